Context: an optimization exercise on an open-source flow, tuned for small area. The choices shown serve that exercise and are no tape-out recipe.
The RTL was checked by simulation tests, not by an equivalence proof against the original design.
Order is by start time. A run may have started before the one above it ended, and the first run may already hold edits.
Some runs may be left out. An edit can pass the tests and still lose a function that they never use.
Power and IR drop assume default switching activity.

===== design/flow/run.sh =====
#!/bin/bash
# synth_recipe.tcl (not shown) runs the flow's synth.tcl, then flattens the netlist and writes it again
# the make line also repeats each setting of config.mk as NAME=value (left out here)
make -C /OpenROAD-flow-scripts/flow DESIGN_CONFIG=/design/flow/config.mk WORK_HOME=/design/flow/orfs CLKGATE_MAP_FILE= SYNTH_SCRIPT=/design/flow/synth_recipe.tcl finish

===== design/flow/config.mk =====
export PLATFORM = sky130hd
export DESIGN_NAME = AHB_Master_ALU_REG_pipelined
export DESIGN_NICKNAME = AHB_Master_ALU_REG_pipelined
export VERILOG_FILES = /design/flow/design.v
export SDC_FILE = /design/flow/constraint.sdc
export NUM_CORES = 4
export LEC_CHECK = 0
export CAP_MARGIN = 20
export CORE_MARGIN = 2
export CORE_UTILIZATION = 40
export PLACE_DENSITY = 0.6
export SLEW_MARGIN = 20

===== design/flow/constraint.sdc =====
create_clock -name core_clock -period 6.0 [get_ports {HCLK}]
set_input_delay 1.2000 -clock core_clock [delete_from_list [all_inputs] [get_ports {HCLK}]]
set_output_delay 1.2000 -clock core_clock [all_outputs]
set_load 0.01 [all_outputs]

===== design/flow/design.v =====
module AHB_Master_ALU_REG_pipelined (
    input wire        HCLK,        
    input wire        HRESETn,     
    output reg [31:0] HADDR,       
    output reg [2:0] HBURST,         
    output reg [2:0]  HSIZE,       
    output reg [1:0]  HTRANS,      
    output reg [31:0] HWDATA,      
    output reg        HWRITE,      
    input wire [31:0] HRDATA,      
    input wire        HREADY,      
    input wire        HRESP,
    input wire [63:0] cpu_inst
);
    wire [31:0] ReadData1, ReadData2;
    wire [31:0] ALUResult;
    reg RegWrite;
    reg [31:0] WriteData;
    reg type_data ;
    reg ALU_REG;
    reg write_read;
    reg [7:0] burst_length;
    reg [2:0] ReadReg1_ADDR;  
    reg [2:0] ReadReg2_ADDR;   
    reg [2:0] WriteReg_ADDR;   
    reg [2:0] AlU_OP;
    reg [2:0] WriteReg_ADDR2;
    reg [31:0] HWDATA_t;
    reg [31:0] HADDR_delay;
ALU alu(
    .A(ReadData1),
    .B(ReadData2),
    .AlU_OP(AlU_OP),
    .Result(ALUResult)
);
RegisterFile rf(
    .clk(HCLK),
    .rst_n(HRESETn),
    .ReadReg1_ADDR(ReadReg1_ADDR),
    .ReadReg2_ADDR(ReadReg2_ADDR),
    .WriteReg_ADDR(WriteReg_ADDR2),
    .WriteData(WriteData),
    .RegWrite(RegWrite),
    .ReadData1(ReadData1),
    .ReadData2(ReadData2)
);
localparam      IDLE         = 2'b00,
                BUSY     = 2'b01,
                NONSEQ   = 2'b10,
                SEQ      = 2'b11;
reg [9:0] burst_counter;
reg work;
always @(posedge HCLK or negedge HRESETn) begin
    if (!HRESETn)
        HADDR_delay <= 32'b0;
    else
        HADDR_delay <= cpu_inst [63:32];
end
always @(posedge HCLK or negedge HRESETn) begin
    if (!HRESETn)
    begin   
        HTRANS <= IDLE;   
        HADDR <= 32'b0;
        HBURST <= 3'b0;
        HSIZE <= 3'b0;
        HWDATA <= 32'b0;
        HWRITE <= 1'b0;
        RegWrite <= 1'b0;
        WriteData <= 32'b0;
        type_data <= 1'b0;
        ALU_REG <= 1'b0;
        write_read <= 1'b0;
        burst_length <= 8'b0;
        ReadReg1_ADDR <= 3'b0;
        ReadReg2_ADDR <= 3'b0;
        WriteReg_ADDR <= 3'b0;
        AlU_OP <= 3'b0;
        WriteReg_ADDR2 <= 3'b0;
        HWDATA_t <= 32'b0;
        burst_counter <= 10'b0;
        work <= 1'b0;
    end
    else
begin
        RegWrite <= 0;
        case (HTRANS)
            IDLE:begin
                if (type_data == 1)
                begin
                    if(ALU_REG)
                        begin
                            if(write_read)
                            begin
                                WriteData   <= ALUResult;
                                RegWrite    <= 1;
                            end                           
                             else
                            begin
                                HWDATA_t      <= ALUResult;
                                RegWrite    <= 0;
                            end                        end
                        else
                        begin
                            if (HWRITE)
                            begin
                                WriteData   <= HRDATA;
                                RegWrite    <= 1;
                            end
                            else
                            begin
                                HWDATA_t      <= ReadData1;
                                RegWrite    <= 0;
                            end
                        end
                        type_data <= 1;
                end
                type_data <= 1;
                HADDR <= HADDR_delay;
                HSIZE <= cpu_inst[6:4];  
                HWRITE <= cpu_inst[0];   
                HBURST <= cpu_inst[3:1];
                work <= cpu_inst[7];
                write_read <= cpu_inst [31];
                ALU_REG <= cpu_inst [18];
                burst_length <= cpu_inst[15:8];
                ReadReg1_ADDR <= cpu_inst[21:19]; 
                ReadReg2_ADDR <=  cpu_inst[24:22]; 
                WriteReg_ADDR <=  cpu_inst[27:25]; 
                WriteReg_ADDR2 <= WriteReg_ADDR;
                HWDATA <= HWDATA_t;
                AlU_OP <= cpu_inst [30:28];
                if (HREADY && work) begin
                    HTRANS <= NONSEQ;
                    burst_counter <= 0;        
                end
            end 
            BUSY:begin
                work <= cpu_inst[7];
                if (work) begin
                    HTRANS <= IDLE; 
                end
            end
            NONSEQ:begin
                type_data <= 1;
                HADDR <= HADDR_delay;
                HSIZE <= cpu_inst[6:4];  
                HWRITE <= cpu_inst[0];   
                HBURST <= cpu_inst[3:1];
                work <= cpu_inst[7];
                write_read <= cpu_inst [31];
                ALU_REG <= cpu_inst [18];
                burst_length <= cpu_inst[15:8];
                ReadReg1_ADDR <= cpu_inst[21:19]; 
                ReadReg2_ADDR <=  cpu_inst[24:22]; 
                WriteReg_ADDR <=  cpu_inst[27:25]; 
                WriteReg_ADDR2 <= WriteReg_ADDR;
                HWDATA <= HWDATA_t;
                AlU_OP <= cpu_inst [30:28];
                if(ALU_REG)
                        begin
                            if(write_read)
                            begin
                                WriteData   <= ALUResult;
                                RegWrite    <= 1;
                            end
                            else
                            begin
                                HWDATA_t      <= ALUResult;
                                RegWrite    <= 0;
                            end
                        end
                        else
                        begin
                            if (HWRITE)
                            begin
                                WriteData   <= HRDATA;
                                RegWrite    <= 1;
                            end
                            else
                            begin
                                HWDATA_t      <= ReadData1;
                                RegWrite    <= 0;
                            end
                        end
                if (HREADY) begin
                    if (!work)
                    HTRANS <= BUSY;
                    else if (HBURST) begin
                        type_data <= 1;
                        burst_counter <= burst_counter + 1;
                        HTRANS <= SEQ;
                    end else begin
                        type_data <= 1;
                        HTRANS <= IDLE;
                    end
                end
            end  
            SEQ:begin
                HWDATA <= HWDATA_t;
                ReadReg1_ADDR <= ReadReg1_ADDR +1;
                WriteReg_ADDR <=  WriteReg_ADDR;
                WriteReg_ADDR2 <= WriteReg_ADDR;
                RegWrite    <= 0;
                if (HREADY) begin
                    if(ALU_REG)
                        begin
                            if(write_read)
                            begin
                                WriteData   <= ALUResult;
                                RegWrite    <= 1;
                            end
                            else
                            begin
                                HWDATA_t      <= ALUResult;
                                RegWrite    <= 0;
                            end                        end
                        else
                        begin
                            if (HWRITE)
                            begin
                                WriteData   <= HRDATA;
                                RegWrite    <= 1;
                            end
                            else
                            begin
                                HWDATA_t      <= ReadData1;
                                RegWrite    <= 0;
                            end
                        end
                    HADDR <= HADDR + (4 << HSIZE); 
                        burst_counter <= burst_counter + 1;
                    if (!work)
                    HTRANS <= BUSY;
                    else if(HBURST == 3'b001 && burst_counter * HSIZE < 8'b11111111 && burst_counter < burst_length-1)
                    HTRANS <= SEQ;
                        else begin
                        HTRANS <= IDLE;
                    end
                end  
            end
            default:HTRANS <= IDLE;
        endcase
    end
end
endmodule
module ALU(
    input [31:0] A,    
    input [31:0] B,       
    input [2:0] AlU_OP,   
    output reg [31:0] Result 
);
    always @(*) begin
        case (AlU_OP)
            3'b000: Result = A + B;     
            3'b001: Result = A - B;     
            3'b010: Result = A & B;     
            3'b011: Result = A | B;     
            3'b100: Result = A ^ B;     
            3'b101: Result = ~A;        
            3'b110: Result = A << 1;    
            3'b111: Result = A >> 1;    
            default: Result = 8'b0;
        endcase
    end
endmodule
module RegisterFile(
    input clk,
    input rst_n,
    input [2:0] ReadReg1_ADDR,
    input [2:0] ReadReg2_ADDR,
    input [2:0] WriteReg_ADDR,
    input [31:0] WriteData,
    input RegWrite,
    output [31:0] ReadData1,
    output [31:0] ReadData2
);
    reg [31:0] registers [7:0]; 
    assign ReadData1 = registers[ReadReg1_ADDR];
    assign ReadData2 = registers[ReadReg2_ADDR];
    integer i;
    always @(posedge clk or negedge rst_n) begin
        if (!rst_n) begin
            for (i = 0; i < 8; i = i + 1)
                registers[i] <= 32'b0;
        end
        else if (RegWrite) begin
            registers[WriteReg_ADDR] <= WriteData;
        end
    end
endmodule

==> flow_metrics.env, run 1 <==
export IMPL_ctsLongestPathBuffers=3
export IMPL_max_slew_worst_pin_slew_ns=0.949
export IMPL_viasPerCell=5.86
export IMPL_maxCapViolCount=0
export IMPL_nets=3369
export IMPL_final_cells=4111
export IMPL_clk_pin_slew_ns=0.06
export IMPL_asyncSetResetFlopFracSynth=1.00
export IMPL_layout_commonest_cell="dfrtp_1"
export IMPL_worstPathMaxFanout=12
export IMPL_drive_above_1_share=0.228
export IMPL_syn_nets=3116
export IMPL_finalCritPeriodShare=0.942
export IMPL_critPathCaptureType="register"
export IMPL_ys_flop_type="dfrtp_1"
export IMPL_clkLatencyLatePin_ns=0.62
export IMPL_dp_cells=4012
export IMPL_grt_pass1_wl_mm=145
export IMPL_ctsHoldBuffers=0
export IMPL_dp_hpwl_mm=64.7
export IMPL_routabilityCongestion=0.889
export IMPL_yosys_register_bits=463
export IMPL_cts_root_buffer="clkbuf_16"
export IMPL_grt_ovfl_total=0
export IMPL_period_minus_slack_ns=5.65
export IMPL_grt_max_degree=133
export IMPL_startpoint_type="register"
export IMPL_drc=0
export IMPL_final_cell_mix="456 x dfrtp_1, 345 x mux2_2, 274 x nand2_1"
export IMPL_routed_wl_mm=94.3
export IMPL_clock_skew_ns=0.0128
export IMPL_detail_route_antenna_nets=0
export IMPL_synth_yosys_seq_area_share=0.405
export IMPL_io_pins=173
export IMPL_synth_avg_cell_area_sq_um=9.99
export IMPL_critPathKind="register to register"
export IMPL_cp_required_ns=6.50
export IMPL_cts_max_level=2
export IMPL_synthCells=2864
export IMPL_coreArea_sq_mm=0.0711
export IMPL_synth_edf_count=0
export IMPL_setup_viol=0
export IMPL_rsz0062_at_grt="false"
export IMPL_wl_per_cell_um=22.9
export IMPL_critPathArrivalTime_ns=6.15
export IMPL_fin_tns_setup_ns=0
export IMPL_grt_pass1_vias=24395
export IMPL_fmax_ghz=0.177
export IMPL_netlist_area_sq_mm=0.0286
export IMPL_firstDrtPassIters=8
export IMPL_io_buffers=169
export IMPL_worst_hold_slack_ns=0.445
export IMPL_ys_warn_count=4
export IMPL_die_w_um=271
export IMPL_die_h_um=271
export IMPL_cts_tree="yes"
export IMPL_rows=98
export IMPL_initial_utilization=0.402
export IMPL_fin_ws_ns=0.345
export IMPL_status="finished clean"
export IMPL_yosysUniqueCellTypes=98
export IMPL_holdCritPathClass="register to register"
export IMPL_dp_slack_ns=0.208
export IMPL_cts_made_buffers=52
export IMPL_final_max_slew_viol_count=0
export IMPL_antenna_found_initial=3
export IMPL_vias=24083
export IMPL_clock_sinks=463
export IMPL_relSlewSlack=0.359
export IMPL_drt_initial_drc_count=2025
export IMPL_hold_viol=0
export IMPL_grtUsageTotal=0.253
export IMPL_nFillCells=6573
export IMPL_dieArea_sq_mm=0.0737
export IMPL_area_delta_synth_final_pct=19.5
## cell families after synthesis
group	count (synthesis)	synth area share
xor gates and xnor gates	73	0.0224
buffers and inverters	323	0.0473
DFF	463	0.405
AOI/OAI and AO/OA	716	0.171
adders and majority gates	152	0.0691
and+or+nand+nor	700	0.112
muxes	437	0.173
## per-stage QoR
stage	util	area (sq um)
2_1_floorplan	-	28600
3_3_place_gp	0.456	32400
3_5_place_dp	0.456	32400
4_1_cts	0.480	34100
5_1_grt	0.480	34200
6_report	0.480	34200
## final timing paths
path | start | end | slack [ns] | depth (start not counted)
worst max-delay path | ReadReg2_ADDR[1]$_DFFE_PN0N_ | WriteData[23]$_DFFE_PN0P_ | 0.35 | 24
worst min-delay path | HADDR_delay[0]$_DFF_PN0_ | HADDR[0]$_DFFE_PN0P_ | 0.44 | 2
worst max register to register | ReadReg2_ADDR[1]$_DFFE_PN0N_ | WriteData[23]$_DFFE_PN0P_ | 0.35 | 24
worst min register to register | HADDR_delay[0]$_DFF_PN0_ | HADDR[0]$_DFFE_PN0P_ | 0.44 | 2
max in group asynchronous | HRESETn | HADDR[6]$_DFFE_PN0P_ | 4.15 | 2
min in group asynchronous | HRESETn | HWDATA_t[12]$_DFFE_PN0P_ | 0.58 | 1
## layout make-up
type | instances | area (sq um) | area share
diodes | 1 | 2.50 | 0.0000732
clock buffers | 72 | 1470 | 0.0429
clock inverters | 25 | 270 | 0.00791
inverters | 131 | 492 | 0.0144
multi-input cells | 2078 | 15700 | 0.460
flip-flops and latches | 463 | 11600 | 0.340
well taps | 950 | 1190 | 0.0348
repair buffers | 391 | 3440 | 0.101
## critical path, stage by stage (launching register included)
cell and delay [ns]:
dfrtp_4 0.59, buf_4 0.22, nor2b_1 0.15, buf_4 0.18, buf_4 0.18, a222oi_1 0.33
o2bb2ai_2 0.26, inv_2 0.12, nor4_4 0.26, nand2_2 0.12, o21ai_0 0.23, xnor2_1 0.19
ha_1 0.29, a21o_1 0.19, a21o_1 0.17, a21oi_1 0.20, buf_4 0.16, o21ai_0 0.06
o21ba_2 0.32, o31ai_1 0.13, a21oi_1 0.23, mux2_2 0.36, o311ai_0 0.33, buf_4 0.20
a21oi_1 0.06
## flip-flops by register name, summed over array words and instances, names as in the netlist, 2 cells and up
| name | count |
|---|---|
| rf.registers | 256 |
| HADDR | 32 |
| HADDR_delay | 32 |
| HWDATA | 32 |
| HWDATA_t | 32 |
| WriteData | 32 |
| burst_counter | 10 |
| burst_length | 8 |
| AlU_OP | 3 |
| HBURST | 3 |
| HSIZE | 3 |
| ReadReg1_ADDR | 3 |
| ReadReg2_ADDR | 3 |
| WriteReg_ADDR2 | 3 |
| WriteReg_ADDR | 3 |
| HTRANS | 2 |
## cells in the mapped netlist, types with 20 or more instances
cell,n,share of area
a31oi_1,27,0.0059
o211ai_1,24,0.0063
o31ai_1,27,0.0071
o21a_1,26,0.0068
a221oi_1,38,0.012
nor2_1,216,0.028
a21o_1,20,0.0052
xnor2_1,58,0.018
nand2_1,274,0.036
nand2b_1,24,0.0052
clkbuf_1,132,0.017
mux2i_1,76,0.027
buf_2,28,0.0049
dfrtp_1,463,0.41
o21ai_0,156,0.027
ha_1,142,0.062
mux2_2,345,0.14
nor2b_1,21,0.0046
nand3_1,29,0.0051
inv_1,125,0.016
a21oi_1,163,0.029
a222oi_1,36,0.013
nand4_1,23,0.0050
o22ai_1,29,0.0063
and3_1,20,0.0044
a211oi_1,22,0.0058
## routing by layer
metal | GRT usage | routed length [um] | vias to the layer above
met5 | 0 | 0 | -
met1 | 0.325 | 39700 | 12092
met2 | 0.428 | 45100 | 892
met3 | 0.0409 | 6110 | 177
met4 | 0.0934 | 3500 | 0
li1 | - | - | 10922
## what timing repair did
action | CTS | global route
gates resized for setup | 0 | 4
endpoints found under the hold margin | 0 | 0
setup buffers | 0 | 1
endpoints found under the setup margin | 0 | 8
Power of run 1 is left out: the tool's default activity adds up to more than one toggle a clock period on the data nets, which glitch-free logic cannot reach.
==> run 2, diff against run 1 <==
==> design/flow/design.v (replaced) <==
module AHB_Master_ALU_REG_pipelined (
    input wire        HCLK,
    input wire        HRESETn,
    output reg [31:0] HADDR,
    output reg [2:0]  HBURST,
    output reg [2:0]  HSIZE,
    output reg [1:0]  HTRANS,
    output reg [31:0] HWDATA,
    output reg        HWRITE,
    input wire [31:0] HRDATA,
    input wire        HREADY,
    input wire        HRESP,
    input wire [63:0] cpu_inst
);
localparam IDLE = 2'b00, BUSY = 2'b01, NONSEQ = 2'b10, SEQ = 2'b11;
reg        type_data;    
reg        work;
reg        RegWrite;
reg        t_written;    
reg [7:0]  rf_valid;     
reg [31:0] HADDR_delay;
reg [31:0] HWDATA_t;
reg [31:0] WriteData;
reg        ALU_REG;
reg        write_read;
reg [2:0]  AlU_OP;
reg [2:0]  ReadReg1_ADDR;
reg [2:0]  ReadReg2_ADDR;
reg [2:0]  WriteReg_ADDR;
reg [2:0]  WriteReg_ADDR2;
reg [7:0]  beats;        
reg [31:0] registers [0:7];
wire st_idle   = (HTRANS == IDLE);
wire st_busy   = (HTRANS == BUSY);
wire st_nonseq = (HTRANS == NONSEQ);
wire st_seq    = (HTRANS == SEQ);
wire ld        = ~HTRANS[0];             
reg [31:0] A, B;
integer i;
always @(*) begin
    A = 32'b0;
    B = 32'b0;
    for (i = 0; i < 8; i = i + 1) begin
        if (ReadReg1_ADDR == i && rf_valid[i]) A = A | registers[i];
        if (ReadReg2_ADDR == i && rf_valid[i]) B = B | registers[i];
    end
end
wire op_add = ALU_REG & (AlU_OP == 3'd0);
wire op_sub = ALU_REG & (AlU_OP == 3'd1);
wire op_and = ALU_REG & (AlU_OP == 3'd2);
wire op_or  = ALU_REG & (AlU_OP == 3'd3);
wire op_xor = ALU_REG & (AlU_OP == 3'd4);
wire op_not = ALU_REG & (AlU_OP == 3'd5);
wire op_shl = ALU_REG & (AlU_OP == 3'd6);
wire op_shr = ALU_REG & (AlU_OP == 3'd7);
wire mv_a   = ~ALU_REG & ~HWRITE;
wire mv_h   = ~ALU_REG & HWRITE;
wire bm     = op_add | op_sub | op_and | op_or | op_xor;    
wire bi     = op_sub | op_not;                              
wire selP   = op_add | op_sub | op_or | op_xor | op_not | mv_a;
wire selG   = op_and | op_or;
wire arith  = op_add | op_sub;
wire [31:0] bx = (B & {32{bm}}) ^ {32{bi}};
wire [31:0] p  = A ^ bx;
wire [31:0] g  = A & bx;
reg  [31:0] pg_g, pg_p;
integer l, k;
always @(*) begin
    pg_g = g & {32{arith}};
    pg_p = p;
    pg_g[0] = pg_g[0] | (pg_p[0] & op_sub);
    for (l = 0; l < 5; l = l + 1)
        for (k = 0; k < 32; k = k + 1)
            if ((k + 1) % (2 << l) == 0) begin
                pg_g[k] = pg_g[k] | (pg_p[k] & pg_g[k - (1 << l)]);
                pg_p[k] = pg_p[k] & pg_p[k - (1 << l)];
            end
    for (l = 3; l >= 0; l = l - 1)
        for (k = 0; k < 32; k = k + 1)
            if (k >= (3 << l) - 1 && (k + 1 - (1 << l)) % (2 << l) == 0) begin
                pg_g[k] = pg_g[k] | (pg_p[k] & pg_g[k - (1 << l)]);
                pg_p[k] = pg_p[k] & pg_p[k - (1 << l)];
            end
end
wire [31:0] carry = {pg_g[30:0], op_sub};
wire [31:0] result = ((p & {32{selP}}) ^ carry) | (g & {32{selG}})
                   | ({A[30:0], 1'b0} & {32{op_shl}}) | ({1'b0, A[31:1]} & {32{op_shr}})
                   | (HRDATA & {32{mv_h}});
wire        to_rf  = ALU_REG ? write_read : HWRITE;       
wire        fire   = (st_idle & type_data) | st_nonseq | (st_seq & HREADY);
wire [7:0] len_in  = cpu_inst[15:8];
wire [2:0] size_in = cpu_inst[6:4];
reg  [6:0] len_m2;
reg        bor;
integer m;
always @(*) begin
    bor = 1'b1;
    for (m = 1; m < 8; m = m + 1) begin
        len_m2[m-1] = len_in[m] ^ bor;
        bor = bor & ~len_in[m];
    end
end
wire [7:0] lim_len = (len_in == 8'd0) ? 8'd255 :
                     (len_in[7:1] == 7'd0 || len_in == 8'd2) ? 8'd0 : {len_m2, len_in[0]};
reg  [7:0] lim_size;
always @(*) begin
    case (size_in)
        3'd0: lim_size = 8'd255;
        3'd1: lim_size = 8'd254;
        3'd2: lim_size = 8'd127;
        3'd3: lim_size = 8'd84;
        3'd4: lim_size = 8'd63;
        3'd5: lim_size = 8'd50;
        3'd6: lim_size = 8'd42;
        default: lim_size = 8'd36;
    endcase
end
reg        len_lt;
reg  [7:0] beats_m1;
reg        bb;
always @(*) begin
    len_lt = 1'b0;
    for (m = 0; m < 8; m = m + 1)
        len_lt = (~lim_len[m] & lim_size[m]) | (~(lim_len[m] ^ lim_size[m]) & len_lt);
    bb = 1'b1;
    for (m = 0; m < 8; m = m + 1) begin
        beats_m1[m] = beats[m] ^ bb;
        bb = bb & ~beats[m];
    end
end
wire [7:0] beats_ld = len_lt ? lim_len : lim_size;
wire       seq_more = (HBURST == 3'b001) && (beats != 8'd0);
wire       inc = st_seq & HREADY;
reg [29:0] acarry;
integer j;
always @(*) begin
    acarry[0] = inc & (HSIZE == 3'd0);
    for (j = 1; j < 30; j = j + 1)
        acarry[j] = (acarry[j-1] & HADDR[j+1]) | (j < 8 ? (inc & (HSIZE == j)) : 1'b0);
end
always @(posedge HCLK or negedge HRESETn) begin
    if (!HRESETn) begin
        HTRANS    <= IDLE;
        HADDR     <= 32'b0;
        HBURST    <= 3'b0;
        HSIZE     <= 3'b0;
        HWDATA    <= 32'b0;
        HWRITE    <= 1'b0;
        RegWrite  <= 1'b0;
        type_data <= 1'b0;
        work      <= 1'b0;
        t_written <= 1'b0;
        rf_valid  <= 8'b0;
    end else begin
        type_data <= 1'b1;
        RegWrite  <= fire & to_rf;
        if (fire & ~to_rf)
            t_written <= 1'b1;
        if (RegWrite)
            rf_valid[WriteReg_ADDR2] <= 1'b1;
        if (~st_seq)
            work <= cpu_inst[7];
        if (ld) begin
            HSIZE  <= cpu_inst[6:4];
            HWRITE <= cpu_inst[0];
            HBURST <= cpu_inst[3:1];
        end
        if (~st_busy & t_written)
            HWDATA <= HWDATA_t;
        if ((st_idle & type_data) | st_nonseq)
            HADDR <= HADDR_delay;
        else
            HADDR <= HADDR ^ {acarry, 2'b00};
        case (HTRANS)
            IDLE:   if (HREADY && work) HTRANS <= NONSEQ;
            BUSY:   if (work) HTRANS <= IDLE;
            NONSEQ: if (HREADY) HTRANS <= !work ? BUSY : (HBURST != 3'b0) ? SEQ : IDLE;
            SEQ:    if (HREADY) HTRANS <= !work ? BUSY : seq_more ? SEQ : IDLE;
        endcase
    end
end
always @(posedge HCLK) begin
    HADDR_delay <= cpu_inst[63:32];
    WriteData   <= result;
    WriteReg_ADDR2 <= WriteReg_ADDR;
    if (fire & ~to_rf)
        HWDATA_t <= result;
    if (RegWrite)
        registers[WriteReg_ADDR2] <= WriteData;
    if (ld) begin
        write_read    <= cpu_inst[31];
        ALU_REG       <= cpu_inst[18];
        AlU_OP        <= cpu_inst[30:28];
        ReadReg2_ADDR <= cpu_inst[24:22];
        WriteReg_ADDR <= cpu_inst[27:25];
        ReadReg1_ADDR <= cpu_inst[21:19];
    end else if (st_seq)
        ReadReg1_ADDR <= {ReadReg1_ADDR[2] ^ (ReadReg1_ADDR[1] & ReadReg1_ADDR[0]), ReadReg1_ADDR[1] ^ ReadReg1_ADDR[0], ~ReadReg1_ADDR[0]};
    if (st_nonseq)
        beats <= beats_ld;
    else if (HREADY && ~&beats)
        beats <= beats_m1;
end
endmodule
==> flow_metrics.env, run 2 <==
export IMPL_largest_reg_flops=256
export IMPL_setup_viol=8
export IMPL_grt_ovfl_total=0
export IMPL_synth_edf_count=310
export IMPL_grt_use_met2=0.385
export IMPL_worst_path_max_delay_cell="mux2_4"
export IMPL_routed_wl_mm=67.0
export IMPL_path_delay_family="adder cells"
export IMPL_synth_common_cells="310 x edfxtp_1, 112 x a22oi_1, 91 x ha_1"
export IMPL_status="finished with violations"
export IMPL_coreArea_sq_mm=0.0514
export IMPL_io_pins=173
export IMPL_vias=15471
export IMPL_critPathCaptureType="register"
export IMPL_synth_avg_cell_area_sq_um=13.4
export IMPL_netlist_top_cells_area="edfxtp_1 45%, dfrtp_1 10%, dfxtp_1 6.4%"
export IMPL_final_design_area_no_fill_sq_mm=0.0258
export IMPL_power_density_mw_per_mm2=536
export IMPL_routabilityCongestion=0.891
export IMPL_yosysMostFrequentCell="edfxtp_1"
export IMPL_grtUsageTotal=0.245
export IMPL_hold_viol=0
export IMPL_synthMuxAreaShare=0.0516
export IMPL_wl_per_cell_um=27.1
export IMPL_die_h_um=232
export IMPL_drc=0
export IMPL_detail_route_antenna_nets=0
export IMPL_critPathKind="input port to register"
export IMPL_max_stage_delay_ns=0.25
export IMPL_fin_ws_ns=-0.962
export IMPL_yosys_register_bits=462
export IMPL_io_buffers=169
export IMPL_antenna_found_initial=2
export IMPL_drive_above_1_share=0.173
export IMPL_cts_root_buffer="clkbuf_16"
export IMPL_ctsLongestPathBuffers=3
export IMPL_rr_endpoint="HADDR[30]$_DFF_PN0_"
export IMPL_min_to="WriteReg_ADDR2[0]$_DFF_P_"
export IMPL_grt_use_met3=0.0560
export IMPL_fmax_ghz=0.144
export IMPL_synthXorXnorAreaFrac=0.0168
export IMPL_drt_initial_drc_count=2551
export IMPL_final_core_util=0.502
export IMPL_cp_common_cell="ha_4"
export IMPL_synth_yosys_seq_area_share=0.614
export IMPL_so_faults="setup timing"
export IMPL_netlist_area_sq_mm=0.0208
export IMPL_grt_max_degree=52
export IMPL_nets=1943
export IMPL_clk_pin_slew_ns=0.06
export IMPL_final_max_slew_viol_count=0
export IMPL_reg2reg_slack_ns=-0.65
export IMPL_ff2ff_path_depth=41
export IMPL_synth_adder_area_share=0.0547
export IMPL_rows=83
export IMPL_diodes=0
export IMPL_clock_skew_ns=0.0335
export IMPL_yosysTopAreaCellShare=0.447
export IMPL_multiInputGateArea_sq_mm=0.00798
export IMPL_finalCritPeriodShare=1.16
export IMPL_initial_utilization=0.405
export IMPL_ctsHoldBuffers=0
export IMPL_viasPerCell=6.26
export IMPL_synthSimpleGateAreaFrac=0.0582
export IMPL_critPathBufInv=2
export IMPL_place_area_sq_mm=0.0240
export IMPL_final_cells=2472
export IMPL_startpoint="HREADY"
export IMPL_min_from="WriteReg_ADDR[0]$_DFFE_PN_"
export IMPL_ff_latch_area_sq_mm=0.0128
export IMPL_dp_hpwl_mm=43.1
export IMPL_synth_compound_area_frac=0.176
export IMPL_reg2reg_from="HTRANS[0]$_DFFE_PN0P_"
export IMPL_firstDrtPassIters=9
export IMPL_yosysTopAreaCell="edfxtp_1"
export IMPL_grtUsageMet1=0.335
export IMPL_area_delta_synth_final_pct=24.0
export IMPL_nFillCells=4464
export IMPL_synth_top_family_by_area="compound AO/OA/AOI/OAI gates"
export IMPL_cts_made_buffers=49
export IMPL_grt_pass1_vias=15718
export IMPL_clkLatencyLatePin_ns=0.59
export IMPL_finalPower_mw=13.8
export IMPL_synthCells=1555
export IMPL_cts_max_level=2
export IMPL_vdd_ir_drop_max_mv=0.290
export IMPL_ys_warn_count=1
export IMPL_holdCritPathClass="register to register"
export IMPL_syn_nets=1746
export IMPL_final_cell_mix="310 x edfxtp_1, 167 x clkdlybuf4s50_1, 112 x a22oi_1"
export IMPL_rsz0062_at_grt="true"
export IMPL_die_w_um=232
export IMPL_top_register="registers"
export IMPL_yosysUniqueCellTypes=76
export IMPL_grt_busiest_layer="met2"
export IMPL_holdPathStages=0
export IMPL_clock_sinks=462
export IMPL_cts_tree="yes"
export IMPL_startpoint_type="input port"
export IMPL_worstPathMaxFanout=2
export IMPL_dieArea_sq_mm=0.0539
export IMPL_period_minus_slack_ns=6.96
export IMPL_dp_cells=2379
export IMPL_p_leak_nw=9.21
export IMPL_asyncSetResetFlopFracSynth=0.184
export IMPL_cp_required_ns=6.46
export IMPL_maxCapViolCount=0
export IMPL_critPathArrivalTime_ns=7.42
export IMPL_relSlewSlack=0.218
export IMPL_layout_commonest_cell="edfxtp_1"
export IMPL_max_slew_worst_pin_slew_ns=1.17
export IMPL_ys_flop_type="edfxtp_1"
export IMPL_grt_pass1_wl_mm=98.5
## run 2: logic make-up after synthesis
family                     after synthesis
DFF                                    462
other                                    1
AOI/OAI and AO/OA                      474
and+or+nand+nor                        235
muxes                                   97
buffers and inverters                  155
adders and majority gates               91
xor gates and xnor gates                40
## run 2: power breakdown
group	switching, mW	total [mW]	internal, mW
Clock	1.26	3.11	1.84
Combinational	3.29	5.57	2.28
Sequential	0.615	5.16	4.54
## run 2: final cells by class
cell class	instances	area share
flip-flops and latches	462	0.495
clock buffers	65	0.0538
inverters	52	0.00756
well taps	680	0.0330
clock inverters	26	0.0106
multi-input cells	938	0.309
repair buffers	249	0.0906
## run 2: routing by layer
layer,vias up,part of all wire
met5,-,0.00019
met4,2,0.028
met3,148,0.11
met2,951,0.46
met1,7699,0.41
li1,6671,-
## run 2: what timing repair did
item,4_1_cts,5_1_grt
pin swaps,8,7
setup endpoints to repair,10,9
gates resized for setup,15,5
setup buffers,2,0
## run 2: worst reg2reg max path: cells and delay by family (launching register included)
family | cells | cell delay [ns]
muxes | 1 | 0.25
and+or+nand+nor | 3 | 0.23
buffers and inverters | 1 | 0.05
AOI/OAI and AO/OA | 7 | 1.00
adders and majority gates | 29 | 4.55
DFF | 1 | 0.41
## run 2: per-stage QoR
stage / hold WS, ns / worst slack (ns) / setup TNS [ns]
6_report: 0.342 / -0.962 / -4.39
5_1_grt: 0.361 / -1.10 / -5.53
4_1_cts: 0.344 / -0.965 / -4.39
3_5_place_dp: 0.330 / -1.98 / -15.69
3_3_place_gp: 0.334 / -1.92 / -14.88
2_1_floorplan: 0.323 / -1.28 / -7.34
## run 2: how the worst max path moves through the flow
stage | to | slack [ns] | cells past startpoint
after detailed placement | HADDR[30]$_DFF_PN0_ | -1.98 | 42
after global placement | HADDR[30]$_DFF_PN0_ | -1.92 | 42
after floorplan | HADDR[30]$_DFF_PN0_ | -1.28 | 41
after global routing | HADDR[30]$_DFF_PN0_ | -1.10 | 42
final | HADDR[30]$_DFF_PN0_ | -0.96 | 42
after CTS | HADDR[30]$_DFF_PN0_ | -0.97 | 42
==> run 3, diff against run 2 <==
--- a/design/flow/design.v
+++ b/design/flow/design.v
@@ -131,12 +131,20 @@
 wire [7:0] beats_ld = len_lt ? lim_len : lim_size;
 wire       seq_more = (HBURST == 3'b001) && (beats != 8'd0);
 wire       inc = st_seq & HREADY;
+reg [29:0] y, pre;
 reg [29:0] acarry;
-integer j;
-always @(*) begin
+integer j, q;
+always @(*) begin
+    for (j = 0; j < 30; j = j + 1)
+        y[j] = HADDR[j+2] | (j < 8 ? (HSIZE > j) : 1'b0);
+    pre = y;
+    for (q = 0; q < 5; q = q + 1)
+        for (j = 29; j >= 0; j = j - 1)
+            if (j & (1 << q))
+                pre[j] = pre[j] & pre[((j >> q) << q) - 1];
     acarry[0] = inc & (HSIZE == 3'd0);
     for (j = 1; j < 30; j = j + 1)
-        acarry[j] = (acarry[j-1] & HADDR[j+1]) | (j < 8 ? (inc & (HSIZE == j)) : 1'b0);
+        acarry[j] = inc & pre[j-1] & (j < 8 ? (HSIZE <= j) : 1'b1);
 end
 always @(posedge HCLK or negedge HRESETn) begin
     if (!HRESETn) begin
==> flow_metrics.env, run 3 <==
export IMPL_p_leak_nw=8.93
export IMPL_wl_per_cell_um=25.9
export IMPL_grt_pass1_vias=15607
export IMPL_cts_made_buffers=48
export IMPL_rsz0062_at_grt="false"
export IMPL_yosysTopAreaCellShare=0.448
export IMPL_die_w_um=232
export IMPL_vdd_ir_drop_max_mv=0.233
export IMPL_setup_viol=0
export IMPL_holdCritPathClass="register to register"
export IMPL_synth_avg_cell_area_sq_um=12.7
export IMPL_yosysMostFrequentCell="edfxtp_1"
export IMPL_clkLatencyLatePin_ns=0.60
export IMPL_dp_cells=2433
export IMPL_top_register="registers"
export IMPL_dp_hpwl_mm=40.3
export IMPL_internal_power_mw=8.52
export IMPL_synthCells=1644
export IMPL_layout_commonest_cell="edfxtp_1"
export IMPL_drive_above_1_share=0.111
export IMPL_hold_viol=0
export IMPL_post_cts_setup_buffers=0
export IMPL_cts_max_level=2
export IMPL_yosysUniqueCellTypes=67
export IMPL_dieArea_sq_mm=0.0538
export IMPL_cts_root_buffer="clkbuf_16"
export IMPL_top_layer="met4"
export IMPL_maxCapViolCount=0
export IMPL_pwr_share_comb=0.386
export IMPL_grt_ovfl_total=0
export IMPL_synth_common_cells="310 x edfxtp_1, 115 x nand2_1, 113 x a22oi_1"
export IMPL_max_slew_worst_pin_slew_ns=1.15
export IMPL_routabilityCongestion=0.870
export IMPL_initial_utilization=0.405
export IMPL_relSlewSlack=0.235
export IMPL_finalCritPeriodShare=0.814
export IMPL_switching_share=0.372
export IMPL_nFillCells=4495
export IMPL_met1_length_mm=26.6
export IMPL_cp_required_ns=6.30
export IMPL_ctsHoldBuffers=0
export IMPL_drt_initial_drc_count=2606
export IMPL_io_buffers=169
export IMPL_viasPerCell=6.25
export IMPL_antenna_found_initial=1
export IMPL_routed_wl_met3_mm=6.69
export IMPL_yosysTopAreaCell="edfxtp_1"
export IMPL_fin_tns_setup_ns=0
export IMPL_syn_nets=1805
export IMPL_final_cells=2525
export IMPL_cts_resized=0
export IMPL_io_pins=173
export IMPL_ys_flop_type="edfxtp_1"
export IMPL_critPathCaptureType="register"
export IMPL_critPathArrivalTime_ns=5.19
export IMPL_p_clk_frac=0.233
export IMPL_largest_reg_flops=256
export IMPL_ctsLongestPathBuffers=3
export IMPL_startpoint_type="register"
export IMPL_netlist_top_cells_area="edfxtp_1 45%, dfrtp_1 10%, dfxtp_1 6.4%"
export IMPL_power_density_mw_per_mm2=540
export IMPL_detail_route_antenna_nets=0
export IMPL_vias=15791
export IMPL_total_switching_power_mw=5.06
export IMPL_synth_edf_count=310
export IMPL_final_cell_mix="310 x edfxtp_1, 168 x clkdlybuf4s50_1, 114 x nand2_1"
export IMPL_clock_skew_ns=0.0253
export IMPL_clock_sinks=462
export IMPL_nets=1965
export IMPL_pwr_share_seq=0.381
export IMPL_ff_latch_area_sq_mm=0.0128
export IMPL_multiInputGateArea_sq_mm=0.00752
export IMPL_final_max_slew_viol_count=0
export IMPL_synth_yosys_seq_area_share=0.614
export IMPL_rows=83
export IMPL_asyncSetResetFlopFracSynth=0.184
export IMPL_final_core_util=0.489
export IMPL_firstDrtPassIters=7
export IMPL_yosys_register_bits=462
export IMPL_grtUsageTotal=0.239
export IMPL_ys_warn_count=1
export IMPL_grt_pass1_wl_mm=96.2
export IMPL_netlist_area_sq_mm=0.0208
export IMPL_drc=0
export IMPL_routed_wl_mm=65.3
export IMPL_coreArea_sq_mm=0.0514
export IMPL_wl_met2_mm=29.8
export IMPL_worstPathMaxFanout=15
export IMPL_critPathKind="register to register"
export IMPL_cts_tree="yes"
export IMPL_fmax_ghz=0.205
export IMPL_die_h_um=232
export IMPL_status="finished clean"
export IMPL_area_delta_synth_final_pct=20.9
export IMPL_grt_max_degree=57
export IMPL_clk_pin_slew_ns=0.06
export IMPL_period_minus_slack_ns=4.89
run 3: metrics by stage:
stage / area, sq um / total power, mW / setup slack, ns / hold slack [ns]
floorplan: 20800 / 8.16 / 1.69 / 0.323
global placement: 23400 / 10.2 / 0.940 / 0.325
detailed placement: 23400 / 10.3 / 0.838 / 0.328
CTS: 25100 / 13.5 / 1.21 / 0.341
global route: 25200 / 14.2 / 0.952 / 0.345
finish: 25200 / 13.6 / 1.11 / 0.340
run 3: layout make-up:
type / count / share of cell area
well taps: 680 / 0.0338
inverters: 62 / 0.00925
clock inverters: 18 / 0.00915
diodes: 1 / 0.0000995
repair buffers: 217 / 0.0820
clock buffers: 72 / 0.0587
multi-input cells: 1013 / 0.299
flip-flops and latches: 462 / 0.508
run 3: cell families (layout without fill, tap and decap cells):
| family | after synthesis | in the layout | share of synthesized area |
|---|---|---|---|
| other cells | 1 | 2 | 0.000180 |
| flops | 462 | 462 | 0.614 |
| fa+ha+maj | 61 | 61 | 0.0367 |
| buf+inv | 169 | 369 | 0.0307 |
| compound gates | 502 | 502 | 0.182 |
| simple gates | 322 | 322 | 0.0767 |
| xor+xnor | 67 | 67 | 0.0282 |
| mux | 60 | 60 | 0.0316 |
run 3: worst paths after layout:
kind | slack [ns] | start | cells after the start | end
max in group asynchronous | 4.32 | HRESETn | 2 | HWDATA[30]$_DFFE_PN0P_
hold / removal | 0.34 | WriteReg_ADDR[1]$_DFFE_PN_ | 0 | WriteReg_ADDR2[1]$_DFF_P_
min in group asynchronous | 0.57 | HRESETn | 1 | HADDR[7]$_DFF_PN0_
setup reg to reg | 1.11 | ReadReg2_ADDR[1]$_DFFE_PN_ | 13 | HWDATA_t[31]$_DFFE_PP_
hold reg to reg | 0.34 | WriteReg_ADDR[1]$_DFFE_PN_ | 0 | WriteReg_ADDR2[1]$_DFF_P_
setup / recovery | 1.11 | ReadReg2_ADDR[1]$_DFFE_PN_ | 13 | HWDATA_t[31]$_DFFE_PP_
run 3: worst max-delay path, stage by stage, from the launching register on:
cell	delay, ns
edfxtp_1	0.54
and4b_1	1.00
buf_4	0.41
a22o_1	0.18
a221oi_1	0.05
a31oi_1	0.27
xnor2_1	0.11
ha_1	0.42
and4_1	0.29
and2_1	0.20
nand2_1	0.06
o22ai_1	0.27
o21ai_1	0.19
o311ai_0	0.59
run 3: layer usage:
metal | up-vias | global-route usage
met1 | 7780 | 0.325
li1 | 6856 | -
met4 | 0 | 0.0917
met2 | 994 | 0.380
met3 | 161 | 0.0454
met5 | - | 0
run 3: power groups by stage:
stage | Clock, mW | Combinational (mW) | Sequential (mW)
6_report | 3.17 | 5.24 | 5.17
3_5_place_dp | 0 | 5.11 | 5.23
3_3_place_gp | 0 | 5.05 | 5.20
4_1_cts | 3.21 | 5.15 | 5.18
5_1_grt | 3.32 | 5.61 | 5.29
2_1_floorplan | 0 | 3.04 | 5.12
==> run 4, diff against run 3 <==
--- a/design/flow/config.mk
+++ b/design/flow/config.mk
@@ -8,5 +8,8 @@
 export CAP_MARGIN = 20
 export CORE_MARGIN = 2
 export CORE_UTILIZATION = 40
+export CTS_BUF_LIST = sky130_fd_sc_hd__clkbuf_16
+export CTS_CLUSTER_DIAMETER = 80
+export CTS_CLUSTER_SIZE = 25
 export PLACE_DENSITY = 0.6
 export SLEW_MARGIN = 20
==> flow_metrics.env, run 4 <==
export IMPL_nets=1942
export IMPL_cts_resized=0
export IMPL_power_density_mw_per_mm2=507
export IMPL_diodes=0
export IMPL_cts_root_buffer="clkbuf_16"
export IMPL_netlist_area_sq_mm=0.0208
export IMPL_synthCells=1644
export IMPL_dp_hpwl_mm=40.3
export IMPL_startpoint_type="register"
export IMPL_die_h_um=232
export IMPL_holdCritPathClass="register to register"
export IMPL_p_leak_nw=8.52
export IMPL_largest_reg_flops=256
export IMPL_syn_nets=1805
export IMPL_synth_common_cells="310 x edfxtp_1, 115 x nand2_1, 113 x a22oi_1"
export IMPL_final_cells=2479
export IMPL_io_buffers=169
export IMPL_critPathCaptureType="register"
export IMPL_worstPathMaxFanout=15
export IMPL_crit_chain="and4b_1 > buf_4 > a22o_1 > a221oi_1 > a31oi_1 > xnor2_1 > ha_1 > and4_1 > and2_1 > nand2_1 > o22ai_1 > o21ai_1 > o311ai_0"
export IMPL_max_slew_worst_pin_slew_ns=1.15
export IMPL_synth_yosys_seq_area_share=0.614
export IMPL_dp_cells=2433
export IMPL_drc=0
export IMPL_coreArea_sq_mm=0.0514
export IMPL_cts_made_buffers=25
export IMPL_drt_initial_drc_count=2563
export IMPL_yosysMostFrequentCell="edfxtp_1"
export IMPL_setup_viol=0
export IMPL_maxCapViolCount=0
export IMPL_hold_viol=0
export IMPL_antenna_found_initial=0
export IMPL_cp_required_ns=6.29
export IMPL_max_stage_delay_ns=1.04
export IMPL_finalCritPeriodShare=0.818
export IMPL_cts_tree="yes"
export IMPL_rows=83
export IMPL_post_cts_setup_buffers=0
export IMPL_clk_pin_slew_ns=0.10
export IMPL_die_w_um=232
export IMPL_grt_ovfl_total=0
export IMPL_layout_commonest_cell="edfxtp_1"
export IMPL_asyncSetResetFlopFracSynth=0.184
export IMPL_period_minus_slack_ns=4.91
export IMPL_ys_flop_type="edfxtp_1"
export IMPL_grt_max_degree=57
export IMPL_worst_path_max_delay_cell="and4b_1"
export IMPL_synth_edf_count=310
export IMPL_grt_pass1_wl_mm=95.3
export IMPL_fmax_ghz=0.204
export IMPL_ys_warn_count=1
export IMPL_critPathArrivalTime_ns=5.20
export IMPL_viasPerCell=6.28
export IMPL_grt_pass1_vias=15417
export IMPL_status="finished clean"
export IMPL_cts_max_level=1
export IMPL_netlist_top_cells_area="edfxtp_1 45%, dfrtp_1 10%, dfxtp_1 6.4%"
export IMPL_io_pins=173
export IMPL_yosys_register_bits=462
export IMPL_grtUsageTotal=0.235
export IMPL_relSlewSlack=0.236
export IMPL_vdd_ir_drop_max_mv=0.235
export IMPL_routabilityCongestion=0.870
export IMPL_ctsLongestPathBuffers=3
export IMPL_clkLatencyLatePin_ns=0.59
export IMPL_wl_per_cell_um=26.0
export IMPL_area_delta_synth_final_pct=16.5
export IMPL_drive_above_1_share=0.0917
export IMPL_detail_route_antenna_nets=0
export IMPL_rsz0062_at_grt="false"
export IMPL_yosysUniqueCellTypes=67
export IMPL_clock_sinks=462
export IMPL_ctsHoldBuffers=0
export IMPL_clock_skew_ns=0.0270
export IMPL_routed_wl_mm=64.5
export IMPL_fin_tns_setup_ns=0
export IMPL_yosysTopAreaCell="edfxtp_1"
export IMPL_critPathBufInv=1
export IMPL_critPathKind="register to register"
export IMPL_dieArea_sq_mm=0.0538
export IMPL_path_delay_family="simple AND/OR/NAND/NOR gates"
export IMPL_final_cell_mix="310 x edfxtp_1, 168 x clkdlybuf4s50_1, 114 x nand2_1"
export IMPL_top_register="registers"
export IMPL_synth_avg_cell_area_sq_um=12.7
export IMPL_yosysTopAreaCellShare=0.448
export IMPL_final_max_slew_viol_count=0
export IMPL_initial_utilization=0.405
export IMPL_vias=15556
export IMPL_firstDrtPassIters=9
==> run 4: final timing paths <==
| check | cells past startpoint | slack (ns) | endpoint | startpoint |
|---|---|---|---|---|
| hold / removal | 0 | 0.33 | WriteReg_ADDR2[2]$_DFF_P_ | WriteReg_ADDR[2]$_DFFE_PN_ |
| hold reg to reg | 0 | 0.33 | WriteReg_ADDR2[2]$_DFF_P_ | WriteReg_ADDR[2]$_DFFE_PN_ |
| max in group asynchronous | 2 | 4.30 | HWDATA[18]$_DFFE_PN0P_ | HRESETn |
| setup / recovery | 13 | 1.09 | HWDATA_t[31]$_DFFE_PP_ | ReadReg2_ADDR[1]$_DFFE_PN_ |
| setup reg to reg | 13 | 1.09 | HWDATA_t[31]$_DFFE_PP_ | ReadReg2_ADDR[1]$_DFFE_PN_ |
| min in group asynchronous | 1 | 0.57 | HSIZE[0]$_DFFE_PN0N_ | HRESETn |
==> run 4: routing by layer <==
layer	vias to the layer above	share of wire	track usage
met2	901	0.46	0.381
met3	134	0.10	0.0413
met5	-	0	0
met1	7732	0.41	0.323
li1	6789	-	-
met4	0	0.030	0.0707
==> run 4: where the power goes <==
part / switching [mW] / internal (mW)
combinational: 3.17 / 2.07
clock: 1.08 / 0.818
sequential: 0.634 / 4.53
total: 4.88 / 7.41
==> run 4: area by class of cell <==
cell class	count	area, sq um
Clock buffer	25	626
Fill cell	4550	27200
Timing Repair Buffer	217	2060
Clock inverter	20	168
Sequential cell	462	12800
Inverter	62	233
Tap cell	680	851
Multi-Input combinational cell	1013	7520
==> run 4: worst reg2reg max path: stages, from the launching register on <==
cell      delay, ns
edfxtp_1       0.54
and4b_1        1.04
buf_4          0.42
a22o_1         0.18
a221oi_1       0.05
a31oi_1        0.26
xnor2_1        0.11
ha_1           0.42
and4_1         0.29
and2_1         0.20
nand2_1        0.07
o22ai_1        0.27
o21ai_1        0.19
o311ai_0       0.59
==> run 4: metrics by stage <==
step / setup slack (ns) / total power, mW / utilization / hold WS, ns / cell area [sq um]
floorplan: 1.69 / 8.16 / - / 0.323 / 20800
global placement: 0.940 / 10.2 / 0.456 / 0.325 / 23400
detailed placement: 0.838 / 10.3 / 0.456 / 0.328 / 23400
CTS: 1.20 / 12.2 / 0.471 / 0.333 / 24200
global route: 0.904 / 12.9 / 0.471 / 0.335 / 24200
finish: 1.09 / 12.3 / 0.471 / 0.331 / 24200
==> run 4: cell families after synthesis <==
| logic type | synth area share |
|---|---|
| buf+inv | 0.0307 |
| fa+ha+maj | 0.0367 |
| mux | 0.0316 |
| simple gates | 0.0767 |
| xor+xnor | 0.0282 |
| flops | 0.614 |
| compound gates | 0.182 |
| other cells | 0.000180 |
==> run 5, diff against run 4 <==
==> design/flow/flow/run.sh (new file) <==
#!/bin/bash
set -euo pipefail
cd "$(dirname "$0")/.."
cat >> config.mk <<'EOC'
export BUFFER_PORTS_ARGS = -buffer_cell sky130_fd_sc_hd__buf_1
EOC
bash standard.sh > standard.log 2>&1
==> design/flow/standard.sh (new file) <==
#!/bin/bash
# synth_recipe.tcl (not shown) runs the flow's synth.tcl, then flattens the netlist and writes it again
# the make line also repeats each setting of config.mk as NAME=value (left out here)
make -C /OpenROAD-flow-scripts/flow DESIGN_CONFIG=/design/flow/config.mk WORK_HOME=/design/flow/orfs CLKGATE_MAP_FILE= SYNTH_SCRIPT=/design/flow/synth_recipe.tcl "${@:-finish}"
--- a/design/flow/config.mk
+++ b/design/flow/config.mk
@@ -13,3 +13,4 @@
 export CTS_CLUSTER_SIZE = 25
 export PLACE_DENSITY = 0.6
 export SLEW_MARGIN = 20
+export BUFFER_PORTS_ARGS = -buffer_cell sky130_fd_sc_hd__buf_1
removed: design/flow/run.sh
==> flow_metrics.env, run 5 <==
export IMPL_power_density_mw_per_mm2=511
export IMPL_synth_avg_cell_area_sq_um=12.7
export IMPL_vias=15540
export IMPL_synth_compound_area_frac=0.182
export IMPL_dieArea_sq_mm=0.0538
export IMPL_dp_hpwl_mm=39.9
export IMPL_largest_reg_flops=256
export IMPL_yosysMostFrequentCell="edfxtp_1"
export IMPL_max_stage_delay_ns=1.05
export IMPL_path_delay_family="compound AO/OA/AOI/OAI gates"
export IMPL_synth_top_family_by_area="compound AO/OA/AOI/OAI gates"
export IMPL_cts_resized=0
export IMPL_io_pins=173
export IMPL_die_h_um=232
export IMPL_fin_tns_setup_ns=0
export IMPL_asyncSetResetFlopFracSynth=0.184
export IMPL_worst_path_max_delay_cell="and4b_1"
export IMPL_yosysUniqueCellTypes=67
export IMPL_ctsLongestPathBuffers=3
export IMPL_synth_yosys_seq_area_share=0.614
export IMPL_clock_sinks=462
export IMPL_final_cells=2484
export IMPL_netlist_area_sq_mm=0.0208
export IMPL_synth_adder_area_share=0.0367
export IMPL_ctsHoldBuffers=0
export IMPL_finalCritPeriodShare=0.838
export IMPL_drc=0
export IMPL_yosysTopAreaCell="edfxtp_1"
export IMPL_cts_max_level=1
export IMPL_synth_edf_count=310
export IMPL_grt_pass1_vias=15183
export IMPL_ys_warn_count=1
export IMPL_grt_ovfl_total=0
export IMPL_grt_pass1_wl_mm=92.9
export IMPL_fmax_ghz=0.199
export IMPL_antenna_found_initial=0
export IMPL_drive_above_1_share=0.0910
export IMPL_cts_root_buffer="clkbuf_16"
export IMPL_rows=83
export IMPL_maxCapViolCount=0
export IMPL_clock_skew_ns=0.0261
export IMPL_netlist_top_cells_area="edfxtp_1 45%, dfrtp_1 10%, dfxtp_1 6.4%"
export IMPL_critPathKind="register to register"
export IMPL_drt_initial_drc_count=2520
export IMPL_wl_per_cell_um=25.0
export IMPL_clkLatencyLatePin_ns=0.58
export IMPL_layout_commonest_cell="edfxtp_1"
export IMPL_firstDrtPassIters=7
export IMPL_critPathArrivalTime_ns=5.27
export IMPL_synthMuxAreaShare=0.0316
export IMPL_final_design_area_no_fill_sq_mm=0.0232
export IMPL_dp_cells=2439
export IMPL_final_max_slew_viol_count=0
export IMPL_worst_hold_slack_ns=0.345
export IMPL_critPathBufInv=1
export IMPL_ys_flop_type="edfxtp_1"
export IMPL_top_register="registers"
export IMPL_yosysTopAreaCellShare=0.448
export IMPL_area_delta_synth_final_pct=11.4
export IMPL_status="finished clean"
export IMPL_detail_route_antenna_nets=0
export IMPL_synth_common_cells="310 x edfxtp_1, 115 x nand2_1, 113 x a22oi_1"
export IMPL_vdd_ir_drop_max_mv=0.263
export IMPL_finalPower_mw=11.8
export IMPL_cp_common_cell="a22oi_1"
export IMPL_holdCritPathClass="register to register"
export IMPL_routabilityCongestion=0.934
export IMPL_critPathCaptureType="register"
export IMPL_period_minus_slack_ns=5.03
export IMPL_io_buffers=169
export IMPL_synthXorXnorAreaFrac=0.0282
export IMPL_synthCells=1644
export IMPL_die_w_um=232
export IMPL_nets=1946
export IMPL_cts_made_buffers=24
export IMPL_viasPerCell=6.26
export IMPL_cp_required_ns=6.25
export IMPL_crit_chain="and4b_1 > buf_4 > a22o_1 > a221oi_1 > a31oi_1 > xnor2_1 > ha_1 > nand4_1 > nor2_1 > a22oi_1 > o21ai_1 > a22oi_1 > o2111ai_1"
export IMPL_routed_wl_mm=62.2
export IMPL_startpoint_type="register"
export IMPL_p_leak_nw=8.08
export IMPL_setup_viol=0
export IMPL_grtUsageTotal=0.227
export IMPL_final_cell_mix="310 x edfxtp_1, 168 x buf_1, 114 x nand2_1"
export IMPL_clk_pin_slew_ns=0.10
export IMPL_cts_tree="yes"
export IMPL_synthSimpleGateAreaFrac=0.0767
export IMPL_grt_max_degree=57
export IMPL_place_area_sq_mm=0.0224
export IMPL_worstPathMaxFanout=13
export IMPL_syn_nets=1805
export IMPL_relSlewSlack=0.203
export IMPL_rsz0062_at_grt="false"
export IMPL_hold_viol=0
export IMPL_initial_utilization=0.405
export IMPL_post_cts_setup_buffers=0
export IMPL_max_slew_worst_pin_slew_ns=1.20
export IMPL_yosys_register_bits=462
export IMPL_coreArea_sq_mm=0.0514
run 5: logic make-up (layout without fill, tap and decap cells):
kind of cell / count (synthesis) / in the layout
DFF: 462 / 462
xor gates and xnor gates: 67 / 67
buffers and inverters: 169 / 328
adders and majority gates: 61 / 61
and+or+nand+nor: 322 / 322
other: 1 / 2
muxes: 60 / 60
AOI/OAI and AO/OA: 502 / 502
run 5: worst paths after layout:
check	cells past startpoint	start	endpoint	slack, ns
max in group asynchronous	2	HRESETn	HWDATA[0]$_DFFE_PN0P_	4.27
hold reg to reg	0	WriteReg_ADDR[1]$_DFFE_PN_	WriteReg_ADDR2[1]$_DFF_P_	0.34
hold / removal	0	WriteReg_ADDR[1]$_DFFE_PN_	WriteReg_ADDR2[1]$_DFF_P_	0.34
setup / recovery	13	ReadReg2_ADDR[2]$_DFFE_PN_	HWDATA_t[20]$_DFFE_PP_	0.97
setup reg to reg	13	ReadReg2_ADDR[2]$_DFFE_PN_	HWDATA_t[20]$_DFFE_PP_	0.97
min in group asynchronous	1	HRESETn	HSIZE[1]$_DFFE_PN0N_	0.68
run 5: through the flow:
step           worst slack [ns]  utilization
2_1_floorplan              1.69            -
3_3_place_gp               1.24        0.436
3_5_place_dp               1.15        0.436
4_1_cts                    1.19        0.451
5_1_grt                   0.841        0.451
6_report                  0.972        0.451
run 5: worst reg2reg max path, stage by stage, from the launching register on:
cell	delay (ns)
edfxtp_1	0.56
and4b_1	1.06
buf_4	0.38
a22o_1	0.16
a221oi_1	0.05
a31oi_1	0.23
xnor2_1	0.12
ha_1	0.39
nand4_1	0.22
nor2_1	0.07
a22oi_1	0.51
o21ai_1	0.28
a22oi_1	0.41
o2111ai_1	0.27
run 5: cell type report:
type / count / area [sq um]
clock inverters: 19 / 135
well taps: 680 / 851
inverters: 62 / 233
multi-input cells: 1013 / 7520
clock buffers: 25 / 626
fillers: 4703 / 28200
flip-flops and latches: 462 / 12800
repair buffers: 222 / 1040
diodes: 1 / 2.50
run 5: power breakdown:
part	internal (mW)	total [mW]	switching, mW
clock	0.810	1.85	1.04
sequential	4.53	5.15	0.628
combinational	1.72	4.84	3.11
run 5: routing by layer:
layer | vias to the layer above | global-route usage | wire [um]
met5 | - | 0 | 0
met4 | 0 | 0.0621 | 1570
met3 | 112 | 0.0389 | 6450
met2 | 962 | 0.370 | 28800
met1 | 7666 | 0.312 | 25300
li1 | 6800 | - | -
==> run 6, diff against run 5 <==
--- a/design/flow/design.v
+++ b/design/flow/design.v
@@ -35,16 +35,6 @@
 wire st_nonseq = (HTRANS == NONSEQ);
 wire st_seq    = (HTRANS == SEQ);
 wire ld        = ~HTRANS[0];             
-reg [31:0] A, B;
-integer i;
-always @(*) begin
-    A = 32'b0;
-    B = 32'b0;
-    for (i = 0; i < 8; i = i + 1) begin
-        if (ReadReg1_ADDR == i && rf_valid[i]) A = A | registers[i];
-        if (ReadReg2_ADDR == i && rf_valid[i]) B = B | registers[i];
-    end
-end
 wire op_add = ALU_REG & (AlU_OP == 3'd0);
 wire op_sub = ALU_REG & (AlU_OP == 3'd1);
 wire op_and = ALU_REG & (AlU_OP == 3'd2);
@@ -55,12 +45,23 @@
 wire op_shr = ALU_REG & (AlU_OP == 3'd7);
 wire mv_a   = ~ALU_REG & ~HWRITE;
 wire mv_h   = ~ALU_REG & HWRITE;
-wire bm     = op_add | op_sub | op_and | op_or | op_xor;    
+wire bm     = op_add | op_sub | op_and | op_or | op_xor | op_shl;    
 wire bi     = op_sub | op_not;                              
-wire selP   = op_add | op_sub | op_or | op_xor | op_not | mv_a;
+wire selP   = op_add | op_sub | op_or | op_xor | op_not | mv_a | op_shl;
 wire selG   = op_and | op_or;
-wire arith  = op_add | op_sub;
-wire [31:0] bx = (B & {32{bm}}) ^ {32{bi}};
+wire arith  = op_add | op_sub | op_shl;
+wire [2:0] rb_addr = op_shl ? ReadReg1_ADDR : ReadReg2_ADDR;
+reg [31:0] A, B;
+integer i;
+always @(*) begin
+    A = 32'b0;
+    B = 32'b0;
+    for (i = 0; i < 8; i = i + 1) begin
+        if (ReadReg1_ADDR == i && rf_valid[i]) A = A | registers[i];
+        if (rb_addr == i && rf_valid[i] && bm) B = B | registers[i];
+    end
+end
+wire [31:0] bx = B ^ {32{bi}};
 wire [31:0] p  = A ^ bx;
 wire [31:0] g  = A & bx;
 reg  [31:0] pg_g, pg_p;
@@ -84,52 +85,48 @@
 end
 wire [31:0] carry = {pg_g[30:0], op_sub};
 wire [31:0] result = ((p & {32{selP}}) ^ carry) | (g & {32{selG}})
-                   | ({A[30:0], 1'b0} & {32{op_shl}}) | ({1'b0, A[31:1]} & {32{op_shr}})
+                   | ({1'b0, A[31:1]} & {32{op_shr}})
                    | (HRDATA & {32{mv_h}});
 wire        to_rf  = ALU_REG ? write_read : HWRITE;       
 wire        fire   = (st_idle & type_data) | st_nonseq | (st_seq & HREADY);
 wire [7:0] len_in  = cpu_inst[15:8];
 wire [2:0] size_in = cpu_inst[6:4];
-reg  [6:0] len_m2;
-reg        bor;
-integer m;
-always @(*) begin
-    bor = 1'b1;
-    for (m = 1; m < 8; m = m + 1) begin
-        len_m2[m-1] = len_in[m] ^ bor;
-        bor = bor & ~len_in[m];
-    end
-end
-wire [7:0] lim_len = (len_in == 8'd0) ? 8'd255 :
-                     (len_in[7:1] == 7'd0 || len_in == 8'd2) ? 8'd0 : {len_m2, len_in[0]};
-reg  [7:0] lim_size;
+reg  [7:0] tp1;         
+reg        use_len;     
 always @(*) begin
     case (size_in)
-        3'd0: lim_size = 8'd255;
-        3'd1: lim_size = 8'd254;
-        3'd2: lim_size = 8'd127;
-        3'd3: lim_size = 8'd84;
-        3'd4: lim_size = 8'd63;
-        3'd5: lim_size = 8'd50;
-        3'd6: lim_size = 8'd42;
-        default: lim_size = 8'd36;
+        3'd0: tp1 = 8'd1;
+        3'd1: tp1 = 8'd0;
+        3'd2: tp1 = 8'd129;
+        3'd3: tp1 = 8'd86;
+        3'd4: tp1 = 8'd65;
+        3'd5: tp1 = 8'd52;
+        3'd6: tp1 = 8'd44;
+        default: tp1 = 8'd38;
     endcase
-end
-reg        len_lt;
+    case (size_in)
+        3'd0, 3'd1: use_len = 1'b1;
+        3'd2: use_len = (len_in <= 8'd129);
+        3'd3: use_len = (len_in <= 8'd86);
+        3'd4: use_len = (len_in <= 8'd65);
+        3'd5: use_len = (len_in <= 8'd52);
+        3'd6: use_len = (len_in <= 8'd44);
+        default: use_len = (len_in <= 8'd38);
+    endcase
+    use_len = use_len & (len_in != 8'd0);
+end
+wire [7:0] beats_ld = use_len ? ((len_in[7:1] == 7'd0) ? 8'd2 : len_in) : tp1;
 reg  [7:0] beats_m1;
 reg        bb;
-always @(*) begin
-    len_lt = 1'b0;
-    for (m = 0; m < 8; m = m + 1)
-        len_lt = (~lim_len[m] & lim_size[m]) | (~(lim_len[m] ^ lim_size[m]) & len_lt);
+integer m;
+always @(*) begin
     bb = 1'b1;
     for (m = 0; m < 8; m = m + 1) begin
         beats_m1[m] = beats[m] ^ bb;
         bb = bb & ~beats[m];
     end
 end
-wire [7:0] beats_ld = len_lt ? lim_len : lim_size;
-wire       seq_more = (HBURST == 3'b001) && (beats != 8'd0);
+wire       seq_more = (HBURST == 3'b001) && (beats != 8'd2);
 wire       inc = st_seq & HREADY;
 reg [29:0] y, pre;
 reg [29:0] acarry;
@@ -206,7 +203,7 @@
         ReadReg1_ADDR <= {ReadReg1_ADDR[2] ^ (ReadReg1_ADDR[1] & ReadReg1_ADDR[0]), ReadReg1_ADDR[1] ^ ReadReg1_ADDR[0], ~ReadReg1_ADDR[0]};
     if (st_nonseq)
         beats <= beats_ld;
-    else if (HREADY && ~&beats)
+    else if (HREADY && beats != 8'd1)
         beats <= beats_m1;
 end
 endmodule
==> design/flow/run.sh (new file) <==
#!/bin/bash
# synth_recipe.tcl (not shown) runs the flow's synth.tcl, then flattens the netlist and writes it again
# the make line also repeats each setting of config.mk as NAME=value (left out here)
make -C /OpenROAD-flow-scripts/flow DESIGN_CONFIG=/design/flow/config.mk WORK_HOME=/design/flow/orfs CLKGATE_MAP_FILE= SYNTH_SCRIPT=/design/flow/synth_recipe.tcl finish
--- a/design/flow/config.mk
+++ b/design/flow/config.mk
@@ -7,10 +7,9 @@
 export LEC_CHECK = 0
 export CAP_MARGIN = 20
 export CORE_MARGIN = 2
-export CORE_UTILIZATION = 40
+export CORE_UTILIZATION = 65
 export CTS_BUF_LIST = sky130_fd_sc_hd__clkbuf_16
 export CTS_CLUSTER_DIAMETER = 80
-export CTS_CLUSTER_SIZE = 25
-export PLACE_DENSITY = 0.6
+export CTS_CLUSTER_SIZE = 30
+export PLACE_DENSITY = 0.8
 export SLEW_MARGIN = 20
-export BUFFER_PORTS_ARGS = -buffer_cell sky130_fd_sc_hd__buf_1
removed: design/flow/flow/run.sh
removed: design/flow/standard.sh
==> flow_metrics.env, run 6 <==
export IMPL_status="finished clean"
export IMPL_path_depth=17
export IMPL_drive_above_1_share=0.104
export IMPL_synthCells=1577
export IMPL_synth_avg_cell_area_sq_um=12.9
export IMPL_nets=1861
export IMPL_max_slew_worst_pin_slew_ns=1.22
export IMPL_ctsHoldBuffers=0
export IMPL_die_w_um=181
export IMPL_netlist_top_cells_area="edfxtp_1 46%, dfrtp_1 10%, dfxtp_1 6.6%"
export IMPL_pwr_share_seq=0.422
export IMPL_synthMuxAreaShare=0.0354
export IMPL_layout_commonest_cell="edfxtp_1"
export IMPL_synth_common_cells="310 x edfxtp_1, 171 x a22oi_1, 98 x nand2_1"
export IMPL_critPathArrivalTime_ns=6.06
export IMPL_die_h_um=181
export IMPL_grt_max_degree=65
export IMPL_routabilityCongestion=0.903
export IMPL_critPathKind="register to register"
export IMPL_ys_warn_count=1
export IMPL_drc=0
export IMPL_grt_pass1_vias=15154
export IMPL_switching_share=0.397
export IMPL_dp_cells=2082
export IMPL_viasPerCell=7.20
export IMPL_clkLatencyLatePin_ns=0.57
export IMPL_antenna_found_initial=0
export IMPL_finalCritPeriodShare=0.962
export IMPL_syn_nets=1726
export IMPL_p_leak_nw=8.30
export IMPL_holdCritPathClass="register to register"
export IMPL_power_density_mw_per_mm2=526
export IMPL_critPathCaptureType="register"
export IMPL_grt_ovfl_total=0
export IMPL_startpoint_type="register"
export IMPL_io_buffers=169
export IMPL_holdPathStages=0
export IMPL_netlist_area_sq_mm=0.0204
export IMPL_clock_sinks=462
export IMPL_ctsLongestPathBuffers=3
export IMPL_yosysTopAreaCell="edfxtp_1"
export IMPL_clk_pin_slew_ns=0.11
export IMPL_synth_adder_area_share=0.0301
export IMPL_crit_chain="nand4b_1 > a21oi_1 > nor2b_1 > and3_1 > buf_4 > a22oi_1 > nand4_1 > xnor2_1 > ha_1 > nor4bb_1 > o31a_2 > nand3b_1 > a211oi_1 > or2_2 > a31oi_1 > nand2b_1 > o211ai_1"
export IMPL_synth_compound_area_frac=0.166
export IMPL_maxCapViolCount=0
export IMPL_path_delay_family="compound AO/OA/AOI/OAI gates"
export IMPL_max_stage_delay_ns=0.59
export IMPL_top_register="registers"
export IMPL_dp_hpwl_mm=36.1
export IMPL_rsz0062_at_grt="false"
export IMPL_internal_power_mw=7.43
export IMPL_synthSimpleGateAreaFrac=0.0826
export IMPL_fmax_ghz=0.173
export IMPL_asyncSetResetFlopFracSynth=0.184
export IMPL_setup_viol=0
export IMPL_period_minus_slack_ns=5.77
export IMPL_yosys_register_bits=462
export IMPL_post_cts_setup_buffers=0
export IMPL_relSlewSlack=0.188
export IMPL_rows=64
export IMPL_cts_root_buffer="clkbuf_16"
export IMPL_worstPathMaxFanout=21
export IMPL_vdd_ir_drop_max_mv=0.298
export IMPL_synth_edf_count=310
export IMPL_p_clk_frac=0.152
export IMPL_finalPower_mw=12.3
export IMPL_detail_route_antenna_nets=0
export IMPL_yosysUniqueCellTypes=72
export IMPL_clock_skew_ns=0.0406
export IMPL_cts_max_level=1
export IMPL_synth_yosys_seq_area_share=0.628
export IMPL_area_delta_synth_final_pct=14.9
export IMPL_coreArea_sq_mm=0.0307
export IMPL_critPathBufInv=1
export IMPL_cts_resized=0
export IMPL_initial_utilization=0.662
export IMPL_yosysTopAreaCellShare=0.457
export IMPL_dieArea_sq_mm=0.0328
export IMPL_total_switching_power_mw=4.88
export IMPL_cp_required_ns=6.29
export IMPL_synth_top_family_by_area="compound AO/OA/AOI/OAI gates"
export IMPL_routed_wl_mm=58.6
export IMPL_ys_flop_type="edfxtp_1"
export IMPL_grt_pass1_wl_mm=87.6
export IMPL_worst_path_max_delay_cell="a211oi_1"
export IMPL_grtUsageTotal=0.352
export IMPL_final_cell_mix="310 x edfxtp_1, 171 x a22oi_1, 168 x clkdlybuf4s50_1"
export IMPL_ff2ff_path_depth=17
export IMPL_drt_initial_drc_count=2893
export IMPL_hold_viol=0
export IMPL_cts_made_buffers=23
export IMPL_synthXorXnorAreaFrac=0.0301
export IMPL_firstDrtPassIters=12
export IMPL_largest_reg_flops=256
export IMPL_wl_per_cell_um=27.6
export IMPL_final_cells=2126
export IMPL_pwr_share_comb=0.426
export IMPL_cts_tree="yes"
export IMPL_vias=15305
export IMPL_fin_tns_setup_ns=0
export IMPL_yosysMostFrequentCell="edfxtp_1"
export IMPL_io_pins=173
export IMPL_final_max_slew_viol_count=0
[run 6: changes by cell type after synthesis, moves of 12 or more]
| cell | delta |
|---|---|
| nand4_1 | +27 |
| a221oi_1 | -34 |
| o21ai_0 | -37 |
| a22o_1 | -29 |
| a22oi_1 | +58 |
| nor2_1 | +19 |
| a31oi_1 | -25 |
| ha_1 | -12 |
| a21oi_1 | +12 |
| nand2_1 | -17 |
| inv_1 | -24 |
[run 6: per-layer routing]
metal / GRT usage / vias up / share of wire
met5: 0.00593 / - / 0
met4: 0.180 / 0 / 0.060
met3: 0.0718 / 258 / 0.13
met2: 0.557 / 1244 / 0.46
met1: 0.468 / 7284 / 0.35
li1: - / 6519 / -
[run 6: power groups by stage]
stage / sequential [mW] / clock [mW] / combinational, mW
after CTS: 5.19 / 1.89 / 5.09
after detailed placement: 5.25 / 0 / 5.03
after global placement: 5.20 / 0 / 4.89
final: 5.19 / 1.88 / 5.24
after floorplan: 5.15 / 0 / 3.06
after global routing: 5.29 / 2.00 / 5.55
[run 6: cell type report]
class	instances	area [sq um]
multi-input combinational	968	7100
fill	1914	7360
timing repair buffer	219	2080
tap	396	495
inverter	38	143
clock inverter	18	190
antenna	1	2.50
clock buffer	24	601
sequential	462	12800
[run 6: path summary, 6_finish.rpt]
check                                            from                         to  slack [ns]
setup / recovery                  AlU_OP[1]$_DFFE_PN_     HWDATA_t[22]$_DFFE_PP_        0.23
hold / removal             WriteReg_ADDR[2]$_DFFE_PN_  WriteReg_ADDR2[2]$_DFF_P_        0.35
setup reg to reg                  AlU_OP[1]$_DFFE_PN_     HWDATA_t[22]$_DFFE_PP_        0.23
hold reg to reg            WriteReg_ADDR[2]$_DFFE_PN_  WriteReg_ADDR2[2]$_DFF_P_        0.35
max in group asynchronous                     HRESETn      HWDATA[7]$_DFFE_PN0P_        4.34
min in group asynchronous                     HRESETn      HBURST[2]$_DFFE_PN0N_        0.55
[run 6: logic make-up (layout without fill, tap and decap cells)]
kind of cell	Yosys count	count (layout)
xor gates and xnor gates	70	70
buffers and inverters	147	299
muxes	65	65
other	1	2
AOI/OAI and AO/OA	440	440
and+or+nand+nor	343	343
adders and majority gates	49	49
DFF	462	462
[run 6: through the flow]
stage,instance area (sq um),worst slack (ns),utilization,hold WS (ns)
final,23400,0.231,0.761,0.354
after global routing,23400,0.0306,0.761,0.361
after CTS,23400,0.146,0.760,0.354
after detailed placement,22600,0.214,0.734,0.328
after global placement,22600,0.305,0.734,0.325
after floorplan,20400,1.47,-,0.323

-- port drivers added, routing unchanged --
Ports are ideal in the flow. The routed layouts listed here were re-timed in OpenROAD.
Step 1 assumes that a clkbuf_16 drives the clock port and a buf_2 every other input.
Step 2 also shifts input and output timing later by t, the mid clock arrival at the registers, as if the neighbouring blocks saw the same clock.
Slacks: no drivers / after step 1 / after step 2; pairs: no drivers / after step 1.
run | t (ns) | setup WS [ns] | worst register clock-pin slew, ns
run 1 | 0.673 | 0.345 / 0.345 / 0.345 | 0.06 / 0.06
run 2 | 0.633 | -0.962 / -0.949 / -1.582 | 0.06 / 0.06
run 3 | 0.646 | 1.113 / 1.113 / 0.842 | 0.07 / 0.07
run 4 | 0.629 | 1.093 / 1.093 / 0.869 | 0.10 / 0.10
run 5 | 0.622 | 0.972 / 0.972 / 0.972 | 0.10 / 0.10
run 6 | 0.613 | 0.231 / 0.231 / 0.231 | 0.11 / 0.11
For run 2, which loses most, drivers alone change the setup slack by +0.013 ns; drivers and shift together by -0.620 ns.
